Background: an optimization exercise with open tools, aiming at small area and a short achievable clock period. Do not read the settings as production practice. The RTL was checked by simulation tests, not by an equivalence proof against the original design. Runs are listed by start time; runs that overlapped did not see each other's results, and the first one shown may already differ from the original design. The series may have gaps, and a smaller design here may also do less where the tests do not look.

### design.v
`timescale 1ns/1ns
module block(inp_data, inp_weight,inp_mac, clk, reset, outp_data, outp_mac);
	input [15:0] inp_data, inp_weight,inp_mac;
	output reg [15:0] outp_data, outp_mac;
	input clk, reset;
	wire [15:0]outp_mac1;
	wire [15:0]outp_mac2;
    function automatic [1:0] full_adder(input a, input b, input cin);
        reg sum, carry;
        begin
            sum = a ^ b ^ cin;
            carry = (a & b) | (b & cin) | (a & cin);
            full_adder = {carry, sum};
        end
    endfunction
    function automatic [11:0] add_11bit(input [10:0] fractionA, input [10:0] fractionB);
        reg [10:0] result;
        reg carry_in, carry_out;
        integer i;
        begin
            carry_in = 0;
            carry_out = 0;
            for (i = 0; i < 11; i = i + 1) begin
                {carry_out, result[i]} = full_adder(fractionA[i], fractionB[i], carry_in);
                carry_in = carry_out;
            end
            add_11bit = {carry_out, result};
        end
    endfunction
    function automatic [11:0] sub_11bit(input [10:0] fractionB, input [10:0] fractionA);
        reg [10:0] A_inverted;
        reg [10:0] sum;
        reg [11:0] carry;
        integer i;
        begin
            A_inverted = ~fractionA;
            carry[0] = 1'b1;
            for (i = 0; i < 11; i = i + 1) begin
                sum[i] = fractionB[i] ^ A_inverted[i] ^ carry[i];
                carry[i+1] = (fractionB[i] & A_inverted[i]) | (fractionB[i] & carry[i]) | (A_inverted[i] & carry[i]);
            end
            sub_11bit = {~carry[11], sum};
        end
    endfunction
    function automatic [5:0] add_sub_exponent(input [5:0] exp1, input [5:0] exp2, input op);
        reg [5:0] result;
        reg carry;
        integer i;
        reg [5:0] operand_b;
        begin
            carry = op;
            operand_b = exp2 ^ {6{op}};
            for (i = 0; i < 6; i = i + 1) begin
                {carry, result[i]} = full_adder(exp1[i], operand_b[i], carry);
            end
            add_sub_exponent = result;
        end
    endfunction
    function automatic [15:0] fp16_add(input [15:0] floatA, input [15:0] floatB);
        reg sign;
        reg signed [5:0] exponent;
        reg [9:0] mantissa;
        reg [4:0] exponentA, exponentB;
        reg [10:0] fractionA, fractionB, fraction;
        reg [11:0] fraction1;
        reg [7:0] shiftAmount;
        reg cout;
        reg [15:0] sum;
    begin
        sign = 1'b0;
        cout = 1'b0;
        fraction = 11'd0;
        shiftAmount = 8'd0;
        exponentA = floatA[14:10];
        exponentB = floatB[14:10];
        fractionA = {1'b1,floatA[9:0]};
        fractionB = {1'b1,floatB[9:0]};
        exponent = exponentA;
        if (floatA == 0) begin
            sum = floatB;
        end else if (floatB == 0) begin
            sum = floatA;
        end else if (floatA[14:0] == floatB[14:0] && floatA[15]^floatB[15]==1'b1) begin
            sum=0;
        end else begin
            if (exponentB > exponentA) begin
                shiftAmount = add_sub_exponent(exponentB,exponentA,1);
                fractionA = fractionA >> (shiftAmount);
                exponent = exponentB;
            end else if (exponentA > exponentB) begin
                shiftAmount = add_sub_exponent(exponentA,exponentB,1);
                fractionB = fractionB >> (shiftAmount);
                exponent = exponentA;
            end
            if (floatA[15] == floatB[15]) begin
                fraction1 = add_11bit(fractionA ,fractionB);
                {cout,fraction} = fraction1;
                if (cout == 1'b1) begin
                    {cout,fraction} = {cout,fraction} >> 1;
                    exponent = add_sub_exponent(exponent,1,0);
                end
                sign = floatA[15];
            end else begin
                if (floatA[15] == 1'b1) begin
                    {cout,fraction}=sub_11bit(fractionB ,fractionA);
                end else begin
                    {cout,fraction} = sub_11bit(fractionA ,fractionB);
                end
                sign = cout;
                if (cout == 1'b1) begin
                    fraction = -fraction;
                end
                if (fraction [10] == 0) begin
                    if (fraction[9] == 1'b1) begin
                        fraction = fraction << 1;
                        exponent = add_sub_exponent(exponent, 1, 1);
                    end else if (fraction[8] == 1'b1) begin
                        fraction = fraction << 2;
                        exponent = add_sub_exponent(exponent, 2, 1);
                    end else if (fraction[7] == 1'b1) begin
                        fraction = fraction << 3;
                        exponent = add_sub_exponent(exponent, 3, 1);
                    end else if (fraction[6] == 1'b1) begin
                        fraction = fraction << 4;
                        exponent = add_sub_exponent(exponent, 4, 1);
                    end else if (fraction[5] == 1'b1) begin
                        fraction = fraction << 5;
                        exponent = add_sub_exponent(exponent, 5, 1);
                    end else if (fraction[4] == 1'b1) begin
                        fraction = fraction << 6;
                        exponent = add_sub_exponent(exponent, 6, 1);
                    end else if (fraction[3] == 1'b1) begin
                        fraction = fraction << 7;
                        exponent = add_sub_exponent(exponent, 7, 1);
                    end else if (fraction[2] == 1'b1) begin
                        fraction = fraction << 8;
                        exponent = add_sub_exponent(exponent, 8, 1);
                    end else if (fraction[1] == 1'b1) begin
                        fraction = fraction << 9;
                        exponent = add_sub_exponent(exponent, 9, 1);
                    end else if (fraction[0] == 1'b1) begin
                        fraction = fraction << 10;
                        exponent = add_sub_exponent(exponent, 10, 1);
                    end
                end
            end
            mantissa = fraction[9:0];
            if(exponent[5]==1'b1) begin
                sum = 16'b0000000000000000;
            end
            else begin
                sum = {sign,exponent[4:0],mantissa};
            end
        end
        fp16_add=sum;
    end
    endfunction
    function automatic [15:0] float_mult_function(input [15:0] floatA, input [15:0] floatB);
        reg sign;
        reg signed [5:0] exponent;
        reg [9:0] mantissa;
        reg [10:0] fractionA, fractionB;
        reg [21:0] fraction;
        reg [15:0] product_out;
        begin
            if (floatA == 16'b0 || floatB == 16'b0) begin
                product_out = 16'b0;
            end else begin
                sign = floatA[15] ^ floatB[15];
                exponent = floatA[14:10] + floatB[14:10] - 5'd15;
                fractionA = {1'b1, floatA[9:0]};
                fractionB = {1'b1, floatB[9:0]};
                fraction = fractionA * fractionB;
                if (fraction[21] == 1'b1) begin
                    fraction = fraction << 1;
                    exponent = exponent + 1;
                end else if (fraction[20] == 1'b1) begin
                    fraction = fraction << 2;
                    exponent = exponent + 0;
                end else if (fraction[19] == 1'b1) begin
                    fraction = fraction << 3;
                    exponent = exponent - 1;
                end else if (fraction[18] == 1'b1) begin
                    fraction = fraction << 4;
                    exponent = exponent - 2;
                end else if (fraction[17] == 1'b1) begin
                    fraction = fraction << 5;
                    exponent = exponent - 3;
                end else if (fraction[16] == 1'b1) begin
                    fraction = fraction << 6;
                    exponent = exponent - 4;
                end else if (fraction[15] == 1'b1) begin
                    fraction = fraction << 7;
                    exponent = exponent - 5;
                end else if (fraction[14] == 1'b1) begin
                    fraction = fraction << 8;
                    exponent = exponent - 6;
                end else if (fraction[13] == 1'b1) begin
                    fraction = fraction << 9;
                    exponent = exponent - 7;
                end else if (fraction[12] == 1'b1) begin
                    fraction = fraction << 10;
                    exponent = exponent - 8;
                end
                mantissa = fraction[21:12];
                if (exponent[5] == 1'b1) begin
                    product_out = 16'b0000000000000000;
                end else begin
                    product_out = {sign, exponent[4:0], mantissa};
                end
            end
            float_mult_function = product_out;
        end
    endfunction
	assign outp_mac1=float_mult_function(inp_data,inp_weight);
	assign outp_mac2=fp16_add(outp_mac1,inp_mac);
	always @(posedge reset or posedge clk) begin
		if(reset) begin
			outp_data <= 0;
			outp_mac <= 0;
		end
		else begin
			outp_data <= inp_data;
			outp_mac <=outp_mac2;
		end
	end
endmodule
### run.sh
#!/bin/bash
# synth_recipe.tcl (not shown) runs the flow's synth.tcl, then flattens the netlist and writes it again
# the make line also repeats each setting of config.mk as NAME=value (left out here)
make -C /OpenROAD-flow-scripts/flow DESIGN_CONFIG=/design/flow/config.mk WORK_HOME=/design/flow/orfs CLKGATE_MAP_FILE= SYNTH_SCRIPT=/design/flow/synth_recipe.tcl finish
### constraint.sdc
create_clock -name core_clock -period 22.0 [get_ports {clk}]
set_input_delay 4.4000 -clock core_clock [delete_from_list [all_inputs] [get_ports {clk}]]
set_output_delay 4.4000 -clock core_clock [all_outputs]
set_load 0.01 [all_outputs]
### config.mk
export PLATFORM = sky130hd
export DESIGN_NAME = block
export DESIGN_NICKNAME = block
export VERILOG_FILES = /design/flow/design.v
export SDC_FILE = /design/flow/constraint.sdc
export NUM_CORES = 4
export LEC_CHECK = 0
export CAP_MARGIN = 20
export CORE_MARGIN = 2
export CORE_UTILIZATION = 40
export SLEW_MARGIN = 20
==> summary.txt, run 1 <==
Outcome
  – Outcome: timing/DRC/antenna clean

Final layout
  – Most frequent cells in the layout: 187 x inv_1, 160 x nand2_1, 129 x ha_1
  – Nets: 1996
  – Share of cells above drive strength 1: 0.0606
  – Area Growth Syn to Fin: 10.8%
  – Commonest non-fill, non-tap cell in the layout: inv_1
  – Antenna cells: 0

Routing
  – DR iter-0 viols: 1537
  – Routed WL: 44900 µm
  – WL per Instance: 21.3 µm
  – Vias: 12970
  – Drt via density: 6.17
  – ANT nets after route: 0
  – Residual DRC: 0
  – DRT Pass-1 Iters: 9

Global routing
  – Pin count of the biggest net entering global routing: 33
  – Vias in the first global route: 12371
  – Gr usage total: 0.270
  – Global-route wire length before repair: 72000 µm
  – Initial antenna violation count: 1
  – Congestion Overflow GR: 0

Setup path
  – Slowest Stage Delay on Critical Path: 610 ps
  – CP max FO: 18
  – CP Buf/Inv Count: 10
  – Worst Setup Path Type: in -> reg
  – Startpoint types: input port
  – CP delay by family, top: adder cells
  – Critical path's most frequent cell: fa_1
  – Req. time, crit path: 22140 ps
  – Worst setup EP type: flip-flop
  – WP data arrival: 21370 ps
  – Critical Path Slowest Stage Cell: clkdlybuf4s50_1

Yosys
  – Post-Synthesis Cell Area: 12800 µm²
  – Async SR Flop Fraction: 1.00
  – Syn nets: 1964
  – Ys Warns: 1
  – Syn Inst Count: 1668
  – Synth unique cells: 91
  – Count of state elements after synthesis: 32
  – Top FF cell, synth: dfrtp_1
  – Post-synth EDFFs: 0
  – Register area share after synthesis: 0.0625
  – Average cell area after synthesis: 7.68 µm²

Clocking
  – Root Buffer: clkbuf_16
  – Max clock buf depth: 2
  – CTS Sinks: 32
  – TritonCTS buffer count: 5
  – Post-CTS Hold Fix Bufs: 0
  – CTS tree: built
  – H-tree Lvls: 2
  – Clock-pin slew on the worst setup and hold paths: 60 ps

STA
  – Count of pins over their slew limit: 0
  – Final setup viols: 0
  – FMAX: 0.0471 GHz
  – Setup total negative slack: 0 ps
  – Post-layout min period: 21230 ps
  – RSZ-0062 raised after global routing: no
  – Hold Violations, Final: 0
  – Worst-margin pin slew: 1050 ps
  – Relative max-transition margin: 0.278
  – Fin crit share: 0.965

Placement
  – Placer Congestion: 0.976
  – IO buf count: 81
  – HPWL after DPL: 35800 µm

Die
  – # rows: 65
  – Boundary Pins: 82
  – Die Area: 33500 µm²
  – Initial Util: 0.406
  – Die Height: 183 µm
  – Core Region: 31600 µm²
  – Die W: 183 µm

Min path
  – HP Class: in -> async

Job
  – Max-Cap Viols: 0
==> sequential cells by signal, summed over array words and instances (netlist names) <==
signal	flops
outp_mac	16
outp_data	16
==> what timing repair did <==
action                                 CTS  global route
setup endpoints to repair                0            16
endpoints found under the hold margin    0             0
setup buffers                            0             0
resized for setup                        0            16
==> worst min-delay path: stages <==
cell             delay [ps]
clkdlybuf4s50_1         400
inv_1                    50
buf_4                   390
==> path summary, 6_finish.rpt <==
check                            start           end  slack (ps)  cells past startpoint
worst max-delay path       inp_data[1]  outp_mac[14]         770                     59
worst min-delay path             reset  outp_mac[15]        4530                      3
max in group asynchronous        reset  outp_data[4]       17160                      3
min in group core_clock    inp_data[6]  outp_data[6]        4530                      1
==> Yosys cell counts (all sizes together), types with 7 or more instances <==
master,count,area (µm²)
o221ai,14,123
a31oi,18,113
nor4,25,156
xnor2,42,375
dfrtp,32,801
nor2,106,400
nand4,12,75.1
o31a,8,70.1
xor2,21,184
nand3,45,225
clkbuf,74,279
or3,9,56.3
o22ai,14,93.8
nand2,162,618
and3,15,93.8
a211oi,34,270
o21ai,86,430
nand2b,12,75.1
o31ai,22,195
inv,187,702
buf,18,115
a21oi,94,474
nor3,45,225
o211ai,23,183
fa,117,2340
o21a,10,75.1
a211o,7,61.3
and2,71,444
mux2i,37,395
a21o,12,90.1
a221oi,18,158
mux2,17,191
ha,129,1610
a22oi,15,118
o2111ai,8,76.3
nor2b,13,81.3
or2,10,62.6
==> area by class of cell <==
class	count	area (µm²)
Multi-Input combinational cell	1354	10900
Inverter	190	713
Clock buffer	5	125
Tap cell	402	503
Clock inverter	3	18.8
Sequential cell	32	801
Timing Repair Buffer	117	1100
Fill cell	3159	17400
==> per-layer routing <==
layer	up-vias	share of wire	GRT usage	routed length, µm
met2	653	0.42	0.400	19000
met3	91	0.082	0.0377	3690
met5	-	0.00040	0	18
met1	6252	0.47	0.413	21100
met4	2	0.024	0.0614	1070
li1	5972	-	-	-
==> cells by family after synthesis <==
group	Yosys count	synth area share
muxes	54	0.0458
and+or+nand+nor	540	0.206
xor gates and xnor gates	63	0.0437
buffers and inverters	282	0.0864
AOI/OAI and AO/OA	451	0.247
adders and majority gates	246	0.309
DFF	32	0.0625
==> per-stage QoR <==
step                utilization  instance area [µm²]  setup WS [ps]  instances  hold slack, ps
floorplan                     -                12800           2720       1668            4430
global placement          0.444                14000            652       2095            4840
detailed placement        0.444                14000            377       2095            4840
global route              0.450                14200           14.4       2103            4560
finish                    0.450                14200            770       2103            4530
CTS                       0.448                14100            656       2103            4540
Power of run 1 is not shown: default switching activity piles up to over one toggle a cycle in this logic, so the estimate is an artifact.
==> inputs of run 2 (changes only) <==
==> design.v (replaced) <==
`timescale 1ns/1ns
module block(inp_data, inp_weight, inp_mac, clk, reset, outp_data, outp_mac);
	input [15:0] inp_data, inp_weight, inp_mac;
	output reg [15:0] outp_data, outp_mac;
	input clk, reset;
	wire [9:0] ma = inp_data[9:0];
	wire [9:0] mb = inp_weight[9:0];
	wire pp_0_0;
	wire pp_0_1;
	wire pp_0_2;
	wire pp_0_3;
	wire pp_0_4;
	wire pp_0_5;
	wire pp_0_6;
	wire pp_0_7;
	wire pp_0_8;
	wire pp_0_9;
	wire pp_1_0;
	wire pp_1_1;
	wire pp_1_2;
	wire pp_1_3;
	wire pp_1_4;
	wire pp_1_5;
	wire pp_1_6;
	wire pp_1_7;
	wire pp_1_8;
	wire pp_1_9;
	wire pp_2_0;
	wire pp_2_1;
	wire pp_2_2;
	wire pp_2_3;
	wire pp_2_4;
	wire pp_2_5;
	wire pp_2_6;
	wire pp_2_7;
	wire pp_2_8;
	wire pp_2_9;
	wire pp_3_0;
	wire pp_3_1;
	wire pp_3_2;
	wire pp_3_3;
	wire pp_3_4;
	wire pp_3_5;
	wire pp_3_6;
	wire pp_3_7;
	wire pp_3_8;
	wire pp_3_9;
	wire pp_4_0;
	wire pp_4_1;
	wire pp_4_2;
	wire pp_4_3;
	wire pp_4_4;
	wire pp_4_5;
	wire pp_4_6;
	wire pp_4_7;
	wire pp_4_8;
	wire pp_4_9;
	wire pp_5_0;
	wire pp_5_1;
	wire pp_5_2;
	wire pp_5_3;
	wire pp_5_4;
	wire pp_5_5;
	wire pp_5_6;
	wire pp_5_7;
	wire pp_5_8;
	wire pp_5_9;
	wire pp_6_0;
	wire pp_6_1;
	wire pp_6_2;
	wire pp_6_3;
	wire pp_6_4;
	wire pp_6_5;
	wire pp_6_6;
	wire pp_6_7;
	wire pp_6_8;
	wire pp_6_9;
	wire pp_7_0;
	wire pp_7_1;
	wire pp_7_2;
	wire pp_7_3;
	wire pp_7_4;
	wire pp_7_5;
	wire pp_7_6;
	wire pp_7_7;
	wire pp_7_8;
	wire pp_7_9;
	wire pp_8_0;
	wire pp_8_1;
	wire pp_8_2;
	wire pp_8_3;
	wire pp_8_4;
	wire pp_8_5;
	wire pp_8_6;
	wire pp_8_7;
	wire pp_8_8;
	wire pp_8_9;
	wire pp_9_0;
	wire pp_9_1;
	wire pp_9_2;
	wire pp_9_3;
	wire pp_9_4;
	wire pp_9_5;
	wire pp_9_6;
	wire pp_9_7;
	wire pp_9_8;
	wire pp_9_9;
	wire hs0;
	wire hc0;
	wire fs1;
	wire fc1;
	wire hs2;
	wire hc2;
	wire fs3;
	wire fc3;
	wire hs4;
	wire hc4;
	wire fs5;
	wire fc5;
	wire hs6;
	wire hc6;
	wire fs7;
	wire fc7;
	wire hs8;
	wire hc8;
	wire fs9;
	wire fc9;
	wire fs10;
	wire fc10;
	wire hs11;
	wire hc11;
	wire fs12;
	wire fc12;
	wire fs13;
	wire fc13;
	wire fs14;
	wire fc14;
	wire fs15;
	wire fc15;
	wire fs16;
	wire fc16;
	wire fs17;
	wire fc17;
	wire fs18;
	wire fc18;
	wire fs19;
	wire fc19;
	wire fs20;
	wire fc20;
	wire fs21;
	wire fc21;
	wire fs22;
	wire fc22;
	wire fs23;
	wire fc23;
	wire fs24;
	wire fc24;
	wire fs25;
	wire fc25;
	wire fs26;
	wire fc26;
	wire fs27;
	wire fc27;
	wire fs28;
	wire fc28;
	wire fs29;
	wire fc29;
	wire hs30;
	wire hc30;
	wire fs31;
	wire fc31;
	wire hs32;
	wire hc32;
	wire fs33;
	wire fc33;
	wire fs34;
	wire fc34;
	wire fs35;
	wire fc35;
	wire fs36;
	wire fc36;
	wire fs37;
	wire fc37;
	wire fs38;
	wire fc38;
	wire fs39;
	wire fc39;
	wire fs40;
	wire fc40;
	wire fs41;
	wire fc41;
	wire fs42;
	wire fc42;
	wire fs43;
	wire fc43;
	wire fs44;
	wire fc44;
	wire fs45;
	wire fc45;
	wire fs46;
	wire fc46;
	wire fs47;
	wire fc47;
	wire fs48;
	wire fc48;
	wire fs49;
	wire fc49;
	wire fs50;
	wire fc50;
	wire fs51;
	wire fc51;
	wire fs52;
	wire fc52;
	wire fs53;
	wire fc53;
	wire fs54;
	wire fc54;
	wire fs55;
	wire fc55;
	wire hs56;
	wire hc56;
	wire fs57;
	wire fc57;
	wire fs58;
	wire fc58;
	wire fs59;
	wire fc59;
	wire fs60;
	wire fc60;
	wire fs61;
	wire fc61;
	wire fs62;
	wire fc62;
	wire fs63;
	wire fc63;
	wire fs64;
	wire fc64;
	wire fs65;
	wire fc65;
	wire fs66;
	wire fc66;
	wire fs67;
	wire fc67;
	wire fs68;
	wire fc68;
	wire fs69;
	wire fc69;
	wire fs70;
	wire fc70;
	wire fs71;
	wire fc71;
	wire hs72;
	wire hc72;
	wire fs73;
	wire fc73;
	wire fs74;
	wire fc74;
	wire fs75;
	wire fc75;
	wire fs76;
	wire fc76;
	wire fs77;
	wire fc77;
	wire fs78;
	wire fc78;
	wire fs79;
	wire fc79;
	wire fs80;
	wire fc80;
	wire fs81;
	wire fc81;
	wire fs82;
	wire fc82;
	wire fs83;
	wire fc83;
	wire fs84;
	wire fc84;
	wire fs85;
	wire fc85;
	wire fs86;
	wire fc86;
	wire fs87;
	wire fc87;
	wire fs88;
	wire fc88;
	wire fs89;
	wire fc89;
	assign pp_0_0 = ma[0] & mb[0];
	assign pp_0_1 = ma[0] & mb[1];
	assign pp_0_2 = ma[0] & mb[2];
	assign pp_0_3 = ma[0] & mb[3];
	assign pp_0_4 = ma[0] & mb[4];
	assign pp_0_5 = ma[0] & mb[5];
	assign pp_0_6 = ma[0] & mb[6];
	assign pp_0_7 = ma[0] & mb[7];
	assign pp_0_8 = ma[0] & mb[8];
	assign pp_0_9 = ma[0] & mb[9];
	assign pp_1_0 = ma[1] & mb[0];
	assign pp_1_1 = ma[1] & mb[1];
	assign pp_1_2 = ma[1] & mb[2];
	assign pp_1_3 = ma[1] & mb[3];
	assign pp_1_4 = ma[1] & mb[4];
	assign pp_1_5 = ma[1] & mb[5];
	assign pp_1_6 = ma[1] & mb[6];
	assign pp_1_7 = ma[1] & mb[7];
	assign pp_1_8 = ma[1] & mb[8];
	assign pp_1_9 = ma[1] & mb[9];
	assign pp_2_0 = ma[2] & mb[0];
	assign pp_2_1 = ma[2] & mb[1];
	assign pp_2_2 = ma[2] & mb[2];
	assign pp_2_3 = ma[2] & mb[3];
	assign pp_2_4 = ma[2] & mb[4];
	assign pp_2_5 = ma[2] & mb[5];
	assign pp_2_6 = ma[2] & mb[6];
	assign pp_2_7 = ma[2] & mb[7];
	assign pp_2_8 = ma[2] & mb[8];
	assign pp_2_9 = ma[2] & mb[9];
	assign pp_3_0 = ma[3] & mb[0];
	assign pp_3_1 = ma[3] & mb[1];
	assign pp_3_2 = ma[3] & mb[2];
	assign pp_3_3 = ma[3] & mb[3];
	assign pp_3_4 = ma[3] & mb[4];
	assign pp_3_5 = ma[3] & mb[5];
	assign pp_3_6 = ma[3] & mb[6];
	assign pp_3_7 = ma[3] & mb[7];
	assign pp_3_8 = ma[3] & mb[8];
	assign pp_3_9 = ma[3] & mb[9];
	assign pp_4_0 = ma[4] & mb[0];
	assign pp_4_1 = ma[4] & mb[1];
	assign pp_4_2 = ma[4] & mb[2];
	assign pp_4_3 = ma[4] & mb[3];
	assign pp_4_4 = ma[4] & mb[4];
	assign pp_4_5 = ma[4] & mb[5];
	assign pp_4_6 = ma[4] & mb[6];
	assign pp_4_7 = ma[4] & mb[7];
	assign pp_4_8 = ma[4] & mb[8];
	assign pp_4_9 = ma[4] & mb[9];
	assign pp_5_0 = ma[5] & mb[0];
	assign pp_5_1 = ma[5] & mb[1];
	assign pp_5_2 = ma[5] & mb[2];
	assign pp_5_3 = ma[5] & mb[3];
	assign pp_5_4 = ma[5] & mb[4];
	assign pp_5_5 = ma[5] & mb[5];
	assign pp_5_6 = ma[5] & mb[6];
	assign pp_5_7 = ma[5] & mb[7];
	assign pp_5_8 = ma[5] & mb[8];
	assign pp_5_9 = ma[5] & mb[9];
	assign pp_6_0 = ma[6] & mb[0];
	assign pp_6_1 = ma[6] & mb[1];
	assign pp_6_2 = ma[6] & mb[2];
	assign pp_6_3 = ma[6] & mb[3];
	assign pp_6_4 = ma[6] & mb[4];
	assign pp_6_5 = ma[6] & mb[5];
	assign pp_6_6 = ma[6] & mb[6];
	assign pp_6_7 = ma[6] & mb[7];
	assign pp_6_8 = ma[6] & mb[8];
	assign pp_6_9 = ma[6] & mb[9];
	assign pp_7_0 = ma[7] & mb[0];
	assign pp_7_1 = ma[7] & mb[1];
	assign pp_7_2 = ma[7] & mb[2];
	assign pp_7_3 = ma[7] & mb[3];
	assign pp_7_4 = ma[7] & mb[4];
	assign pp_7_5 = ma[7] & mb[5];
	assign pp_7_6 = ma[7] & mb[6];
	assign pp_7_7 = ma[7] & mb[7];
	assign pp_7_8 = ma[7] & mb[8];
	assign pp_7_9 = ma[7] & mb[9];
	assign pp_8_0 = ma[8] & mb[0];
	assign pp_8_1 = ma[8] & mb[1];
	assign pp_8_2 = ma[8] & mb[2];
	assign pp_8_3 = ma[8] & mb[3];
	assign pp_8_4 = ma[8] & mb[4];
	assign pp_8_5 = ma[8] & mb[5];
	assign pp_8_6 = ma[8] & mb[6];
	assign pp_8_7 = ma[8] & mb[7];
	assign pp_8_8 = ma[8] & mb[8];
	assign pp_8_9 = ma[8] & mb[9];
	assign pp_9_0 = ma[9] & mb[0];
	assign pp_9_1 = ma[9] & mb[1];
	assign pp_9_2 = ma[9] & mb[2];
	assign pp_9_3 = ma[9] & mb[3];
	assign pp_9_4 = ma[9] & mb[4];
	assign pp_9_5 = ma[9] & mb[5];
	assign pp_9_6 = ma[9] & mb[6];
	assign pp_9_7 = ma[9] & mb[7];
	assign pp_9_8 = ma[9] & mb[8];
	assign pp_9_9 = ma[9] & mb[9];
	assign hs0 = pp_0_9 ^ pp_1_8;
	assign hc0 = pp_0_9 & pp_1_8;
	assign fs1 = pp_1_9 ^ pp_2_8 ^ pp_3_7;
	assign fc1 = (pp_1_9 & pp_2_8) | (pp_1_9 & pp_3_7) | (pp_2_8 & pp_3_7);
	assign hs2 = pp_4_6 ^ pp_5_5;
	assign hc2 = pp_4_6 & pp_5_5;
	assign fs3 = pp_2_9 ^ pp_3_8 ^ pp_4_7;
	assign fc3 = (pp_2_9 & pp_3_8) | (pp_2_9 & pp_4_7) | (pp_3_8 & pp_4_7);
	assign hs4 = pp_5_6 ^ pp_6_5;
	assign hc4 = pp_5_6 & pp_6_5;
	assign fs5 = pp_3_9 ^ pp_4_8 ^ pp_5_7;
	assign fc5 = (pp_3_9 & pp_4_8) | (pp_3_9 & pp_5_7) | (pp_4_8 & pp_5_7);
	assign hs6 = pp_0_6 ^ pp_1_5;
	assign hc6 = pp_0_6 & pp_1_5;
	assign fs7 = pp_0_7 ^ pp_1_6 ^ pp_2_5;
	assign fc7 = (pp_0_7 & pp_1_6) | (pp_0_7 & pp_2_5) | (pp_1_6 & pp_2_5);
	assign hs8 = pp_3_4 ^ pp_4_3;
	assign hc8 = pp_3_4 & pp_4_3;
	assign fs9 = pp_0_8 ^ pp_1_7 ^ pp_2_6;
	assign fc9 = (pp_0_8 & pp_1_7) | (pp_0_8 & pp_2_6) | (pp_1_7 & pp_2_6);
	assign fs10 = pp_3_5 ^ pp_4_4 ^ pp_5_3;
	assign fc10 = (pp_3_5 & pp_4_4) | (pp_3_5 & pp_5_3) | (pp_4_4 & pp_5_3);
	assign hs11 = pp_6_2 ^ pp_7_1;
	assign hc11 = pp_6_2 & pp_7_1;
	assign fs12 = hs0 ^ pp_2_7 ^ pp_3_6;
	assign fc12 = (hs0 & pp_2_7) | (hs0 & pp_3_6) | (pp_2_7 & pp_3_6);
	assign fs13 = pp_4_5 ^ pp_5_4 ^ pp_6_3;
	assign fc13 = (pp_4_5 & pp_5_4) | (pp_4_5 & pp_6_3) | (pp_5_4 & pp_6_3);
	assign fs14 = pp_7_2 ^ pp_8_1 ^ pp_9_0;
	assign fc14 = (pp_7_2 & pp_8_1) | (pp_7_2 & pp_9_0) | (pp_8_1 & pp_9_0);
	assign fs15 = hc0 ^ fs1 ^ hs2;
	assign fc15 = (hc0 & fs1) | (hc0 & hs2) | (fs1 & hs2);
	assign fs16 = pp_6_4 ^ pp_7_3 ^ pp_8_2;
	assign fc16 = (pp_6_4 & pp_7_3) | (pp_6_4 & pp_8_2) | (pp_7_3 & pp_8_2);
	assign fs17 = pp_9_1 ^ ma[0] ^ mb[0];
	assign fc17 = (pp_9_1 & ma[0]) | (pp_9_1 & mb[0]) | (ma[0] & mb[0]);
	assign fs18 = fc1 ^ hc2 ^ fs3;
	assign fc18 = (fc1 & hc2) | (fc1 & fs3) | (hc2 & fs3);
	assign fs19 = hs4 ^ pp_7_4 ^ pp_8_3;
	assign fc19 = (hs4 & pp_7_4) | (hs4 & pp_8_3) | (pp_7_4 & pp_8_3);
	assign fs20 = pp_9_2 ^ ma[1] ^ mb[1];
	assign fc20 = (pp_9_2 & ma[1]) | (pp_9_2 & mb[1]) | (ma[1] & mb[1]);
	assign fs21 = fc3 ^ hc4 ^ fs5;
	assign fc21 = (fc3 & hc4) | (fc3 & fs5) | (hc4 & fs5);
	assign fs22 = pp_6_6 ^ pp_7_5 ^ pp_8_4;
	assign fc22 = (pp_6_6 & pp_7_5) | (pp_6_6 & pp_8_4) | (pp_7_5 & pp_8_4);
	assign fs23 = pp_9_3 ^ ma[2] ^ mb[2];
	assign fc23 = (pp_9_3 & ma[2]) | (pp_9_3 & mb[2]) | (ma[2] & mb[2]);
	assign fs24 = fc5 ^ pp_4_9 ^ pp_5_8;
	assign fc24 = (fc5 & pp_4_9) | (fc5 & pp_5_8) | (pp_4_9 & pp_5_8);
	assign fs25 = pp_6_7 ^ pp_7_6 ^ pp_8_5;
	assign fc25 = (pp_6_7 & pp_7_6) | (pp_6_7 & pp_8_5) | (pp_7_6 & pp_8_5);
	assign fs26 = pp_9_4 ^ ma[3] ^ mb[3];
	assign fc26 = (pp_9_4 & ma[3]) | (pp_9_4 & mb[3]) | (ma[3] & mb[3]);
	assign fs27 = pp_5_9 ^ pp_6_8 ^ pp_7_7;
	assign fc27 = (pp_5_9 & pp_6_8) | (pp_5_9 & pp_7_7) | (pp_6_8 & pp_7_7);
	assign fs28 = pp_8_6 ^ pp_9_5 ^ ma[4];
	assign fc28 = (pp_8_6 & pp_9_5) | (pp_8_6 & ma[4]) | (pp_9_5 & ma[4]);
	assign fs29 = pp_6_9 ^ pp_7_8 ^ pp_8_7;
	assign fc29 = (pp_6_9 & pp_7_8) | (pp_6_9 & pp_8_7) | (pp_7_8 & pp_8_7);
	assign hs30 = pp_0_4 ^ pp_1_3;
	assign hc30 = pp_0_4 & pp_1_3;
	assign fs31 = pp_0_5 ^ pp_1_4 ^ pp_2_3;
	assign fc31 = (pp_0_5 & pp_1_4) | (pp_0_5 & pp_2_3) | (pp_1_4 & pp_2_3);
	assign hs32 = pp_3_2 ^ pp_4_1;
	assign hc32 = pp_3_2 & pp_4_1;
	assign fs33 = hs6 ^ pp_2_4 ^ pp_3_3;
	assign fc33 = (hs6 & pp_2_4) | (hs6 & pp_3_3) | (pp_2_4 & pp_3_3);
	assign fs34 = pp_4_2 ^ pp_5_1 ^ pp_6_0;
	assign fc34 = (pp_4_2 & pp_5_1) | (pp_4_2 & pp_6_0) | (pp_5_1 & pp_6_0);
	assign fs35 = hc6 ^ fs7 ^ hs8;
	assign fc35 = (hc6 & fs7) | (hc6 & hs8) | (fs7 & hs8);
	assign fs36 = pp_5_2 ^ pp_6_1 ^ pp_7_0;
	assign fc36 = (pp_5_2 & pp_6_1) | (pp_5_2 & pp_7_0) | (pp_6_1 & pp_7_0);
	assign fs37 = fc7 ^ hc8 ^ fs9;
	assign fc37 = (fc7 & hc8) | (fc7 & fs9) | (hc8 & fs9);
	assign fs38 = fs10 ^ hs11 ^ pp_8_0;
	assign fc38 = (fs10 & hs11) | (fs10 & pp_8_0) | (hs11 & pp_8_0);
	assign fs39 = fc9 ^ fc10 ^ hc11;
	assign fc39 = (fc9 & fc10) | (fc9 & hc11) | (fc10 & hc11);
	assign fs40 = fs12 ^ fs13 ^ fs14;
	assign fc40 = (fs12 & fs13) | (fs12 & fs14) | (fs13 & fs14);
	assign fs41 = fc12 ^ fc13 ^ fc14;
	assign fc41 = (fc12 & fc13) | (fc12 & fc14) | (fc13 & fc14);
	assign fs42 = fs15 ^ fs16 ^ fs17;
	assign fc42 = (fs15 & fs16) | (fs15 & fs17) | (fs16 & fs17);
	assign fs43 = fc15 ^ fc16 ^ fc17;
	assign fc43 = (fc15 & fc16) | (fc15 & fc17) | (fc16 & fc17);
	assign fs44 = fs18 ^ fs19 ^ fs20;
	assign fc44 = (fs18 & fs19) | (fs18 & fs20) | (fs19 & fs20);
	assign fs45 = fc18 ^ fc19 ^ fc20;
	assign fc45 = (fc18 & fc19) | (fc18 & fc20) | (fc19 & fc20);
	assign fs46 = fs21 ^ fs22 ^ fs23;
	assign fc46 = (fs21 & fs22) | (fs21 & fs23) | (fs22 & fs23);
	assign fs47 = fc21 ^ fc22 ^ fc23;
	assign fc47 = (fc21 & fc22) | (fc21 & fc23) | (fc22 & fc23);
	assign fs48 = fs24 ^ fs25 ^ fs26;
	assign fc48 = (fs24 & fs25) | (fs24 & fs26) | (fs25 & fs26);
	assign fs49 = fc24 ^ fc25 ^ fc26;
	assign fc49 = (fc24 & fc25) | (fc24 & fc26) | (fc25 & fc26);
	assign fs50 = fs27 ^ fs28 ^ mb[4];
	assign fc50 = (fs27 & fs28) | (fs27 & mb[4]) | (fs28 & mb[4]);
	assign fs51 = fc27 ^ fc28 ^ fs29;
	assign fc51 = (fc27 & fc28) | (fc27 & fs29) | (fc28 & fs29);
	assign fs52 = pp_9_6 ^ ma[5] ^ mb[5];
	assign fc52 = (pp_9_6 & ma[5]) | (pp_9_6 & mb[5]) | (ma[5] & mb[5]);
	assign fs53 = fc29 ^ pp_7_9 ^ pp_8_8;
	assign fc53 = (fc29 & pp_7_9) | (fc29 & pp_8_8) | (pp_7_9 & pp_8_8);
	assign fs54 = pp_9_7 ^ ma[6] ^ mb[6];
	assign fc54 = (pp_9_7 & ma[6]) | (pp_9_7 & mb[6]) | (ma[6] & mb[6]);
	assign fs55 = pp_8_9 ^ pp_9_8 ^ ma[7];
	assign fc55 = (pp_8_9 & pp_9_8) | (pp_8_9 & ma[7]) | (pp_9_8 & ma[7]);
	assign hs56 = pp_0_3 ^ pp_1_2;
	assign hc56 = pp_0_3 & pp_1_2;
	assign fs57 = hs30 ^ pp_2_2 ^ pp_3_1;
	assign fc57 = (hs30 & pp_2_2) | (hs30 & pp_3_1) | (pp_2_2 & pp_3_1);
	assign fs58 = hc30 ^ fs31 ^ hs32;
	assign fc58 = (hc30 & fs31) | (hc30 & hs32) | (fs31 & hs32);
	assign fs59 = fc31 ^ hc32 ^ fs33;
	assign fc59 = (fc31 & hc32) | (fc31 & fs33) | (hc32 & fs33);
	assign fs60 = fc33 ^ fc34 ^ fs35;
	assign fc60 = (fc33 & fc34) | (fc33 & fs35) | (fc34 & fs35);
	assign fs61 = fc35 ^ fc36 ^ fs37;
	assign fc61 = (fc35 & fc36) | (fc35 & fs37) | (fc36 & fs37);
	assign fs62 = fc37 ^ fc38 ^ fs39;
	assign fc62 = (fc37 & fc38) | (fc37 & fs39) | (fc38 & fs39);
	assign fs63 = fc39 ^ fc40 ^ fs41;
	assign fc63 = (fc39 & fc40) | (fc39 & fs41) | (fc40 & fs41);
	assign fs64 = fc41 ^ fc42 ^ fs43;
	assign fc64 = (fc41 & fc42) | (fc41 & fs43) | (fc42 & fs43);
	assign fs65 = fc43 ^ fc44 ^ fs45;
	assign fc65 = (fc43 & fc44) | (fc43 & fs45) | (fc44 & fs45);
	assign fs66 = fc45 ^ fc46 ^ fs47;
	assign fc66 = (fc45 & fc46) | (fc45 & fs47) | (fc46 & fs47);
	assign fs67 = fc47 ^ fc48 ^ fs49;
	assign fc67 = (fc47 & fc48) | (fc47 & fs49) | (fc48 & fs49);
	assign fs68 = fc49 ^ fc50 ^ fs51;
	assign fc68 = (fc49 & fc50) | (fc49 & fs51) | (fc50 & fs51);
	assign fs69 = fc51 ^ fc52 ^ fs53;
	assign fc69 = (fc51 & fc52) | (fc51 & fs53) | (fc52 & fs53);
	assign fs70 = fc53 ^ fc54 ^ fs55;
	assign fc70 = (fc53 & fc54) | (fc53 & fs55) | (fc54 & fs55);
	assign fs71 = fc55 ^ pp_9_9 ^ ma[8];
	assign fc71 = (fc55 & pp_9_9) | (fc55 & ma[8]) | (pp_9_9 & ma[8]);
	assign hs72 = pp_0_2 ^ pp_1_1;
	assign hc72 = pp_0_2 & pp_1_1;
	assign fs73 = hs56 ^ pp_2_1 ^ pp_3_0;
	assign fc73 = (hs56 & pp_2_1) | (hs56 & pp_3_0) | (pp_2_1 & pp_3_0);
	assign fs74 = hc56 ^ fs57 ^ pp_4_0;
	assign fc74 = (hc56 & fs57) | (hc56 & pp_4_0) | (fs57 & pp_4_0);
	assign fs75 = fc57 ^ fs58 ^ pp_5_0;
	assign fc75 = (fc57 & fs58) | (fc57 & pp_5_0) | (fs58 & pp_5_0);
	assign fs76 = fc58 ^ fs59 ^ fs34;
	assign fc76 = (fc58 & fs59) | (fc58 & fs34) | (fs59 & fs34);
	assign fs77 = fc59 ^ fs60 ^ fs36;
	assign fc77 = (fc59 & fs60) | (fc59 & fs36) | (fs60 & fs36);
	assign fs78 = fc60 ^ fs61 ^ fs38;
	assign fc78 = (fc60 & fs61) | (fc60 & fs38) | (fs61 & fs38);
	assign fs79 = fc61 ^ fs62 ^ fs40;
	assign fc79 = (fc61 & fs62) | (fc61 & fs40) | (fs62 & fs40);
	assign fs80 = fc62 ^ fs63 ^ fs42;
	assign fc80 = (fc62 & fs63) | (fc62 & fs42) | (fs63 & fs42);
	assign fs81 = fc63 ^ fs64 ^ fs44;
	assign fc81 = (fc63 & fs64) | (fc63 & fs44) | (fs64 & fs44);
	assign fs82 = fc64 ^ fs65 ^ fs46;
	assign fc82 = (fc64 & fs65) | (fc64 & fs46) | (fs65 & fs46);
	assign fs83 = fc65 ^ fs66 ^ fs48;
	assign fc83 = (fc65 & fs66) | (fc65 & fs48) | (fs66 & fs48);
	assign fs84 = fc66 ^ fs67 ^ fs50;
	assign fc84 = (fc66 & fs67) | (fc66 & fs50) | (fs67 & fs50);
	assign fs85 = fc67 ^ fs68 ^ fs52;
	assign fc85 = (fc67 & fs68) | (fc67 & fs52) | (fs68 & fs52);
	assign fs86 = fc68 ^ fs69 ^ fs54;
	assign fc86 = (fc68 & fs69) | (fc68 & fs54) | (fs69 & fs54);
	assign fs87 = fc69 ^ fs70 ^ mb[7];
	assign fc87 = (fc69 & fs70) | (fc69 & mb[7]) | (fs70 & mb[7]);
	assign fs88 = fc70 ^ fs71 ^ mb[8];
	assign fc88 = (fc70 & fs71) | (fc70 & mb[8]) | (fs71 & mb[8]);
	assign fs89 = fc71 ^ ma[9] ^ mb[9];
	assign fc89 = (fc71 & ma[9]) | (fc71 & mb[9]) | (ma[9] & mb[9]);
	wire [21:0] mx = {1'b0, fc89, fc88, fc87, fc86, fc85, fc84, fc83, fc82, fc81, fc80, fc79, fc78, fc77, fc76, fc75, fc74, fc73, hc72, hs72, pp_0_1, pp_0_0};
	wire [21:0] my = {1'b0, 1'b1, fs89, fs88, fs87, fs86, fs85, fs84, fs83, fs82, fs81, fs80, fs79, fs78, fs77, fs76, fs75, fs74, fs73, pp_2_0, pp_1_0, 1'b0};
	wire [21:0] F = mx + my;
	wire [11:0] G = F[21:10];
	wire p21 = G[11];
	wire [4:0] ea = inp_data[14:10];
	wire [4:0] eb = inp_weight[14:10];
	wire [4:0] em = inp_mac[14:10];
	wire sP = inp_data[15] ^ inp_weight[15];
	wire sM = inp_mac[15];
	wire [5:0] eq0 = {1'b0, ea} + {1'b0, eb} + 6'd49;    
	wire [5:0] eq1 = {1'b0, ea} + {1'b0, eb} + 6'd50;    
	wire [5:0] ep = p21 ? eq1 : eq0;
	wire pz = (inp_data == 16'd0) | (inp_weight == 16'd0) | ep[5];
	wire [9:0] mp = p21 ? G[10:1] : G[9:0];
	wire pnat0 = ~sP & (ep[4:0] == 5'd0) & (mp == 10'd0);
	wire Pzero = pz | pnat0;
	wire Mzero = (inp_mac == 16'd0);
	wire [6:0] A0 = {2'b00, em} - {eq0[5], eq0};    
	wire mbig = ~A0[6] & (A0 != 7'd0);        
	wire [6:0] nA0 = -A0;
	wire [11:0] Gs = G >> A0[5:0];
	wire [10:0] Gn = p21 ? G[11:1] : G[10:0];
	wire [10:0] X = mbig ? Gs[10:0] : Gn;
	wire [10:0] fM = {1'b1, inp_mac[9:0]};
	wire [10:0] Ms = ~A0[6] ? fM : (fM >> nA0[5:0]);
	wire [10:0] Y = (p21 & ~mbig) ? {1'b0, Ms[10:1]} : Ms;
	wire [4:0] eL = mbig ? em : (p21 ? eq1[4:0] : eq0[4:0]);
	wire sub = sP ^ sM;
	wire [11:0] S = sub ? ({1'b0, X} - {1'b0, Y}) : ({1'b0, X} + {1'b0, Y});
	wire neg = sub & S[11];
	wire [11:0] V = neg ? -S : S;
	wire sign = neg ? sM : sP;
	reg [3:0] lz;
	integer i;
	always @* begin
		lz = 4'd12;
		for (i = 0; i <= 11; i = i + 1)
			if (V[i]) lz = 4'd11 - i[3:0];
	end
	wire [11:0] Vn = V << lz;
	wire [5:0] er = {1'b0, eL} + 6'd1 - {2'b00, lz};
	wire Vz = (V == 12'd0);
	reg [15:0] R;
	always @* begin
		if (Mzero) R = Pzero ? 16'd0 : {sP, ep[4:0], mp};
		else if (Pzero) R = inp_mac;
		else if (Vz | er[5]) R = 16'd0;
		else R = {sign, er[4:0], Vn[10:1]};
	end
	always @(posedge reset or posedge clk) begin
		if (reset) begin
			outp_data <= 0;
			outp_mac <= 0;
		end else begin
			outp_data <= inp_data;
			outp_mac <= R;
		end
	end
endmodule
--- a/config.mk
+++ b/config.mk
@@ -5,6 +5,7 @@
 export SDC_FILE = /design/flow/constraint.sdc
 export NUM_CORES = 4
 export LEC_CHECK = 0
+export ABC_AREA = 1
 export CAP_MARGIN = 20
 export CORE_MARGIN = 2
 export CORE_UTILIZATION = 40
==> summary.txt, run 2 <==
Yosys
  – Top-count cell post-synth: nand2_1
  – Register area share after synthesis: 0.0899 (+0.0274)
  – Synth top area cells: fa_1 19%, nand2_1 14%, inv_1 11%
  – Most area-hungry cell type in the Yosys netlist: fa_1
  – Most instantiated cells after synthesis: 331 x nand2_1, 270 x inv_1, 104 x nand3_1
  – Syn nets: 1533 (-22%)
  – Synth unique cells: 59 (-35%)
  – Area share of the largest cell type after synthesis: 0.189 (+0.00590)
  – Ys Warns: 1 (unchanged)
  – Post-synth EDFFs: 0 (unchanged)
  – Async SR Flop Fraction: 1.00 (unchanged)
  – Syn Inst Count: 1337 (-20%)
  – Average cell area after synthesis: 6.66 µm² (-13%)
  – Top FF cell, synth: dfrtp_1
  – Count of state elements after synthesis: 32 (unchanged)
  – Post-Synthesis Cell Area: 8910 µm² (-30%)

STA
  – Worst-margin pin slew: 840 ps (-213 ps)
  – Relative max-transition margin: 0.440 (+0.161)
  – Hold Violations, Final: 0 (unchanged)
  – Count of pins over their slew limit: 0 (unchanged)
  – Setup total negative slack: 0 ps (unchanged)
  – Post-layout min period: 16070 ps (-5170 ps)
  – RSZ-0062 raised after global routing: no
  – Fin crit share: 0.730 (-0.235)
  – Final setup viols: 0 (unchanged)
  – FMAX: 0.0622 GHz (+32%)

Clocking
  – Post-CTS sizing: 0 (unchanged)
  – Root Buffer: clkbuf_16
  – CTS tree: built
  – Post-CTS Hold Fix Bufs: 0 (unchanged)
  – Clock-pin slew on the worst setup and hold paths: 60 ps (about the same)
  – Max clock buf depth: 2 (unchanged)
  – H-tree Lvls: 2 (unchanged)
  – CTS Sinks: 32 (unchanged)
  – TritonCTS buffer count: 5 (unchanged)
  – Postcts setup bufs: 0 (unchanged)

Global routing
  – Vias in the first global route: 8427 (-32%)
  – Congestion Overflow GR: 0 (unchanged)
  – Global-route wire length before repair: 43200 µm (-40%)
  – Gr usage total: 0.224 (-0.0461)
  – Pin count of the biggest net entering global routing: 33 (unchanged)
  – Initial antenna violation count: 0 (-1)

Die
  – Die W: 153 µm (-16%)
  – Initial Util: 0.408 (+0.00230)
  – Die Area: 23500 µm² (-30%)
  – # rows: 54 (-17%)
  – Core Region: 21800 µm² (-31%)
  – Boundary Pins: 82 (unchanged)
  – Die Height: 153 µm (-16%)

Final layout
  – Final std cells w/o fill: 1664 (-21%)
  – Commonest non-fill, non-tap cell in the layout: nand2_1
  – Antenna cells: 0 (unchanged)
  – Most frequent cells in the layout: 331 x nand2_1, 270 x inv_1, 104 x nand3_1
  – Nets: 1579 (-21%)
  – Biggest registers after layout: outp_data (16), outp_mac (16)
  – Area of the multi-input gates: 6820 µm² (-38%)
  – Area Growth Syn to Fin: 12.5%
  – Share of cells above drive strength 1: 0.0629 (+0.00231)
  – Fill cells: 2284 (-28%)
  – Sequential cell area: 801 µm² (unchanged)

Job
  – Max-Cap Viols: 0 (unchanged)

Setup path
  – Req. time, crit path: 22200 ps (+60 ps)
  – CP max FO: 25 (+7)
  – Startpoint types: input port
  – Critical Path Slowest Stage Cell: clkdlybuf4s50_1
  – Worst Setup Path Type: in -> reg
  – Critical path's most frequent cell: inv_1
  – Worst setup EP type: flip-flop
  – WP data arrival: 16270 ps (-5100 ps)
  – Slowest Stage Delay on Critical Path: 890 ps (+280 ps)

Routing
  – Drt via density: 5.21 (-15%)
  – WL per Instance: 15.4 µm (-28%)
  – Routed WL: 25700 µm (-43%)
  – DR iter-0 viols: 720 (-53%)
  – Residual DRC: 0 (unchanged)
  – ANT nets after route: 0 (unchanged)
  – DRT Pass-1 Iters: 7 (-2)
  – Vias: 8677 (-33%)

Placement
  – IO buf count: 81 (unchanged)
  – Post-Place Cells: 1656 (-21%)
  – Placer Congestion: 0.906 (-7.2%)
  – HPWL after DPL: 21000 µm (-41%)

Outcome
  – Outcome: timing/DRC/antenna clean

Min path
  – HP Class: in -> async
## run 2: cell type report
type,instances,share of cell area
Timing Repair Buffer,83,0.0824
Clock inverter,2,0.000999
Tap cell,280,0.0350
Inverter,283,0.107
Sequential cell,32,0.0799
Clock buffer,6,0.0139
Multi-Input combinational cell,978,0.681
## run 2: cell families after synthesis
logic type / after synthesis / share of synthesized area
compound gates: 208 / 0.138
xor+xnor: 46 / 0.0482
fa+ha+maj: 146 / 0.276
buf+inv: 327 / 0.145
flops: 32 / 0.0899
mux: 2 / 0.00225
simple gates: 576 / 0.301
## run 2: worst max path at each step
stage                   from          end  slack, ps  cells past startpoint
2_1_floorplan  inp_weight[9]  outp_mac[0]       7890                     57
3_3_place_gp     inp_data[4]  outp_mac[0]       5770                     57
3_5_place_dp     inp_data[4]  outp_mac[0]       5650                     57
4_1_cts          inp_data[4]  outp_mac[0]       5940                     57
5_1_grt          inp_data[4]  outp_mac[1]       4830                     58
6_report         inp_data[4]  outp_mac[0]       5930                     57
## run 2: per-stage QoR
| step | setup WS, ps | util | cell area, µm² | hold WS (ps) |
|---|---|---|---|---|
| detailed placement | 5650 | 0.452 | 9870 | 4830 |
| global placement | 5770 | 0.452 | 9870 | 4820 |
| CTS | 5940 | 0.459 | 10000 | 4540 |
| finish | 5930 | 0.459 | 10000 | 4520 |
| floorplan | 7890 | - | 8910 | 4430 |
| global route | 4830 | 0.459 | 10000 | 4580 |
## run 2: critical path: cells and delay by family
kind / cells / cell delay, ps
compound gates: 17 / 3000
xor+xnor: 3 / 840
fa+ha+maj: 11 / 3900
buf+inv: 11 / 1810
simple gates: 15 / 2290
## run 2: metal layers
metal	global-route usage	share of wire
met5	0	0
met4	0.0507	0.020
met3	0.0156	0.058
met2	0.356	0.44
met1	0.334	0.48
Power of run 2 is left out for the same reason.
==> inputs of run 3 (changes only) <==
==> design.v (replaced) <==
`timescale 1ns/1ns
module block(inp_data, inp_weight, inp_mac, clk, reset, outp_data, outp_mac);
	input [15:0] inp_data, inp_weight, inp_mac;
	output reg [15:0] outp_data, outp_mac;
	input clk, reset;
	wire [9:0] ma = inp_data[9:0];
	wire [9:0] mb = inp_weight[9:0];
	wire pp_0_0;
	wire pp_0_1;
	wire pp_0_2;
	wire pp_0_3;
	wire pp_0_4;
	wire pp_0_5;
	wire pp_0_6;
	wire pp_0_7;
	wire pp_0_8;
	wire pp_0_9;
	wire pp_1_0;
	wire pp_1_1;
	wire pp_1_2;
	wire pp_1_3;
	wire pp_1_4;
	wire pp_1_5;
	wire pp_1_6;
	wire pp_1_7;
	wire pp_1_8;
	wire pp_1_9;
	wire pp_2_0;
	wire pp_2_1;
	wire pp_2_2;
	wire pp_2_3;
	wire pp_2_4;
	wire pp_2_5;
	wire pp_2_6;
	wire pp_2_7;
	wire pp_2_8;
	wire pp_2_9;
	wire pp_3_0;
	wire pp_3_1;
	wire pp_3_2;
	wire pp_3_3;
	wire pp_3_4;
	wire pp_3_5;
	wire pp_3_6;
	wire pp_3_7;
	wire pp_3_8;
	wire pp_3_9;
	wire pp_4_0;
	wire pp_4_1;
	wire pp_4_2;
	wire pp_4_3;
	wire pp_4_4;
	wire pp_4_5;
	wire pp_4_6;
	wire pp_4_7;
	wire pp_4_8;
	wire pp_4_9;
	wire pp_5_0;
	wire pp_5_1;
	wire pp_5_2;
	wire pp_5_3;
	wire pp_5_4;
	wire pp_5_5;
	wire pp_5_6;
	wire pp_5_7;
	wire pp_5_8;
	wire pp_5_9;
	wire pp_6_0;
	wire pp_6_1;
	wire pp_6_2;
	wire pp_6_3;
	wire pp_6_4;
	wire pp_6_5;
	wire pp_6_6;
	wire pp_6_7;
	wire pp_6_8;
	wire pp_6_9;
	wire pp_7_0;
	wire pp_7_1;
	wire pp_7_2;
	wire pp_7_3;
	wire pp_7_4;
	wire pp_7_5;
	wire pp_7_6;
	wire pp_7_7;
	wire pp_7_8;
	wire pp_7_9;
	wire pp_8_0;
	wire pp_8_1;
	wire pp_8_2;
	wire pp_8_3;
	wire pp_8_4;
	wire pp_8_5;
	wire pp_8_6;
	wire pp_8_7;
	wire pp_8_8;
	wire pp_8_9;
	wire pp_9_0;
	wire pp_9_1;
	wire pp_9_2;
	wire pp_9_3;
	wire pp_9_4;
	wire pp_9_5;
	wire pp_9_6;
	wire pp_9_7;
	wire pp_9_8;
	wire pp_9_9;
	wire hs0;
	wire hc0;
	wire fs1;
	wire fc1;
	wire hs2;
	wire hc2;
	wire fs3;
	wire fc3;
	wire hs4;
	wire hc4;
	wire fs5;
	wire fc5;
	wire hs6;
	wire hc6;
	wire fs7;
	wire fc7;
	wire hs8;
	wire hc8;
	wire fs9;
	wire fc9;
	wire fs10;
	wire fc10;
	wire hs11;
	wire hc11;
	wire fs12;
	wire fc12;
	wire fs13;
	wire fc13;
	wire fs14;
	wire fc14;
	wire fs15;
	wire fc15;
	wire fs16;
	wire fc16;
	wire fs17;
	wire fc17;
	wire fs18;
	wire fc18;
	wire fs19;
	wire fc19;
	wire fs20;
	wire fc20;
	wire fs21;
	wire fc21;
	wire fs22;
	wire fc22;
	wire fs23;
	wire fc23;
	wire fs24;
	wire fc24;
	wire fs25;
	wire fc25;
	wire fs26;
	wire fc26;
	wire fs27;
	wire fc27;
	wire fs28;
	wire fc28;
	wire fs29;
	wire fc29;
	wire hs30;
	wire hc30;
	wire fs31;
	wire fc31;
	wire hs32;
	wire hc32;
	wire fs33;
	wire fc33;
	wire fs34;
	wire fc34;
	wire fs35;
	wire fc35;
	wire fs36;
	wire fc36;
	wire fs37;
	wire fc37;
	wire fs38;
	wire fc38;
	wire fs39;
	wire fc39;
	wire fs40;
	wire fc40;
	wire fs41;
	wire fc41;
	wire fs42;
	wire fc42;
	wire fs43;
	wire fc43;
	wire fs44;
	wire fc44;
	wire fs45;
	wire fc45;
	wire fs46;
	wire fc46;
	wire fs47;
	wire fc47;
	wire fs48;
	wire fc48;
	wire fs49;
	wire fc49;
	wire fs50;
	wire fc50;
	wire fs51;
	wire fc51;
	wire fs52;
	wire fc52;
	wire fs53;
	wire fc53;
	wire fs54;
	wire fc54;
	wire fs55;
	wire fc55;
	wire hs56;
	wire hc56;
	wire fs57;
	wire fc57;
	wire fs58;
	wire fc58;
	wire fs59;
	wire fc59;
	wire fs60;
	wire fc60;
	wire fs61;
	wire fc61;
	wire fs62;
	wire fc62;
	wire fs63;
	wire fc63;
	wire fs64;
	wire fc64;
	wire fs65;
	wire fc65;
	wire fs66;
	wire fc66;
	wire fs67;
	wire fc67;
	wire fs68;
	wire fc68;
	wire fs69;
	wire fc69;
	wire fs70;
	wire fc70;
	wire fs71;
	wire fc71;
	wire hs72;
	wire hc72;
	wire fs73;
	wire fc73;
	wire fs74;
	wire fc74;
	wire fs75;
	wire fc75;
	wire fs76;
	wire fc76;
	wire fs77;
	wire fc77;
	wire fs78;
	wire fc78;
	wire fs79;
	wire fc79;
	wire fs80;
	wire fc80;
	wire fs81;
	wire fc81;
	wire fs82;
	wire fc82;
	wire fs83;
	wire fc83;
	wire fs84;
	wire fc84;
	wire fs85;
	wire fc85;
	wire fs86;
	wire fc86;
	wire fs87;
	wire fc87;
	wire fs88;
	wire fc88;
	wire fs89;
	wire fc89;
	assign pp_0_0 = ma[0] & mb[0];
	assign pp_0_1 = ma[0] & mb[1];
	assign pp_0_2 = ma[0] & mb[2];
	assign pp_0_3 = ma[0] & mb[3];
	assign pp_0_4 = ma[0] & mb[4];
	assign pp_0_5 = ma[0] & mb[5];
	assign pp_0_6 = ma[0] & mb[6];
	assign pp_0_7 = ma[0] & mb[7];
	assign pp_0_8 = ma[0] & mb[8];
	assign pp_0_9 = ma[0] & mb[9];
	assign pp_1_0 = ma[1] & mb[0];
	assign pp_1_1 = ma[1] & mb[1];
	assign pp_1_2 = ma[1] & mb[2];
	assign pp_1_3 = ma[1] & mb[3];
	assign pp_1_4 = ma[1] & mb[4];
	assign pp_1_5 = ma[1] & mb[5];
	assign pp_1_6 = ma[1] & mb[6];
	assign pp_1_7 = ma[1] & mb[7];
	assign pp_1_8 = ma[1] & mb[8];
	assign pp_1_9 = ma[1] & mb[9];
	assign pp_2_0 = ma[2] & mb[0];
	assign pp_2_1 = ma[2] & mb[1];
	assign pp_2_2 = ma[2] & mb[2];
	assign pp_2_3 = ma[2] & mb[3];
	assign pp_2_4 = ma[2] & mb[4];
	assign pp_2_5 = ma[2] & mb[5];
	assign pp_2_6 = ma[2] & mb[6];
	assign pp_2_7 = ma[2] & mb[7];
	assign pp_2_8 = ma[2] & mb[8];
	assign pp_2_9 = ma[2] & mb[9];
	assign pp_3_0 = ma[3] & mb[0];
	assign pp_3_1 = ma[3] & mb[1];
	assign pp_3_2 = ma[3] & mb[2];
	assign pp_3_3 = ma[3] & mb[3];
	assign pp_3_4 = ma[3] & mb[4];
	assign pp_3_5 = ma[3] & mb[5];
	assign pp_3_6 = ma[3] & mb[6];
	assign pp_3_7 = ma[3] & mb[7];
	assign pp_3_8 = ma[3] & mb[8];
	assign pp_3_9 = ma[3] & mb[9];
	assign pp_4_0 = ma[4] & mb[0];
	assign pp_4_1 = ma[4] & mb[1];
	assign pp_4_2 = ma[4] & mb[2];
	assign pp_4_3 = ma[4] & mb[3];
	assign pp_4_4 = ma[4] & mb[4];
	assign pp_4_5 = ma[4] & mb[5];
	assign pp_4_6 = ma[4] & mb[6];
	assign pp_4_7 = ma[4] & mb[7];
	assign pp_4_8 = ma[4] & mb[8];
	assign pp_4_9 = ma[4] & mb[9];
	assign pp_5_0 = ma[5] & mb[0];
	assign pp_5_1 = ma[5] & mb[1];
	assign pp_5_2 = ma[5] & mb[2];
	assign pp_5_3 = ma[5] & mb[3];
	assign pp_5_4 = ma[5] & mb[4];
	assign pp_5_5 = ma[5] & mb[5];
	assign pp_5_6 = ma[5] & mb[6];
	assign pp_5_7 = ma[5] & mb[7];
	assign pp_5_8 = ma[5] & mb[8];
	assign pp_5_9 = ma[5] & mb[9];
	assign pp_6_0 = ma[6] & mb[0];
	assign pp_6_1 = ma[6] & mb[1];
	assign pp_6_2 = ma[6] & mb[2];
	assign pp_6_3 = ma[6] & mb[3];
	assign pp_6_4 = ma[6] & mb[4];
	assign pp_6_5 = ma[6] & mb[5];
	assign pp_6_6 = ma[6] & mb[6];
	assign pp_6_7 = ma[6] & mb[7];
	assign pp_6_8 = ma[6] & mb[8];
	assign pp_6_9 = ma[6] & mb[9];
	assign pp_7_0 = ma[7] & mb[0];
	assign pp_7_1 = ma[7] & mb[1];
	assign pp_7_2 = ma[7] & mb[2];
	assign pp_7_3 = ma[7] & mb[3];
	assign pp_7_4 = ma[7] & mb[4];
	assign pp_7_5 = ma[7] & mb[5];
	assign pp_7_6 = ma[7] & mb[6];
	assign pp_7_7 = ma[7] & mb[7];
	assign pp_7_8 = ma[7] & mb[8];
	assign pp_7_9 = ma[7] & mb[9];
	assign pp_8_0 = ma[8] & mb[0];
	assign pp_8_1 = ma[8] & mb[1];
	assign pp_8_2 = ma[8] & mb[2];
	assign pp_8_3 = ma[8] & mb[3];
	assign pp_8_4 = ma[8] & mb[4];
	assign pp_8_5 = ma[8] & mb[5];
	assign pp_8_6 = ma[8] & mb[6];
	assign pp_8_7 = ma[8] & mb[7];
	assign pp_8_8 = ma[8] & mb[8];
	assign pp_8_9 = ma[8] & mb[9];
	assign pp_9_0 = ma[9] & mb[0];
	assign pp_9_1 = ma[9] & mb[1];
	assign pp_9_2 = ma[9] & mb[2];
	assign pp_9_3 = ma[9] & mb[3];
	assign pp_9_4 = ma[9] & mb[4];
	assign pp_9_5 = ma[9] & mb[5];
	assign pp_9_6 = ma[9] & mb[6];
	assign pp_9_7 = ma[9] & mb[7];
	assign pp_9_8 = ma[9] & mb[8];
	assign pp_9_9 = ma[9] & mb[9];
	ha_cell u_hs0 (.a(pp_0_9), .b(pp_1_8), .s(hs0), .co(hc0));
	fa_cell u_fs1 (.a(pp_1_9), .b(pp_2_8), .c(pp_3_7), .s(fs1), .co(fc1));
	ha_cell u_hs2 (.a(pp_4_6), .b(pp_5_5), .s(hs2), .co(hc2));
	fa_cell u_fs3 (.a(pp_2_9), .b(pp_3_8), .c(pp_4_7), .s(fs3), .co(fc3));
	ha_cell u_hs4 (.a(pp_5_6), .b(pp_6_5), .s(hs4), .co(hc4));
	fa_cell u_fs5 (.a(pp_3_9), .b(pp_4_8), .c(pp_5_7), .s(fs5), .co(fc5));
	ha_cell u_hs6 (.a(pp_0_6), .b(pp_1_5), .s(hs6), .co(hc6));
	fa_cell u_fs7 (.a(pp_0_7), .b(pp_1_6), .c(pp_2_5), .s(fs7), .co(fc7));
	ha_cell u_hs8 (.a(pp_3_4), .b(pp_4_3), .s(hs8), .co(hc8));
	fa_cell u_fs9 (.a(pp_0_8), .b(pp_1_7), .c(pp_2_6), .s(fs9), .co(fc9));
	fa_cell u_fs10 (.a(pp_3_5), .b(pp_4_4), .c(pp_5_3), .s(fs10), .co(fc10));
	ha_cell u_hs11 (.a(pp_6_2), .b(pp_7_1), .s(hs11), .co(hc11));
	fa_cell u_fs12 (.a(hs0), .b(pp_2_7), .c(pp_3_6), .s(fs12), .co(fc12));
	fa_cell u_fs13 (.a(pp_4_5), .b(pp_5_4), .c(pp_6_3), .s(fs13), .co(fc13));
	fa_cell u_fs14 (.a(pp_7_2), .b(pp_8_1), .c(pp_9_0), .s(fs14), .co(fc14));
	fa_cell u_fs15 (.a(hc0), .b(fs1), .c(hs2), .s(fs15), .co(fc15));
	fa_cell u_fs16 (.a(pp_6_4), .b(pp_7_3), .c(pp_8_2), .s(fs16), .co(fc16));
	fa_cell u_fs17 (.a(pp_9_1), .b(ma[0]), .c(mb[0]), .s(fs17), .co(fc17));
	fa_cell u_fs18 (.a(fc1), .b(hc2), .c(fs3), .s(fs18), .co(fc18));
	fa_cell u_fs19 (.a(hs4), .b(pp_7_4), .c(pp_8_3), .s(fs19), .co(fc19));
	fa_cell u_fs20 (.a(pp_9_2), .b(ma[1]), .c(mb[1]), .s(fs20), .co(fc20));
	fa_cell u_fs21 (.a(fc3), .b(hc4), .c(fs5), .s(fs21), .co(fc21));
	fa_cell u_fs22 (.a(pp_6_6), .b(pp_7_5), .c(pp_8_4), .s(fs22), .co(fc22));
	fa_cell u_fs23 (.a(pp_9_3), .b(ma[2]), .c(mb[2]), .s(fs23), .co(fc23));
	fa_cell u_fs24 (.a(fc5), .b(pp_4_9), .c(pp_5_8), .s(fs24), .co(fc24));
	fa_cell u_fs25 (.a(pp_6_7), .b(pp_7_6), .c(pp_8_5), .s(fs25), .co(fc25));
	fa_cell u_fs26 (.a(pp_9_4), .b(ma[3]), .c(mb[3]), .s(fs26), .co(fc26));
	fa_cell u_fs27 (.a(pp_5_9), .b(pp_6_8), .c(pp_7_7), .s(fs27), .co(fc27));
	fa_cell u_fs28 (.a(pp_8_6), .b(pp_9_5), .c(ma[4]), .s(fs28), .co(fc28));
	fa_cell u_fs29 (.a(pp_6_9), .b(pp_7_8), .c(pp_8_7), .s(fs29), .co(fc29));
	ha_cell u_hs30 (.a(pp_0_4), .b(pp_1_3), .s(hs30), .co(hc30));
	fa_cell u_fs31 (.a(pp_0_5), .b(pp_1_4), .c(pp_2_3), .s(fs31), .co(fc31));
	ha_cell u_hs32 (.a(pp_3_2), .b(pp_4_1), .s(hs32), .co(hc32));
	fa_cell u_fs33 (.a(hs6), .b(pp_2_4), .c(pp_3_3), .s(fs33), .co(fc33));
	fa_cell u_fs34 (.a(pp_4_2), .b(pp_5_1), .c(pp_6_0), .s(fs34), .co(fc34));
	fa_cell u_fs35 (.a(hc6), .b(fs7), .c(hs8), .s(fs35), .co(fc35));
	fa_cell u_fs36 (.a(pp_5_2), .b(pp_6_1), .c(pp_7_0), .s(fs36), .co(fc36));
	fa_cell u_fs37 (.a(fc7), .b(hc8), .c(fs9), .s(fs37), .co(fc37));
	fa_cell u_fs38 (.a(fs10), .b(hs11), .c(pp_8_0), .s(fs38), .co(fc38));
	fa_cell u_fs39 (.a(fc9), .b(fc10), .c(hc11), .s(fs39), .co(fc39));
	fa_cell u_fs40 (.a(fs12), .b(fs13), .c(fs14), .s(fs40), .co(fc40));
	fa_cell u_fs41 (.a(fc12), .b(fc13), .c(fc14), .s(fs41), .co(fc41));
	fa_cell u_fs42 (.a(fs15), .b(fs16), .c(fs17), .s(fs42), .co(fc42));
	fa_cell u_fs43 (.a(fc15), .b(fc16), .c(fc17), .s(fs43), .co(fc43));
	fa_cell u_fs44 (.a(fs18), .b(fs19), .c(fs20), .s(fs44), .co(fc44));
	fa_cell u_fs45 (.a(fc18), .b(fc19), .c(fc20), .s(fs45), .co(fc45));
	fa_cell u_fs46 (.a(fs21), .b(fs22), .c(fs23), .s(fs46), .co(fc46));
	fa_cell u_fs47 (.a(fc21), .b(fc22), .c(fc23), .s(fs47), .co(fc47));
	fa_cell u_fs48 (.a(fs24), .b(fs25), .c(fs26), .s(fs48), .co(fc48));
	fa_cell u_fs49 (.a(fc24), .b(fc25), .c(fc26), .s(fs49), .co(fc49));
	fa_cell u_fs50 (.a(fs27), .b(fs28), .c(mb[4]), .s(fs50), .co(fc50));
	fa_cell u_fs51 (.a(fc27), .b(fc28), .c(fs29), .s(fs51), .co(fc51));
	fa_cell u_fs52 (.a(pp_9_6), .b(ma[5]), .c(mb[5]), .s(fs52), .co(fc52));
	fa_cell u_fs53 (.a(fc29), .b(pp_7_9), .c(pp_8_8), .s(fs53), .co(fc53));
	fa_cell u_fs54 (.a(pp_9_7), .b(ma[6]), .c(mb[6]), .s(fs54), .co(fc54));
	fa_cell u_fs55 (.a(pp_8_9), .b(pp_9_8), .c(ma[7]), .s(fs55), .co(fc55));
	ha_cell u_hs56 (.a(pp_0_3), .b(pp_1_2), .s(hs56), .co(hc56));
	fa_cell u_fs57 (.a(hs30), .b(pp_2_2), .c(pp_3_1), .s(fs57), .co(fc57));
	fa_cell u_fs58 (.a(hc30), .b(fs31), .c(hs32), .s(fs58), .co(fc58));
	fa_cell u_fs59 (.a(fc31), .b(hc32), .c(fs33), .s(fs59), .co(fc59));
	fa_cell u_fs60 (.a(fc33), .b(fc34), .c(fs35), .s(fs60), .co(fc60));
	fa_cell u_fs61 (.a(fc35), .b(fc36), .c(fs37), .s(fs61), .co(fc61));
	fa_cell u_fs62 (.a(fc37), .b(fc38), .c(fs39), .s(fs62), .co(fc62));
	fa_cell u_fs63 (.a(fc39), .b(fc40), .c(fs41), .s(fs63), .co(fc63));
	fa_cell u_fs64 (.a(fc41), .b(fc42), .c(fs43), .s(fs64), .co(fc64));
	fa_cell u_fs65 (.a(fc43), .b(fc44), .c(fs45), .s(fs65), .co(fc65));
	fa_cell u_fs66 (.a(fc45), .b(fc46), .c(fs47), .s(fs66), .co(fc66));
	fa_cell u_fs67 (.a(fc47), .b(fc48), .c(fs49), .s(fs67), .co(fc67));
	fa_cell u_fs68 (.a(fc49), .b(fc50), .c(fs51), .s(fs68), .co(fc68));
	fa_cell u_fs69 (.a(fc51), .b(fc52), .c(fs53), .s(fs69), .co(fc69));
	fa_cell u_fs70 (.a(fc53), .b(fc54), .c(fs55), .s(fs70), .co(fc70));
	fa_cell u_fs71 (.a(fc55), .b(pp_9_9), .c(ma[8]), .s(fs71), .co(fc71));
	ha_cell u_hs72 (.a(pp_0_2), .b(pp_1_1), .s(hs72), .co(hc72));
	fa_cell u_fs73 (.a(hs56), .b(pp_2_1), .c(pp_3_0), .s(fs73), .co(fc73));
	fa_cell u_fs74 (.a(hc56), .b(fs57), .c(pp_4_0), .s(fs74), .co(fc74));
	fa_cell u_fs75 (.a(fc57), .b(fs58), .c(pp_5_0), .s(fs75), .co(fc75));
	fa_cell u_fs76 (.a(fc58), .b(fs59), .c(fs34), .s(fs76), .co(fc76));
	fa_cell u_fs77 (.a(fc59), .b(fs60), .c(fs36), .s(fs77), .co(fc77));
	fa_cell u_fs78 (.a(fc60), .b(fs61), .c(fs38), .s(fs78), .co(fc78));
	fa_cell u_fs79 (.a(fc61), .b(fs62), .c(fs40), .s(fs79), .co(fc79));
	fa_cell u_fs80 (.a(fc62), .b(fs63), .c(fs42), .s(fs80), .co(fc80));
	fa_cell u_fs81 (.a(fc63), .b(fs64), .c(fs44), .s(fs81), .co(fc81));
	fa_cell u_fs82 (.a(fc64), .b(fs65), .c(fs46), .s(fs82), .co(fc82));
	fa_cell u_fs83 (.a(fc65), .b(fs66), .c(fs48), .s(fs83), .co(fc83));
	fa_cell u_fs84 (.a(fc66), .b(fs67), .c(fs50), .s(fs84), .co(fc84));
	fa_cell u_fs85 (.a(fc67), .b(fs68), .c(fs52), .s(fs85), .co(fc85));
	fa_cell u_fs86 (.a(fc68), .b(fs69), .c(fs54), .s(fs86), .co(fc86));
	fa_cell u_fs87 (.a(fc69), .b(fs70), .c(mb[7]), .s(fs87), .co(fc87));
	fa_cell u_fs88 (.a(fc70), .b(fs71), .c(mb[8]), .s(fs88), .co(fc88));
	fa_cell u_fs89 (.a(fc71), .b(ma[9]), .c(mb[9]), .s(fs89), .co(fc89));
	wire [21:0] mx = {1'b0, fc89, fc88, fc87, fc86, fc85, fc84, fc83, fc82, fc81, fc80, fc79, fc78, fc77, fc76, fc75, fc74, fc73, hc72, hs72, pp_0_1, pp_0_0};
	wire [21:0] my = {1'b0, 1'b1, fs89, fs88, fs87, fs86, fs85, fs84, fs83, fs82, fs81, fs80, fs79, fs78, fs77, fs76, fs75, fs74, fs73, pp_2_0, pp_1_0, 1'b0};
	wire [21:0] F = mx + my;
	wire [11:0] G = F[21:10];
	wire p21 = G[11];
	wire [4:0] ea = inp_data[14:10];
	wire [4:0] eb = inp_weight[14:10];
	wire [4:0] em = inp_mac[14:10];
	wire sP = inp_data[15] ^ inp_weight[15];
	wire sM = inp_mac[15];
	wire [5:0] eq0 = {1'b0, ea} + {1'b0, eb} + 6'd49;    
	wire [5:0] eq1 = {1'b0, ea} + {1'b0, eb} + 6'd50;    
	wire [5:0] ep = p21 ? eq1 : eq0;
	wire pz = (inp_data == 16'd0) | (inp_weight == 16'd0) | ep[5];
	wire [9:0] mp = p21 ? G[10:1] : G[9:0];
	wire pnat0 = ~sP & (ep[4:0] == 5'd0) & (mp == 10'd0);
	wire Pzero = pz | pnat0;
	wire Mzero = (inp_mac == 16'd0);
	wire [6:0] A0 = {2'b00, em} - {eq0[5], eq0};    
	wire mbig = ~A0[6] & (A0 != 7'd0);        
	wire [6:0] nA0 = -A0;
	wire [11:0] Gs = G >> A0[5:0];
	wire [10:0] Gn = p21 ? G[11:1] : G[10:0];
	wire [10:0] X = mbig ? Gs[10:0] : Gn;
	wire [10:0] fM = {1'b1, inp_mac[9:0]};
	wire [10:0] Ms = ~A0[6] ? fM : (fM >> nA0[5:0]);
	wire [10:0] Y = (p21 & ~mbig) ? {1'b0, Ms[10:1]} : Ms;
	wire [4:0] eL = mbig ? em : (p21 ? eq1[4:0] : eq0[4:0]);
	wire sub = sP ^ sM;
	wire [11:0] S = sub ? ({1'b0, X} - {1'b0, Y}) : ({1'b0, X} + {1'b0, Y});
	wire neg = sub & S[11];
	wire [11:0] V = neg ? -S : S;
	wire sign = neg ? sM : sP;
	reg [3:0] lz;
	integer i;
	always @* begin
		lz = 4'd12;
		for (i = 0; i <= 11; i = i + 1)
			if (V[i]) lz = 4'd11 - i[3:0];
	end
	wire [11:0] Vn = V << lz;
	wire [5:0] er = {1'b0, eL} + 6'd1 - {2'b00, lz};
	wire Vz = (V == 12'd0);
	reg [15:0] R;
	always @* begin
		if (Mzero) R = Pzero ? 16'd0 : {sP, ep[4:0], mp};
		else if (Pzero) R = inp_mac;
		else if (Vz | er[5]) R = 16'd0;
		else R = {sign, er[4:0], Vn[10:1]};
	end
	always @(posedge reset or posedge clk) begin
		if (reset) begin
			outp_data <= 0;
			outp_mac <= 0;
		end else begin
			outp_data <= inp_data;
			outp_mac <= R;
		end
	end
endmodule
module fa_cell(input a, input b, input c, output s, output co);
	assign s = a ^ b ^ c;
	assign co = (a & b) | (a & c) | (b & c);
endmodule
module ha_cell(input a, input b, output s, output co);
	assign s = a ^ b;
	assign co = a & b;
endmodule
--- a/config.mk
+++ b/config.mk
@@ -10,3 +10,5 @@
 export CORE_MARGIN = 2
 export CORE_UTILIZATION = 40
 export SLEW_MARGIN = 20
+export SYNTH_HIERARCHICAL = 1
+export SYNTH_MINIMUM_KEEP_SIZE = 0
==> summary.txt, run 3 <==
Final layout
  – Share of cells above drive strength 1: 0.0540 (-0.00891)
  – Nets: 1548 (-2.0%)
  – Commonest non-fill, non-tap cell in the layout: nand2_1
  – Biggest registers after layout: outp_data (16), outp_mac (16)
  – Antenna cells: 0 (unchanged)
  – Most frequent cells in the layout: 357 x nand2_1, 221 x inv_1, 118 x nand3_1
  – Area Growth Syn to Fin: 13.2%

Setup path
  – Critical path's most frequent cell: nand2_1
  – WP data arrival: 16460 ps (+190 ps)
  – CP delay by family, top: simple AND/OR/NAND/NOR gates
  – Slowest Stage Delay on Critical Path: 700 ps (-190 ps)
  – Startpoint types: input port
  – Worst setup EP type: flip-flop
  – CP Buf/Inv Count: 11 (unchanged)
  – CP max FO: 24 (-4.0%)
  – Req. time, crit path: 22210 ps (about the same)
  – Critical Path Slowest Stage Cell: clkdlybuf4s50_1
  – Worst Setup Path Type: in -> reg

Clocking
  – H-tree Lvls: 2 (unchanged)
  – Clock-pin slew on the worst setup and hold paths: 60 ps (about the same)
  – Postcts setup bufs: 0 (unchanged)
  – Root Buffer: clkbuf_16
  – CTS Sinks: 32 (unchanged)
  – Post-CTS Hold Fix Bufs: 0 (unchanged)
  – CTS tree: built
  – Post-CTS sizing: 0 (unchanged)
  – TritonCTS buffer count: 5 (unchanged)
  – Max clock buf depth: 2 (unchanged)

Die
  – Die Area: 22800 µm² (-2.9%)
  – # rows: 53 (-1.9%)
  – Die W: 151 µm (-1.4%)
  – Initial Util: 0.410 (+0.00178)
  – Core Region: 21100 µm² (-3.4%)
  – Boundary Pins: 82 (unchanged)
  – Die Height: 151 µm (-1.4%)

STA
  – Hold Violations, Final: 0 (unchanged)
  – Fin crit share: 0.739 (+0.00867)
  – Final setup viols: 0 (unchanged)
  – Count of pins over their slew limit: 0 (unchanged)
  – Final hold slack: 4520 ps (-3.68 ps)
  – Post-layout min period: 16260 ps (+191 ps)
  – RSZ-0062 raised after global routing: no
  – FMAX: 0.0615 GHz (-1.2%)
  – Relative max-transition margin: 0.453 (+0.0132)
  – Worst-margin pin slew: 821 ps (-18.9 ps)
  – Setup total negative slack: 0 ps (unchanged)

Yosys
  – Average cell area after synthesis: 6.62 µm² (-0.65%)
  – Synth unique cells: 53 (-10%)
  – Post-Synthesis Cell Area: 8650 µm² (-2.9%)
  – Async SR Flop Fraction: 1.00 (unchanged)
  – Syn Inst Count: 1306 (-2.3%)
  – Most area-hungry cell type in the Yosys netlist: fa_1
  – Ys Warns: 7 (+6)
  – Post-synth EDFFs: 0 (unchanged)
  – Most instantiated cells after synthesis: 357 x nand2_1, 221 x inv_1, 118 x nand3_1
  – Register area share after synthesis: 0.0926 (+0.00273)
  – Count of state elements after synthesis: 32 (unchanged)
  – Top-count cell post-synth: nand2_1
  – Synth top area cells: fa_1 19%, nand2_1 15%, inv_1 9.6%
  – Top FF cell, synth: dfrtp_1
  – Syn nets: 1502 (-2.0%)
  – Area share of the largest cell type after synthesis: 0.195 (+0.00574)

Global routing
  – Global-route wire length before repair: 42600 µm (-1.4%)
  – Vias in the first global route: 8230 (-2.3%)
  – Gr usage total: 0.236 (+0.0118)
  – Pin count of the biggest net entering global routing: 33 (unchanged)
  – Initial antenna violation count: 0 (unchanged)
  – Congestion Overflow GR: 0 (unchanged)

Job
  – Max-Cap Viols: 0 (unchanged)

Min path
  – HP Class: in -> async

Placement
  – HPWL after DPL: 21000 µm (-0.11%)
  – Placer Congestion: 0.990 (+9.3%)
  – IO buf count: 81 (unchanged)

Routing
  – WL per Instance: 15.9 µm (+2.9%)
  – ANT nets after route: 0 (unchanged)
  – Drt via density: 5.29 (+1.5%)
  – Routed WL: 25800 µm (+0.67%)
  – Residual DRC: 0 (unchanged)
  – DRT Pass-1 Iters: 5 (-2)
  – Vias: 8617 (-0.69%)
  – DR iter-0 viols: 588 (-18%)

Outcome
  – Outcome: timing/DRC/antenna clean
==> run 3: per-module statistics from Yosys, one instance, submodules excluded <==
| module | copies in the design | cells inside |
|---|---|---|
| block | 1 | 1216 |
| fa_cell | 80 | 1 |
| ha_cell | 10 | 1 |
==> run 3: worst max path at each step <==
stage	startpoint	end	slack [ps]	cells past startpoint
6_report	inp_data[3]	outp_mac[0]	5740	58
5_1_grt	inp_data[3]	outp_mac[7]	4700	59
4_1_cts	inp_data[3]	outp_mac[0]	5870	59
3_5_place_dp	inp_data[3]	outp_mac[0]	5670	59
3_3_place_gp	inp_data[3]	outp_mac[0]	5710	58
2_1_floorplan	inp_weight[8]	outp_mac[0]	8270	59
==> run 3: kinds of logic after synthesis <==
group / share of synthesized area
AOI/OAI and AO/OA: 0.133
xor gates and xnor gates: 0.0443
adders and majority gates: 0.284
buffers and inverters: 0.125
DFF: 0.0926
muxes: 0.00232
and+or+nand+nor: 0.319
==> run 3: through the flow <==
stage / std cells / util / area, µm² / worst slack (ps)
4_1_cts: 1628 / 0.464 / 9790 / 5870
3_3_place_gp: 1620 / 0.455 / 9600 / 5710
5_1_grt: 1628 / 0.464 / 9790 / 4700
6_report: 1628 / 0.464 / 9790 / 5740
2_1_floorplan: 1306 / - / 8650 / 8270
3_5_place_dp: 1620 / 0.455 / 9600 / 5670
==> run 3: per-layer routing <==
metal  global-route usage  vias up  wire, µm
met4               0.0350        0       179
met2                0.374      268     11400
met1                0.345     4086     12400
met3               0.0392       12      1800
li1                     -     4251         -
met5                    0        -         0
==> run 3: area by class of cell <==
cell class	instances	area (µm²)
repair buffers	83	826
fillers	2211	11300
well taps	275	344
inverters	231	867
flip-flops and latches	32	801
clock buffers	7	153
clock inverters	1	30.0
multi-input cells	999	6770
Power of run 3 is left out for the same reason.
==> inputs of run 4 (changes only) <==
--- a/design.v
+++ b/design.v
@@ -486,28 +486,47 @@
 	wire sP = inp_data[15] ^ inp_weight[15];
 	wire sM = inp_mac[15];
 	wire [5:0] eq0 = {1'b0, ea} + {1'b0, eb} + 6'd49;    
-	wire [5:0] eq1 = {1'b0, ea} + {1'b0, eb} + 6'd50;    
+	wire [5:0] eq1 = eq0 + 6'd1;                          
 	wire [5:0] ep = p21 ? eq1 : eq0;
 	wire pz = (inp_data == 16'd0) | (inp_weight == 16'd0) | ep[5];
 	wire [9:0] mp = p21 ? G[10:1] : G[9:0];
 	wire pnat0 = ~sP & (ep[4:0] == 5'd0) & (mp == 10'd0);
 	wire Pzero = pz | pnat0;
 	wire Mzero = (inp_mac == 16'd0);
-	wire [6:0] A0 = {2'b00, em} - {eq0[5], eq0};    
-	wire mbig = ~A0[6] & (A0 != 7'd0);        
-	wire [6:0] nA0 = -A0;
-	wire [11:0] Gs = G >> A0[5:0];
-	wire [10:0] Gn = p21 ? G[11:1] : G[10:0];
-	wire [10:0] X = mbig ? Gs[10:0] : Gn;
+	wire [6:0] A0 = {2'b00, em} - {eq0[5], eq0};
+	wire a0neg = A0[6];
+	wire mbig = ~a0neg & (A0 != 7'd0);       
 	wire [10:0] fM = {1'b1, inp_mac[9:0]};
-	wire [10:0] Ms = ~A0[6] ? fM : (fM >> nA0[5:0]);
-	wire [10:0] Y = (p21 & ~mbig) ? {1'b0, Ms[10:1]} : Ms;
-	wire [4:0] eL = mbig ? em : (p21 ? eq1[4:0] : eq0[4:0]);
+	wire [11:0] Z = mbig ? G : (a0neg ? {2'b00, fM[10:1]} : {1'b0, fM});
+	wire [5:0] k = mbig ? A0[5:0] : (a0neg ? ~A0[5:0] : 6'd0);
+	wire far = k[5] | k[4];
+	wire [11:0] z1 = k[0] ? {1'b0, Z[11:1]} : Z;
+	wire [11:0] z2 = k[1] ? {2'b0, z1[11:2]} : z1;
+	wire [11:0] z4 = k[2] ? {4'b0, z2[11:4]} : z2;
+	wire [10:0] z8 = k[3] ? {3'b0, z4[11:8]} : z4[10:0];
+	wire [10:0] zf = far ? 11'd0 : z8;
+	wire [10:0] Sx = (p21 & ~mbig) ? {1'b0, zf[10:1]} : zf;
+	wire [10:0] Gn = p21 ? G[11:1] : G[10:0];
+	wire [10:0] Lx = mbig ? fM : Gn;
+	wire sL = mbig ? sM : sP;
+	wire sS = mbig ? sP : sM;
+	wire [4:0] eL = mbig ? em : ep[4:0];
 	wire sub = sP ^ sM;
-	wire [11:0] S = sub ? ({1'b0, X} - {1'b0, Y}) : ({1'b0, X} + {1'b0, Y});
-	wire neg = sub & S[11];
-	wire [11:0] V = neg ? -S : S;
-	wire sign = neg ? sM : sP;
+	wire [10:0] Sy = Sx ^ {11{sub}};
+	wire [11:0] t = {1'b0, Lx} + {1'b0, Sy};
+	wire cout = t[11];
+	wire [10:0] pr = Lx ^ Sy;
+	reg [10:0] pp;                             
+	integer j;
+	always @* begin
+		pp[0] = 1'b1;
+		for (j = 1; j <= 10; j = j + 1)
+			pp[j] = pp[j-1] & pr[j-1];
+	end
+	wire [10:0] flip = {11{sub}} & (~{11{cout}} | pp);
+	wire [11:0] V = {cout & ~sub, t[10:0] ^ flip};
+	wire neg = sub & ~cout;
+	wire sign = neg ? sS : sL;
 	reg [3:0] lz;
 	integer i;
 	always @* begin
@@ -515,9 +534,12 @@
 		for (i = 0; i <= 11; i = i + 1)
 			if (V[i]) lz = 4'd11 - i[3:0];
 	end
-	wire [11:0] Vn = V << lz;
+	wire [11:0] v1 = lz[0] ? {V[10:0], 1'b0} : V;
+	wire [11:0] v2 = lz[1] ? {v1[9:0], 2'b0} : v1;
+	wire [11:0] v4 = lz[2] ? {v2[7:0], 4'b0} : v2;
+	wire [11:0] Vn = lz[3] ? {v4[3:0], 8'b0} : v4;
 	wire [5:0] er = {1'b0, eL} + 6'd1 - {2'b00, lz};
-	wire Vz = (V == 12'd0);
+	wire Vz = ~|V;
 	reg [15:0] R;
 	always @* begin
 		if (Mzero) R = Pzero ? 16'd0 : {sP, ep[4:0], mp};
==> summary.txt, run 4 <==
Outcome
  – Outcome: timing/DRC/antenna clean

Routing
  – Vias: 7979 (-7.4%)
  – DRT Pass-1 Iters: 5 (unchanged)
  – Drt via density: 5.09 (-3.8%)
  – DR iter-0 viols: 527 (-10%)
  – WL per Instance: 15.4 µm (-3.0%)
  – Routed WL: 24100 µm (-6.6%)
  – ANT nets after route: 0 (unchanged)
  – Residual DRC: 0 (unchanged)

Global routing
  – Pin count of the biggest net entering global routing: 38 (+15%)
  – Congestion Overflow GR: 0 (unchanged)
  – Vias in the first global route: 7993 (-2.9%)
  – Gr usage total: 0.229 (-0.00729)
  – Global-route wire length before repair: 40200 µm (-5.6%)
  – Initial antenna violation count: 0 (unchanged)

Yosys
  – Register area share after synthesis: 0.0965 (+0.00385)
  – Most instantiated cells after synthesis: 375 x nand2_1, 197 x inv_1, 118 x nand3_1
  – Top-count cell post-synth: nand2_1
  – Count of state elements after synthesis: 32 (unchanged)
  – Average cell area after synthesis: 6.65 µm² (+0.47%)
  – Post-synth EDFFs: 0 (unchanged)
  – Top FF cell, synth: dfrtp_1
  – Most area-hungry cell type in the Yosys netlist: fa_1
  – Ys Warns: 7 (unchanged)
  – Area share of the largest cell type after synthesis: 0.203 (+0.00809)
  – Async SR Flop Fraction: 1.00 (unchanged)
  – Post-Synthesis Cell Area: 8300 µm² (-4.0%)
  – Syn nets: 1444 (-3.9%)
  – Synth unique cells: 54 (+1.9%)
  – Syn Inst Count: 1248 (-4.4%)
  – Synth top area cells: fa_1 20%, nand2_1 17%, dfrtp_1 9.6%

Clocking
  – TritonCTS buffer count: 5 (unchanged)
  – CTS tree: built
  – CTS Sinks: 32 (unchanged)
  – Post-CTS sizing: 0 (unchanged)
  – Max clock buf depth: 2 (unchanged)
  – Postcts setup bufs: 0 (unchanged)
  – H-tree Lvls: 2 (unchanged)
  – Root Buffer: clkbuf_16
  – Post-CTS Hold Fix Bufs: 0 (unchanged)
  – Clock-pin slew on the worst setup and hold paths: 70 ps (about the same)

STA
  – Post-layout min period: 14880 ps (-1370 ps)
  – RSZ-0062 raised after global routing: no
  – Worst-margin pin slew: 789 ps (-31.4 ps)
  – FMAX: 0.0672 GHz (+9.2%)
  – Relative max-transition margin: 0.472 (+0.0190)
  – Hold Violations, Final: 0 (unchanged)
  – Final setup viols: 0 (unchanged)
  – Fin crit share: 0.677 (-0.0624)
  – Setup total negative slack: 0 ps (unchanged)
  – Count of pins over their slew limit: 0 (unchanged)

Die
  – Die Height: 148 µm (-2.0%)
  – Die W: 148 µm (-2.0%)
  – Initial Util: 0.409 (-0.00109)
  – Boundary Pins: 82 (unchanged)
  – # rows: 52 (-1.9%)
  – Die Area: 21900 µm² (-3.9%)
  – Core Region: 20300 µm² (-3.7%)

Final layout
  – Commonest non-fill, non-tap cell in the layout: nand2_1
  – Most frequent cells in the layout: 375 x nand2_1, 197 x inv_1, 118 x nand3_1
  – Share of cells above drive strength 1: 0.0439 (-0.0100)
  – Biggest registers after layout: outp_data (16), outp_mac (16)
  – Final std cells w/o fill: 1567 (-3.7%)
  – Area Growth Syn to Fin: 13.4%
  – Fill cells: 2146 (-2.9%)
  – Nets: 1492 (-3.6%)
  – Finished Core Util: 0.464 (about the same)
  – Antenna cells: 0 (unchanged)

Placement
  – HPWL after DPL: 19800 µm (-5.8%)
  – Placer Congestion: 0.925 (-6.6%)
  – Post-Place Cells: 1559 (-3.8%)
  – IO buf count: 81 (unchanged)

Setup path
  – Worst Setup Path Type: in -> reg
  – Startpoint types: input port
  – Critical Path Slowest Stage Cell: clkdlybuf4s50_1
  – CP max FO: 23 (-4.2%)
  – WP data arrival: 15040 ps (-1420 ps)
  – Worst setup EP type: flip-flop
  – Req. time, crit path: 22150 ps (-60 ps)
  – Slowest Stage Delay on Critical Path: 740 ps (+40 ps)
  – Critical path's most frequent cell: nand2_1

Min path
  – HP Class: in -> async

Job
  – Max-Cap Viols: 0 (unchanged)
## run 4: cell count changes after synthesis, moves of 7 or more
cell | previous run | this run
a21oi_1 | 65 | 46
inv_1 | 221 | 197
nand2_1 | 357 | 375
nand3_2 | 10 | 2
nand4_1 | 5 | 13
nor3_1 | 10 | 3
## run 4: kinds of logic (layout without fill, tap and decap cells)
group                      Yosys count  count (layout)  share of synthesized area
DFF                                 32              32                     0.0965
buffers and inverters              251             300                      0.121
and+or+nand+nor                    608             608                      0.318
muxes                                1               1                    0.00121
xor gates and xnor gates            42              42                     0.0484
other                                1               1                   0.000452
adders and majority gates          146             146                      0.296
AOI/OAI and AO/OA                  167             167                      0.119
## run 4: how the worst max path moves through the flow
stage,start,end,slack [ps],cells past startpoint
after detailed placement,inp_data[5],outp_mac[11],6790,52
after global routing,inp_data[1],outp_mac[9],6040,52
after floorplan,inp_weight[8],outp_mac[11],9070,61
final,inp_weight[9],outp_mac[11],7120,52
after CTS,inp_data[2],outp_mac[11],7070,52
after global placement,inp_data[2],outp_mac[11],6910,52
## run 4: critical path: cells and delay by family
family                     cells  cell delay (ps)
xor gates and xnor gates       1              290
adders and majority gates     10             4080
buffers and inverters         10             1840
AOI/OAI and AO/OA              5              500
and+or+nand+nor               26             3950
## run 4: final cells by class
type	count	area, µm²	share of cell area
inverters	209	787	0.0836
clock inverters	3	42.5	0.00452
well taps	270	338	0.0359
clock buffers	5	125	0.0133
flip-flops and latches	32	801	0.0850
repair buffers	83	826	0.0877
multi-input cells	965	6500	0.690
## run 4: modules after synthesis (local to each module, per instance)
module | flip-flops and latches | area [µm²]
block | 32 | 6570
fa_cell | 0 | 20.0
ha_cell | 0 | 12.5
## run 4: routing by layer
metal  global-route usage  vias up  wire [µm]
met4               0.0629        0        636
met2                0.402      248      11600
li1                     -     4041          -
met3               0.0331       40       1300
met5                    0        -          0
met1                0.294     3650      10600
## run 4: through the flow
| stage | cell area, µm² | hold slack (ps) | setup slack (ps) |
|---|---|---|---|
| 2_1_floorplan | 8300 | 4430 | 9070 |
| 3_3_place_gp | 9250 | 4850 | 6910 |
| 4_1_cts | 9420 | 4530 | 7070 |
| 6_report | 9420 | 4510 | 7120 |
| 3_5_place_dp | 9250 | 4860 | 6790 |
| 5_1_grt | 9420 | 4570 | 6040 |
Power of run 4 is left out for the same reason.

[static timing again, ports no longer ideal]
How much do the figures lean on ideal ports? The routed layouts below were timed once more, with nothing changed but the port constraints. Step 1 assumes that a clkbuf_16 drives the clock port and a buf_2 every other input. Step 2 adds t to the input delays and takes it off the output delays; t is the mean of the earliest and latest rising clock arrival at the registers after step 1. Input paths then give back, and output paths get back, about the clock's delay inside the block. Three values: ideal ports, drivers, drivers and shift; two values: the first two.
run | t, ns | setup WS [ns] | hold WS [ns] | worst setup path at the end | cell pins on the clock port's net
run 1 | 0.320 | 0.770 / 0.779 / 0.459 | 4.526 / 4.513 / 4.833 | input to register | 1
run 2 | 0.314 | 5.935 / 5.942 / 5.628 | 4.524 / 4.511 / 4.825 | input to register | 1
run 3 | 0.334 | 5.744 / 5.768 / 5.434 | 4.520 / 4.498 / 4.831 | input to register | 1
run 4 | 0.344 | 7.117 / 7.139 / 6.795 | 4.509 / 4.485 / 4.829 | input to register | 1
After both steps setup and hold are still met in every run listed. The setup slack of run 4, which loses most, moves by +0.022 ns with the drivers and by -0.322 ns with both steps.
